What follows belongs to an exercise in optimizing a design on an open flow for small area; a production flow would make more cautious choices. At most, simulation tests tie the RTL to the original design; equivalence was not proved. Order is by start time. A run may have started before the one above it ended, and the first run may already hold edits. The series may have gaps, and a smaller design here may also do less where the tests do not look. The RTL of runs 2 to 5 was laid out without a check of its function. The clock cells of runs 7 to 12 come from the design's own scripts or RTL, not from TritonCTS. The clock input has no modelled driver; a real chip could not lean on it and would need a root buffer or a full tree. Power figures rest on the tool's default switching activity, not on a simulated workload.

==> design.v <==
module testpc(
	clock,   
	reset,   
	pc,   
	instruction,   
	mem_data,   
	mem_addr,   
	mem_wdata,   
	mwrite_enable,
	mread_enable,
	regwrite_enable,   
	write_addr,   
	reg_write_data   
	);
	input clock, reset;
	input [15:0] instruction, mem_data;
	output [15:0] pc, mem_addr, mem_wdata;
	output [15:0] reg_write_data;
	output mwrite_enable, mread_enable, regwrite_enable;
	output [2:0] write_addr;
	reg [15:0] pc, read_data1, read_data2, ext_imm_data, alu_result;
	reg [15:0] reg_write_data;
	reg [15:0] jump_addr, branch_addr;
	reg [15:0] mwrite_addr, mread_addr;
	reg [6:0] imm_data;
	reg [2:0] read_addr1, read_addr2, write_addr;
	reg [1:0] result_sel;
	reg regwrite_enable, func_sel, imm_sel, mwrite_enable;
	reg mread_enable, memtoreg_sel, jump_enable, branch_enable;
	reg [15:0] reg_table[0:7];
	reg [15:0] c, temp;
	reg c1, c2, s1;
	wire [15:0] b1;
	wire [15:0] and_result, not_result;
	assign mem_addr = alu_result;
	assign mem_wdata = read_data2;
	always@(posedge clock or negedge reset)
	begin
		if(reset == 1'b0)
			pc <= 16'b0000000000000000;
		else if(branch_enable == 1'b1)
		begin
			if(alu_result == 0)
				pc <= pc + branch_addr;
			else
				pc <= pc + 16'b0000000000000001;
		end
		else if(jump_enable == 1'b1)
			pc <= 16'b0000000000000000 + jump_addr;
		else
			pc <= pc + 16'b0000000000000001;
	end
	always@(instruction)
	begin
		begin
			if(instruction[15:13] == 3'b001 && instruction[3:0] <= 4'b0010)   
			begin
				if(instruction[3:0] == 4'b0000)   
				begin
					read_addr1 = instruction[12:10]; 
					read_addr2 = instruction[9:7];  
					write_addr = instruction[6:4];  
					imm_data = 7'b0000000;
					mwrite_addr = 16'b0000000000000000;
					mread_addr = 16'b0000000000000000;
					jump_addr = 16'b0000000000000000;
					branch_addr = 16'b0000000000000000;
					regwrite_enable = 1'b1;
					func_sel = 1'b0;
					result_sel = 2'b00;
					imm_sel = 1'b0;
					mwrite_enable = 1'b0;
					mread_enable = 1'b0;
					memtoreg_sel = 1'b0;
					jump_enable = 1'b0;
					branch_enable = 1'b0;
				end
				else if(instruction[3:0] == 4'b0001)   
				begin
					read_addr1 = instruction[12:10];  
					read_addr2 = instruction[9:7];  
					write_addr = instruction[6:4];  
					imm_data = 7'b0000000;
					mwrite_addr = 16'b0000000000000000;
					mread_addr = 16'b0000000000000000;
					jump_addr = 16'b0000000000000000;
					branch_addr = 16'b0000000000000000;
					regwrite_enable = 1'b1;
					func_sel = 1'b0;
					result_sel = 2'b10;
					imm_sel = 1'b0;
					mwrite_enable = 1'b0;
					mread_enable = 1'b0;
					memtoreg_sel = 1'b0;
					jump_enable = 1'b0;
					branch_enable =	1'b0;		
				end
				else   
				begin
					read_addr1 = instruction[12:10];  
					read_addr2 = instruction[9:7];  
					write_addr = instruction[6:4];  
					imm_data = 7'b0000000;
					mwrite_addr = 16'b0000000000000000;
					mread_addr = 16'b0000000000000000;
					jump_addr = 16'b0000000000000000;
					branch_addr = 16'b0000000000000000;
					regwrite_enable = 1'b1;
					func_sel = 1'b0;
					result_sel = 2'b11;
					imm_sel = 1'b0;
					mwrite_enable = 1'b0;
					mread_enable = 1'b0;
					memtoreg_sel = 1'b0;
					jump_enable = 1'b0;
					branch_enable =	1'b0;		
				end
			end
			else if(instruction[15:13] == 3'b011)   
			begin
				read_addr1 = instruction[12:10];  
				read_addr2 = 3'b000; 
				write_addr = instruction[9:7];  
				imm_data = instruction[6:0];  
				mwrite_addr = 16'b0000000000000000;
				mread_addr = 16'b0000000000000000;
				jump_addr = 16'b0000000000000000;
				branch_addr = 16'b0000000000000000;
				regwrite_enable = 1'b1;
				func_sel = 1'b0;
				result_sel = 2'b00;
				imm_sel = 1'b1;
				mwrite_enable = 1'b0;
				mread_enable = 1'b0;
				memtoreg_sel = 1'b0;
				jump_enable = 1'b0;
				branch_enable =	1'b0;	
			end
			else if(instruction[15:13] == 3'b100)   
			begin
				read_addr1 = instruction[12:10]; 
				read_addr2 = 3'b000;  
				write_addr = instruction[9:7]; 
				imm_data = instruction[6:0];  
				mwrite_addr = 16'b0000000000000000;
				mread_addr = instruction[12:10];
				jump_addr = 16'b0000000000000000;
				branch_addr = 16'b0000000000000000;
				regwrite_enable = 1'b1;
				func_sel = 1'b0;
				result_sel = 2'b00;
				imm_sel = 1'b1;
				mwrite_enable = 1'b0;
				mread_enable = 1'b1;
				memtoreg_sel = 1'b1;
				jump_enable = 1'b0;
				branch_enable =	1'b0;	
			end
			else if(instruction[15:13] == 3'b101)   
			begin
				read_addr1 = instruction[12:10]; 
				read_addr2 = instruction[9:7];
				write_addr = 3'b000;
				imm_data = instruction[6:0]; 
				mwrite_addr = instruction[9:7]; 
				mread_addr = 16'b0000000000000000;
				jump_addr = 16'b0000000000000000;
				branch_addr = 16'b0000000000000000;
				regwrite_enable = 1'b0;
				func_sel = 1'b0;
				result_sel = 2'b00;
				imm_sel = 1'b1;
				mwrite_enable = 1'b1;
				mread_enable = 1'b0;
				memtoreg_sel = 1'b0;
				jump_enable = 1'b0;
				branch_enable =	1'b0;	
			end
			else if(instruction[15:13] == 3'b110)   
			begin
				read_addr1 = instruction[12:10]; 
				read_addr2 = instruction[9:7]; 
				write_addr = 3'b000;
				imm_data = instruction[6:0]; 
				mwrite_addr = 16'b0000000000000000;
				mread_addr = 16'b0000000000000000;
				jump_addr = 16'b0000000000000000;
				branch_addr = instruction[6:0];
				regwrite_enable = 1'b0;
				func_sel = 1'b1;
				result_sel = 2'b00;
				imm_sel = 1'b0;
				mwrite_enable = 1'b0;
				mread_enable = 1'b0;
				memtoreg_sel = 1'b0;
				jump_enable = 1'b0;
				branch_enable =	1'b1;	
			end
			else if(instruction[15:13] == 3'b111)   
			begin
				read_addr1 = 3'b000;
				read_addr2 = 3'b000; 
				write_addr = 3'b000;
				imm_data = 7'b0000000;
				mwrite_addr = 16'b0000000000000000;
				mread_addr = 16'b0000000000000000;
				jump_addr = instruction[12:0];   
				branch_addr = 16'b0000000000000000;
				regwrite_enable = 1'b0;
				func_sel = 1'b0;
				result_sel = 2'b00;
				imm_sel = 1'b0;
				mwrite_enable = 1'b0;
				mread_enable = 1'b0;
				memtoreg_sel = 1'b0;
				jump_enable = 1'b1;
				branch_enable = 1'b0;	
			end
			else   
			begin
				read_addr1 = 3'b000;
				read_addr2 = 3'b000;
				write_addr = 3'b000;
				imm_data = 7'b0000000;
				mwrite_addr = 16'b0000000000000000;
				mread_addr = 16'b0000000000000000;
				jump_addr = 16'b0000000000000000;
				branch_addr = 16'b0000000000000000;
				regwrite_enable = 1'b0;
				func_sel = 1'b0;
				result_sel = 2'b00;
				imm_sel = 1'b0;
				mwrite_enable = 1'b0;
				mread_enable = 1'b0;
				memtoreg_sel = 1'b0;
				jump_enable = 1'b0;
				branch_enable =	1'b0;	
			end
		end
	end
	always@(alu_result, mem_data, memtoreg_sel)
	begin
		if(memtoreg_sel == 1'b1)
			reg_write_data = mem_data;
		else
			reg_write_data = alu_result;
	end
	always@(posedge clock or negedge reset)
	begin
		if(reset == 1'b0)   
		begin
			reg_table[0] <= 16'b0000000000000000;
			reg_table[1] <= 16'b0000000000000000;
			reg_table[2] <= 16'b0000000000000000;
			reg_table[3] <= 16'b0000000000000000;
			reg_table[4] <= 16'b0000000000000000;
			reg_table[5] <= 16'b0000000000000000;
			reg_table[6] <= 16'b0000000000000000;
			reg_table[7] <= 16'b0000000000000000;
		end
		else if(regwrite_enable == 1'b1)
			reg_table[write_addr] <= reg_write_data;
	end
	always@(*)
	begin
		read_data1 = reg_table[read_addr1];
		read_data2 = reg_table[read_addr2];
	end
	reg [15:0] mux_data;
	reg [15:0] adder_result;	
	always@(imm_data)
	begin
		if(imm_data[6] == 1'b1)
			ext_imm_data = 16'b1111111110000000 + imm_data;
		else
			ext_imm_data = 16'b0000000000000000 + imm_data;
	end
	always@(read_data2, ext_imm_data, imm_sel)
	begin
		if(imm_sel == 1'b0)
			mux_data = read_data2;
		else
			mux_data = ext_imm_data;
	end
	always@(mux_data, b1, func_sel)
	case(func_sel)
		1'b0 : temp = mux_data;
		1'b1 : temp = ~mux_data + 1;
	endcase
	assign b1 = temp;
	always@(*)
	begin
	adder_result[0] = read_data1[0] ^ b1[0];
	c[0] = read_data1[0] & b1[0];	
	s1 = b1[1] ^ c[0];
	c1 = b1[1] & c[0];
	adder_result[1] = read_data1[1] ^ s1;
	c2 = read_data1[1] & s1;
	c[1] = c1 | c2;
	s1 = b1[2] ^ c[1];
	c1 = b1[2] & c[1];
	adder_result[2] = read_data1[2] ^ s1;
	c2 = read_data1[2] & s1;
	c[2] = c1 | c2;	
	s1 = b1[3] ^ c[2];
	c1 = b1[3] & c[2];
	adder_result[3] = read_data1[3] ^ s1;
	c2 = read_data1[3] & s1;
	c[3] = c1 | c2;
	s1 = b1[4] ^ c[3];
	c1 = b1[4] & c[3];
	adder_result[4] = read_data1[4] ^ s1;
	c2 = read_data1[4] & s1;
	c[4] = c1 | c2;
	s1 = b1[5] ^ c[4];
	c1 = b1[5] & c[4];
	adder_result[5] = read_data1[5] ^ s1;
	c2 = read_data1[5] & s1;
	c[5] = c1 | c2;
	s1 = b1[6] ^ c[5];
	c1 = b1[6] & c[5];
	adder_result[6] = read_data1[6] ^ s1;
	c2 = read_data1[6] & s1;
	c[6] = c1 | c2;
	s1 = b1[7] ^ c[6];
	c1 = b1[7] & c[6];
	adder_result[7] = read_data1[7] ^ s1;
	c2 = read_data1[7] & s1;
	c[7] = c1 | c2;
	s1 = b1[8] ^ c[7];
	c1 = b1[8] & c[7];
	adder_result[8] = read_data1[8] ^ s1;
	c2 = read_data1[8] & s1;
	c[8] = c1 | c2;
	s1 = b1[9] ^ c[8];
	c1 = b1[9] & c[8];
	adder_result[9] = read_data1[9] ^ s1;
	c2 = read_data1[9] & s1;
	c[9] = c1 | c2;
	s1 = b1[10] ^ c[9];
	c1 = b1[10] & c[9];
	adder_result[10] = read_data1[10] ^ s1;
	c2 = read_data1[10] & s1;
	c[10] = c1 | c2;
	s1 = b1[11] ^ c[10];
	c1 = b1[11] & c[10];
	adder_result[11] = read_data1[11] ^ s1;
	c2 = read_data1[11] & s1;
	c[11] = c1 | c2;
	s1 = b1[12] ^ c[11];
	c1 = b1[12] & c[11];
	adder_result[12] = read_data1[12] ^ s1;
	c2 = read_data1[12] & s1;
	c[12] = c1 | c2;
	s1 = b1[13] ^ c[12];
	c1 = b1[13] & c[12];
	adder_result[13] = read_data1[13] ^ s1;
	c2 = read_data1[13] & s1;
	c[13] = c1 | c2;
	s1 = b1[14] ^ c[13];
	c1 = b1[14] & c[13];
	adder_result[14] = read_data1[14] ^ s1;
	c2 = read_data1[14] & s1;
	c[14] = c1 | c2;
	s1 = b1[15] ^ c[14];
	c1 = b1[15] & c[14];
	adder_result[15] = read_data1[15] ^ s1;
	c2 = read_data1[15] & s1;
	c[15] = c1 | c2;
	end
	assign and_result = read_data1 & mux_data;
	assign not_result = ~read_data1 + mux_data;
	always@(adder_result, and_result, not_result, result_sel)
	case(result_sel)
		2'b00 : alu_result = adder_result;
		2'b01 : 
		begin
			if(adder_result >= 0)
				alu_result = 8'b00000000;
			else
				alu_result = 8'b00000001;
		end
		2'b10 : alu_result = and_result;
		2'b11 : alu_result = not_result;
	endcase
endmodule
==> run.sh <==
#!/bin/bash
# synth_recipe.tcl (not shown) runs the flow's synth.tcl, then flattens the netlist and writes it again
# the make line also repeats each setting of config.mk as NAME=value (left out here)
make -C /OpenROAD-flow-scripts/flow DESIGN_CONFIG=/design/flow/config.mk WORK_HOME=/design/flow/orfs CLKGATE_MAP_FILE= SYNTH_SCRIPT=/design/flow/synth_recipe.tcl finish
==> config.mk <==
export PLATFORM = sky130hd
export DESIGN_NAME = testpc
export DESIGN_NICKNAME = testpc
export VERILOG_FILES = /design/flow/design.v
export SDC_FILE = /design/flow/constraint.sdc
export NUM_CORES = 4
export LEC_CHECK = 0
export CAP_MARGIN = 20
export CORE_MARGIN = 2
export CORE_UTILIZATION = 40
export SLEW_MARGIN = 20
==> constraint.sdc <==
create_clock -name core_clock -period 16.0 [get_ports {clock}]
set_input_delay 3.2000 -clock core_clock [delete_from_list [all_inputs] [get_ports {clock}]]
set_output_delay 3.2000 -clock core_clock [all_outputs]
set_load 0.01 [all_outputs]
==> results.cfg, run 1 <==
[outcome]
status = complete, no violations

[sta]
fin_crit_sh_pct = 98.1
finalSetupViolCount = 0
skew_ps = 17.1
fmax_mhz = 63.7
finalHoldViolCount = 0
rsz0062_at_grt = no
slew_headroom_pct = 36.5
tns_ps = 0
worst_pin_slew_ps = 929
slew_violations = 0
fin_crit_ps = 15690
timing.final.ws_setup_ps = 311

[route]
dr.pass1.iters = 6
routed_via_density = 5.93
ant_nets = 0
wire_per_inst_um = 22.1
drt-total-wl_um = 39100
drc = 0
initialDrtViolationCount = 927
vias = 10486

[global_routing]
track_usage_pct = 27.7
antenna_found_initial = 0
grt_pass1_wl_um = 60800
grt_overflow = 0
grt_max_degree = 79
grt_pass1_vias = 10183

[clock_network]
clock_latency_ps = 430
clk_pin_slew_ps = 60
ctsHoldBuffers = 0
h-tree-depth = 4
cts_tree = built
clkSinkCount = 144
clock_path_buffers = 2
numCtsBuffers = 17
cts_root_buf = clkbuf_16

[floorplanning]
core_area_sq_mm = 0.0270
initial_core_util_pct = 40.6
die_y_um = 169
ioPinCount = 104
die_area_sq_mm = 0.0287
row_count = 60
die_w_um = 169

[power_and_ir_drop]
leakagePower_nw = 5.87
p_per_area_mw_per_mm2 = 197
power_switching_mw = 1.18
clock_power_share_pct = 14.9
p_comb_share_pct = 60.3
vdd_ir_drop_max_v = 0.000116
p_seq_share_pct = 24.9
switching_share_pct = 44.9
intPower_mw = 1.45

[setup_path]
cp_max_fo = 4
path_delay_family = adder cells
cp_num_buf_inv = 5
setup.worst_path.start = instruction[15]
crit_path_max_incr_delay_ps = 580
cpMostUsedCell = fa_1
critPathLaunchType = input port
cp-end-kind = output pin
crit-reg2reg-launch = reg_table[7][0]
cp_slowest_cell = or4b_4
critPathArrivalTime_ps = 12490
required_ps = 12800
worstSetupPathType = in2out

[worst_hold_path]
worstHoldPathType = reg2reg
min_from = reg_table[5][4]

[yosys]
yosys.area.top_type_share_pct = 32.9
ys_ff_latch = 144
synth_ff_type = dfrtp_1
ys_async_sr_fraction_pct = 100
syn_area_sq_mm = 0.0109
syn_nets = 1377
yosys.area.top_type = dfrtp_1
synth_cells = 1287
ys_seq_area_share_pct = 32.9
yosys-top-cells-area = dfrtp_1 33%, mux2_2 6.1%, o21ai_0 4.9%
netlist-cell-type-count = 70
avgSynthCellArea_sq_um = 8.51
synth_warnings = 2
synth-edff-count = 0

[placed_design]
numPortBuffers = 103
globalplace.congestion = 0.961
dp_hpwl_um = 29000
dp_slack_ps = -189

[finish]
nets = 1505
final_common_cell = dfrtp_1
antenna_cells = 0
final_cell_mix = 144 x dfrtp_1, 143 x nand2_1, 119 x nor2_1
post-route-util_pct = 49.7
area_growth_pct = 22.3
drive_gt1_share_pct = 14.7
fillers = 2594

[job]
maxCapViolCount = 0
## sequential cells by signal (all words and copies together) (netlist names)
signal     cells
reg_table    128
pc            16
## logic make-up after synthesis
group	after synthesis	share of synthesized area (%)
mux	100	10.4
compound gates	390	23.5
xor+xnor	36	2.88
flops	144	32.9
buf+inv	149	5.26
fa+ha+maj	56	7.50
simple gates	412	17.5
## cell type report
class / count / area, sq um / share of cell area, %
inverters: 70 / 263 / 1.96
well taps: 341 / 427 / 3.19
repair buffers: 188 / 1670 / 12.5
multi-input cells: 994 / 6860 / 51.2
clock inverters: 12 / 128 / 0.954
flip-flops and latches: 144 / 3600 / 26.9
clock buffers: 20 / 437 / 3.26
## metal layers
metal  part of all wire (%)  GRT usage [%]  vias to the layer above
met1                     44           38.0                     5104
li1                       -              -                     4871
met5                      0              0                        -
met2                     46           44.6                      430
met3                    7.4           4.62                       81
met4                    2.9           8.92                        0
## stage by stage
| step | hold slack (ps) | area (sq um) | std cells | total power, mW |
|---|---|---|---|---|
| final | 514 | 13400 | 1769 | 2.64 |
| after global routing | 548 | 13400 | 1769 | 2.82 |
| after CTS | 513 | 13300 | 1767 | 2.61 |
| after detailed placement | 498 | 12700 | 1733 | 2.20 |
| after global placement | 486 | 12700 | 1733 | 2.19 |
| after floorplan | 461 | 10900 | 1287 | 1.48 |
## worst paths after layout
kind / endpoint / slack [ps] / cells past startpoint
max in group asynchronous: reg_table[0][9] / 12090 / 2
worst max-delay path: mem_addr[15] / 310 / 31
worst max register to register: pc[9] / 6370 / 31
min in group asynchronous: reg_table[7][11] / 2760 / 1
worst min register to register: reg_table[5][4] / 510 / 2
worst min-delay path: reg_table[5][4] / 510 / 2
## repair_timing
| item | in CTS | in global routing |
|---|---|---|
| resized for setup | 3 | 12 |
| buffers inserted | 2 | 2 |
| setup endpoints to repair | 3 | 3 |
| pin swaps | 1 | 4 |
## power by group through the flow
stage	Clock (mW)	Combinational, mW	Sequential [mW]
final	0.392	1.59	0.655
after global routing	0.414	1.73	0.672
after global placement	0	1.53	0.654
after detailed placement	0	1.55	0.657
after floorplan	0	0.877	0.606
after CTS	0.399	1.56	0.651
## cell usage after synthesis, types with 21 or more instances
master,count
inv_1,68
a21oi_1,93
nand2_1,143
clkbuf_1,64
ha_1,40
mux2i_1,35
nor3_1,22
mux2_2,59
nor2_1,119
xnor2_1,21
a22oi_1,34
o21ai_0,108
and2_1,21
dfrtp_1,144
## worst min-delay path, cell delays in order, from the launching register on
cell and delay [ps]:
dfrtp_1 360, nand2_1 50, o21ai_0 60
==> inputs of run 2 (changes only) <==
==> design.v (replaced) <==
module testpc(
	clock,   
	reset,   
	pc,   
	instruction,   
	mem_data,   
	mem_addr,   
	mem_wdata,   
	mwrite_enable,
	mread_enable,
	regwrite_enable,   
	write_addr,   
	reg_write_data   
	);
	input clock, reset;
	input [15:0] instruction, mem_data;
	output [15:0] pc, mem_addr, mem_wdata;
	output [15:0] reg_write_data;
	output mwrite_enable, mread_enable, regwrite_enable;
	output [2:0] write_addr;
	reg [15:0] pc;
	wire [2:0] op = instruction[15:13];
	wire [2:0] rs = instruction[12:10];
	wire [2:0] rt = instruction[9:7];
	wire [2:0] rd = instruction[6:4];
	wire [3:0] fn = instruction[3:0];
	wire [6:0] imm = instruction[6:0];
	wire is_r    = (op == 3'b001);
	wire r_ok    = is_r & ~fn[3] & ~fn[2] & ~(fn[1] & fn[0]);
	wire is_addi = (op == 3'b011);
	wire is_ld   = (op == 3'b100);
	wire is_st   = (op == 3'b101);
	wire is_beq  = (op == 3'b110);
	wire is_jmp  = (op == 3'b111);
	assign regwrite_enable = r_ok | is_addi | is_ld;
	assign mread_enable = is_ld;
	assign mwrite_enable = is_st;
	assign write_addr = (op[2] | op[1]) ? rt : rd;
	reg [15:0] rf [0:7];
	reg [15:0] ra, rb;
	integer k;
	always @(*) begin
		ra = 16'b0;
		rb = 16'b0;
		for (k = 0; k < 8; k = k + 1) begin
			ra = ra | (rf[k] & {16{rs == k && valid[k]}});
			rb = rb | (rf[k] & {16{rt == k && valid[k]}});
		end
	end
	wire imm_sel = op[2] ^ op[1];                
	wire inv = is_beq | (is_r & fn[1]);          
	wire sel_and = ~op[2] & ~op[1] & fn[0];      
	wire s_imm = imm_sel;
	wire s_rb = ~imm_sel & ~sel_and;
	wire [15:0] opb = ({16{s_imm}} & {{9{imm[6]}}, imm}) | ({16{s_rb}} & rb);
	wire [15:0] opa = (ra & (rb | {16{~sel_and}})) ^ {16{inv}};
	wire [15:0] sum;
	wire [16:0] cy;
	assign cy[0] = 1'b0;
	genvar g;
	generate
		for (g = 0; g < 16; g = g + 1) begin : alu_add
			assign sum[g] = opa[g] ^ opb[g] ^ cy[g];
			assign cy[g+1] = (opa[g] & opb[g]) | (cy[g] & (opa[g] ^ opb[g]));
		end
	endgenerate
	wire eq = &sum;
	assign mem_addr = sum;
	assign mem_wdata = rb;
	assign reg_write_data = is_ld ? mem_data : sum;
	reg [7:0] valid;
	always @(posedge clock) begin
		if (regwrite_enable)
			rf[write_addr] <= reg_write_data;
	end
	always @(posedge clock or negedge reset) begin
		if (reset == 1'b0)
			valid <= 8'b0;
		else if (regwrite_enable)
			valid[write_addr] <= 1'b1;
	end
	wire taken = is_beq & eq;
	wire [6:0] pinc = taken ? imm : 7'd1;
	wire [15:0] pc_add;
	wire [16:0] pcy;
	assign pcy[0] = 1'b0;
	generate
		for (g = 0; g < 16; g = g + 1) begin : pc_add_bit
			if (g < 7) begin : fa
				assign pc_add[g] = pc[g] ^ pinc[g] ^ pcy[g];
				assign pcy[g+1] = (pc[g] & pinc[g]) | (pcy[g] & (pc[g] ^ pinc[g]));
			end else begin : ha
				assign pc_add[g] = pc[g] ^ pcy[g];
				assign pcy[g+1] = pc[g] & pcy[g];
			end
		end
	endgenerate
	always @(posedge clock or negedge reset) begin
		if (reset == 1'b0)
			pc <= 16'b0;
		else if (is_jmp)
			pc <= {3'b0, instruction[12:0]};
		else
			pc <= pc_add;
	end
endmodule
--- a/config.mk
+++ b/config.mk
@@ -7,5 +7,5 @@
 export LEC_CHECK = 0
 export CAP_MARGIN = 20
 export CORE_MARGIN = 2
-export CORE_UTILIZATION = 40
+export CORE_UTILIZATION = 70
 export SLEW_MARGIN = 20
==> results.cfg, run 2 <==
[finish]
area_growth_pct = 27.5
post-route-util_pct = 90.8
nets = 810
reg.largest.list = rf (128), pc (16), valid (8)
final_common_cell = edfxtp_1
antenna_cells = 0
largest_reg_flops = 128
fillers = 401
drive_gt1_share_pct = 16.4
instances_no_fill = 894
final_cell_mix = 128 x edfxtp_1, 95 x clkdlybuf4s50_1, 69 x a22oi_1
design_area_sq_mm = 0.00980
regMostFlops = rf

[sta]
skew_ps = 17.4
tns_ps = 0
hold_slack_ps = 506
finalSetupViolCount = 0
slew_violations = 0
fin_crit_ps = 15550
fin_crit_sh_pct = 97.2
worst_pin_slew_ps = 1150
finalHoldViolCount = 0
slew_headroom_pct = 22.8
fmax_mhz = 64.3
timing.final.ws_setup_ps = 449

[route]
routed_via_density = 7.92
vias = 7084
initialDrtViolationCount = 1703
wire_per_inst_um = 32.1
drt-total-wl_um = 28700
dr.pass1.iters = 9
drc = 0
ant_nets = 0

[setup_path]
critPathArrivalTime_ps = 16050
cp-end-kind = flip-flop
critPathLaunchType = input port
required_ps = 16490
worstSetupPathType = in2reg
cp_num_buf_inv = 5
cp_max_fo = 15
cp_slowest_cell = fa_1
path_delay_family = adder cells
cpMostUsedCell = fa_1
crit_path_max_incr_delay_ps = 480

[outcome]
status = complete, no violations

[yosys]
ys_seq_area_share_pct = 57.8
yosys.area.top_type = edfxtp_1
ys_ff_latch = 152
synth_cells = 601
yosys.area.top_type_share_pct = 50.0
synth_warnings = 1
syn_area_sq_mm = 0.00768
yosys-top-cells-area = edfxtp_1 50%, dfrtp_1 7.8%, a22oi_1 6.7%
avgSynthCellArea_sq_um = 12.8
netlist-cell-type-count = 50
synth_common_cells = 128 x edfxtp_1, 69 x a22oi_1, 40 x nand2_1
synth-edff-count = 128
syn_nets = 670
synth_most_common_cell = edfxtp_1
synth_ff_type = edfxtp_1
ys_async_sr_fraction_pct = 15.8

[power_and_ir_drop]
p_per_area_mw_per_mm2 = 150
power_mw = 1.47
vdd_ir_drop_max_v = 0.000120
leakagePower_nw = 3.65

[placed_design]
numPortBuffers = 103
dp_hpwl_um = 16200
dp_slack_ps = -587
placed_cells = 862
place_area_sq_mm = 0.00916
globalplace.congestion = 0.989

[clock_network]
h-tree-depth = 4
clock_latency_ps = 570
clk_pin_slew_ps = 60
clkSinkCount = 152
cts_root_buf = clkbuf_8
clock_path_buffers = 2
numCtsBuffers = 17
cts_tree = built
postCtsSetupRepairBufs = 0

[global_routing]
track_usage_pct = 50.5
grt_pass1_vias = 7244
antenna_found_initial = 0
grt_pass1_wl_um = 42000
grt_max_degree = 32
grt_overflow = 0

[job]
maxCapViolCount = 0

[floorplanning]
ioPinCount = 104
initial_core_util_pct = 71.2
core_area_sq_mm = 0.0108
die_w_um = 109
die_y_um = 109
die_area_sq_mm = 0.0118
row_count = 38

[worst_hold_path]
worstHoldPathType = reg2reg
==> run 2: report_power, final <==
part / switching [mW] / internal (mW) / leakage, nW / total, mW
clock network: 0.175 / 0.226 / 0.275 / 0.401
logic: 0.294 / 0.235 / 1.94 / 0.528
registers: 0.0225 / 0.513 / 1.43 / 0.536
==> run 2: cells by family (layout without fill, tap and decap cells) <==
| family | count (synthesis) | in the layout | share of synthesized area, % |
|---|---|---|---|
| muxes | 11 | 11 | 1.63 |
| and+or+nand+nor | 144 | 144 | 10.5 |
| xor gates and xnor gates | 19 | 19 | 2.36 |
| buffers and inverters | 76 | 229 | 4.18 |
| DFF | 152 | 152 | 57.8 |
| adders and majority gates | 35 | 35 | 7.65 |
| AOI/OAI and AO/OA | 164 | 164 | 15.8 |
==> run 2: worst paths after layout <==
path	start	end	slack, ps	depth (start not counted)
worst max-delay path	instruction[8]	pc[15]	450	44
worst min-delay path	valid[4]	valid[4]	510	1
worst max register to register	valid[4]	pc[15]	2930	42
worst min register to register	valid[4]	valid[4]	510	1
max in group asynchronous	reset	pc[1]	13010	1
min in group asynchronous	reset	pc[15]	2620	1
==> run 2: final cells by class <==
class                      count  area, sq um  area share, %
tap                          140          175           1.79
clock inverter                14          164           1.67
inverter                      32          120           1.23
timing repair buffer         165         1510           15.4
sequential                   152         4440           45.4
clock buffer                  18          418           4.27
multi-input combinational    373         2970           30.3
==> run 2: timing repair <==
| action | CTS | global route |
|---|---|---|
| endpoints found under the setup margin | 7 | 8 |
| hold buffers | 0 | 0 |
| gates resized for setup | 8 | 10 |
| pin swaps | 2 | 4 |
==> run 2: per-layer routing <==
layer	wire length (um)	share of wire [%]	vias up	global-route usage [%]
li1	-	-	2651	-
met1	8590	30	3217	58.4
met2	12400	43	907	74.6
met3	4810	17	309	20.4
met4	2850	10	0	40.1
met5	0	0	-	0
==> run 2: worst reg2reg max path: cells and delay by family, from the launching register on <==
kind / cells / cell delay (ps)
compound gates: 2 / 650
xor+xnor: 4 / 690
fa+ha+maj: 29 / 10200
buf+inv: 3 / 370
flops: 1 / 400
simple gates: 4 / 670
==> inputs of run 3 (changes only) <==
==> flow/run.sh (new file) <==
#!/bin/bash
set -uo pipefail
bash standard.sh \
  BUFFER_PORTS_ARGS="-buffer_cell sky130_fd_sc_hd__buf_1" \
  CTS_ARGS="-sink_clustering_enable -repair_clock_nets -dont_use_dummy_load" \
  finish > standard.log 2>&1
==> standard.sh (new file) <==
#!/bin/bash
# synth_recipe.tcl (not shown) runs the flow's synth.tcl, then flattens the netlist and writes it again
# the make line also repeats each setting of config.mk as NAME=value (left out here)
make -C /OpenROAD-flow-scripts/flow DESIGN_CONFIG=/design/flow/config.mk WORK_HOME=/design/flow/orfs CLKGATE_MAP_FILE= SYNTH_SCRIPT=/design/flow/synth_recipe.tcl "${@:-finish}"
removed: run.sh
==> results.cfg, run 3 <==
[outcome]
status = complete, no violations

[placed_design]
placed_cells = 848
globalplace.congestion = 0.996
numPortBuffers = 103
dp_hpwl_um = 15600

[setup_path]
setup.worst_path.start = instruction[12]
cp-end-kind = flip-flop
reg2regPathDepth = 43
endpoint = pc[15]
cpMostUsedCell = fa_1
required_ps = 16470
worstSetupPathType = in2reg
crit_path_max_incr_delay_ps = 480
cp_slowest_cell = fa_1
critPathArrivalTime_ps = 16020
critPathLaunchType = input port
crit-reg2reg-launch = valid[4]
r2r_end = pc[15]
rrSetupSlack_ps = 2900
cp_max_fo = 8

[route]
drt-total-wl_um = 24500
wire_per_inst_um = 28.3
routed_via_density = 7.58
drc = 0
vias = 6561
ant_nets = 0
initialDrtViolationCount = 1589
dr.pass1.iters = 7

[sta]
finalHoldViolCount = 0
tns_ps = 0
fin_crit_ps = 15550
slew_headroom_pct = 36.4
hold_slack_ps = 501
skew_ps = 21.1
fmax_mhz = 64.3
slew_violations = 0
worst_pin_slew_ps = 950
finalSetupViolCount = 0
fin_crit_sh_pct = 97.2

[power_and_ir_drop]
leakagePower_nw = 3.17
p_per_area_mw_per_mm2 = 141
intPower_mw = 0.827
vdd_ir_drop_max_v = 0.000107
power_switching_mw = 0.420
power_mw = 1.25
clock_power_share_pct = 24.8
p_seq_share_pct = 43.0
switching_share_pct = 33.7
p_comb_share_pct = 32.3

[yosys]
yosys.area.top_type_share_pct = 50.0
synth_cells = 601
synth_common_cells = 128 x edfxtp_1, 69 x a22oi_1, 40 x nand2_1
synth_warnings = 1
synthMuxAreaShare_pct = 1.63
synth-edff-count = 128
syn_area_sq_mm = 0.00768
ys_ff_latch = 152
yosys.area_share.xor_xnor_pct = 2.36
synth_compound_area_share_pct = 15.8
ys_seq_area_share_pct = 57.8
syn_nets = 670
yosys-top-cells-area = edfxtp_1 50%, dfrtp_1 7.8%, a22oi_1 6.7%
netlist-cell-type-count = 50
synth_most_common_cell = edfxtp_1
ys_async_sr_fraction_pct = 15.8
synthAdderAreaFrac_pct = 7.65
synth_top_family_by_area = compound AO/OA/AOI/OAI gates
avgSynthCellArea_sq_um = 12.8
synth-simple-area-share_pct = 10.5
synth_ff_type = edfxtp_1
yosys.area.top_type = edfxtp_1

[job]
maxCapViolCount = 0

[global_routing]
grt_pass1_wl_um = 36000
grt_max_degree = 32
grt_overflow = 0
track_usage_pct = 43.0
grt_pass1_vias = 6625
antenna_found_initial = 0

[finish]
regMostFlops = rf
antenna_cells = 0
drive_gt1_share_pct = 13.1
largest_reg_flops = 128
area_growth_pct = 15.3
final_cell_mix = 128 x edfxtp_1, 102 x buf_1, 69 x a22oi_1
instances_no_fill = 866
nets = 797
final_common_cell = edfxtp_1
reg.largest.list = rf (128), pc (16), valid (8)

[clock_network]
clock_path_buffers = 2
clk_pin_slew_ps = 50
numCtsBuffers = 17
clock_latency_ps = 550
cts_root_buf = clkbuf_8
clkSinkCount = 152
cts_tree = built
h-tree-depth = 4
ctsHoldBuffers = 0

[floorplanning]
die_w_um = 109
initial_core_util_pct = 71.2
die_y_um = 109
ioPinCount = 104
row_count = 38
die_area_sq_mm = 0.0118
core_area_sq_mm = 0.0108

[worst_hold_path]
min_from = valid[5]
worstHoldPathType = reg2reg
[run 3: cell counts after synthesis]
Identical to the previous run, type by type.
[run 3: worst min-delay path by stage]
stage	end	slack [ps]	cells past startpoint
global route	valid[4]	530	1
global placement	valid[2]	480	1
CTS	valid[6]	490	1
detailed placement	valid[6]	480	1
finish	valid[5]	500	1
floorplan	valid[2]	430	1
[run 3: stage by stage]
| stage | cell area, sq um | utilization [%] | setup slack (ps) |
|---|---|---|---|
| finish | 8860 | 82.1 | 448 |
| CTS | 8820 | 81.8 | 144 |
| detailed placement | 8410 | 77.9 | -180 |
| floorplan | 7680 | - | 55.0 |
| global route | 8860 | 82.1 | -31.2 |
| global placement | 8410 | 77.9 | 20.4 |
[run 3: worst max-delay path: cells and delay by family]
family / cells / cell delay [ps]
xor gates and xnor gates: 4 / 770
AOI/OAI and AO/OA: 2 / 470
buffers and inverters: 4 / 430
adders and majority gates: 30 / 10490
and+or+nand+nor: 4 / 670
[run 3: cell type report]
class / count / area (sq um)
Clock buffer: 17 / 414
Sequential cell: 152 / 4440
Tap cell: 140 / 175
Timing Repair Buffer: 152 / 756
Multi-Input combinational cell: 373 / 2950
Inverter: 32 / 120
Fill cell: 602 / 1930
[run 3: power groups by stage]
stage               sequential [mW]  clock (mW)  combinational, mW
floorplan                     0.541           0              0.225
global placement              0.539           0              0.367
detailed placement            0.541           0              0.382
CTS                           0.534       0.309              0.387
global route                  0.538       0.325              0.431
finish                        0.536       0.309              0.402
[run 3: cells by family after synthesis]
family          count (synthesis)
xor+xnor                       19
mux                            11
compound gates                164
simple gates                  144
fa+ha+maj                      35
flops                         152
buf+inv                        76
[run 3: repair_timing]
item	in CTS	in global routing
setup buffers	0	1
gates resized for setup	0	8
setup endpoints to repair	0	6
[run 3: routing by layer]
| metal | vias up | wire (um) | GRT usage, % |
|---|---|---|---|
| met1 | 3024 | 7830 | 52.3 |
| met4 | 0 | 1760 | 29.9 |
| met2 | 742 | 11100 | 64.8 |
| met5 | - | 0 | 0 |
| li1 | 2603 | - | - |
| met3 | 192 | 3810 | 14.9 |
==> inputs of run 4 (changes only) <==
==> design.v (replaced) <==
module tp_ao22 (a, b, c, d, y);
	input a, b, c, d;
	output y;
	assign y = (a & b) | (c & d);
endmodule
module tp_aoi222 (a, b, c, d, e, f, y);
	input a, b, c, d, e, f;
	output y;
	assign y = ~((a & b) | (c & d) | (e & f));
endmodule
module tp_aoi22 (a, b, c, d, y);
	input a, b, c, d;
	output y;
	assign y = ~((a & b) | (c & d));
endmodule
module tp_rport (sel, r0, r1, r2, r3, r4, r5, r6, r7, q);
	input [7:0] sel;
	input [15:0] r0, r1, r2, r3, r4, r5, r6, r7;
	output [15:0] q;
	genvar i;
	generate
		for (i = 0; i < 16; i = i + 1) begin : b
			wire n0, n1, n2;
			tp_aoi222 u0 (.a(sel[0]), .b(r0[i]), .c(sel[1]), .d(r1[i]), .e(sel[2]), .f(r2[i]), .y(n0));
			tp_aoi222 u1 (.a(sel[3]), .b(r3[i]), .c(sel[4]), .d(r4[i]), .e(sel[5]), .f(r5[i]), .y(n1));
			tp_aoi22  u2 (.a(sel[6]), .b(r6[i]), .c(sel[7]), .d(r7[i]), .y(n2));
			assign q[i] = ~(n0 & n1 & n2);
		end
	endgenerate
endmodule
module testpc(
	clock,   
	reset,   
	pc,   
	instruction,   
	mem_data,   
	mem_addr,   
	mem_wdata,   
	mwrite_enable,
	mread_enable,
	regwrite_enable,   
	write_addr,   
	reg_write_data   
	);
	input clock, reset;
	input [15:0] instruction, mem_data;
	output [15:0] pc, mem_addr, mem_wdata;
	output [15:0] reg_write_data;
	output mwrite_enable, mread_enable, regwrite_enable;
	output [2:0] write_addr;
	reg [15:0] pc;
	wire [2:0] op = instruction[15:13];
	wire [2:0] rs = instruction[12:10];
	wire [2:0] rt = instruction[9:7];
	wire [2:0] rd = instruction[6:4];
	wire [3:0] fn = instruction[3:0];
	wire [6:0] imm = instruction[6:0];
	wire is_r    = (op == 3'b001);
	wire r_ok    = is_r & ~fn[3] & ~fn[2] & ~(fn[1] & fn[0]);
	wire is_addi = (op == 3'b011);
	wire is_ld   = (op == 3'b100);
	wire is_st   = (op == 3'b101);
	wire is_beq  = (op == 3'b110);
	wire is_jmp  = (op == 3'b111);
	assign regwrite_enable = r_ok | is_addi | is_ld;
	assign mread_enable = is_ld;
	assign mwrite_enable = is_st;
	assign write_addr = (op[2] | op[1]) ? rt : rd;
	reg [15:0] rf0, rf1, rf2, rf3, rf4, rf5, rf6, rf7;
	reg [7:0] valid;
	wire [7:0] we, hold, sel_a, sel_b;
	wire [15:0] ra, rb;
	genvar r, i;
	generate
		for (r = 0; r < 8; r = r + 1) begin : dec
			assign we[r] = regwrite_enable & (write_addr == r);
			assign hold[r] = ~we[r];
			assign sel_a[r] = valid[r] & (rs == r);
			assign sel_b[r] = valid[r] & (rt == r);
		end
	endgenerate
	tp_rport port_a (.sel(sel_a), .r0(rf0), .r1(rf1), .r2(rf2), .r3(rf3),
		.r4(rf4), .r5(rf5), .r6(rf6), .r7(rf7), .q(ra));
	tp_rport port_b (.sel(sel_b), .r0(rf0), .r1(rf1), .r2(rf2), .r3(rf3),
		.r4(rf4), .r5(rf5), .r6(rf6), .r7(rf7), .q(rb));
	wire imm_sel = op[2] ^ op[1];                
	wire inv = ~op[2] & ~op[1] & fn[1];          
	wire sel_and = ~op[2] & ~op[1] & fn[0];      
	wire s_imm = imm_sel;
	wire s_rb = ~imm_sel & ~sel_and;
	wire [15:0] immx = {{9{imm[6]}}, imm};
	wire [15:0] opa, opb, sum;
	wire [16:0] cy;
	assign cy[0] = 1'b0;
	generate
		for (i = 0; i < 16; i = i + 1) begin : alu
			tp_ao22 u_opb (.a(s_imm), .b(immx[i]), .c(s_rb), .d(rb[i]), .y(opb[i]));
			assign opa[i] = (ra[i] & (rb[i] | ~sel_and)) ^ inv;
			assign sum[i] = opa[i] ^ opb[i] ^ cy[i];
			assign cy[i+1] = (opa[i] & opb[i]) | (cy[i] & (opa[i] ^ opb[i]));
		end
	endgenerate
	wire eq = (ra == rb);
	wire not_ld = ~is_ld;
	assign mem_addr = sum;
	assign mem_wdata = rb;
	generate
		for (i = 0; i < 16; i = i + 1) begin : wb
			tp_ao22 u_wd (.a(is_ld), .b(mem_data[i]), .c(not_ld), .d(sum[i]), .y(reg_write_data[i]));
		end
	endgenerate
	wire [15:0] n0, n1, n2, n3, n4, n5, n6, n7;
	generate
		for (i = 0; i < 16; i = i + 1) begin : wr
			tp_ao22 w0 (.a(we[0]), .b(reg_write_data[i]), .c(hold[0]), .d(rf0[i]), .y(n0[i]));
			tp_ao22 w1 (.a(we[1]), .b(reg_write_data[i]), .c(hold[1]), .d(rf1[i]), .y(n1[i]));
			tp_ao22 w2 (.a(we[2]), .b(reg_write_data[i]), .c(hold[2]), .d(rf2[i]), .y(n2[i]));
			tp_ao22 w3 (.a(we[3]), .b(reg_write_data[i]), .c(hold[3]), .d(rf3[i]), .y(n3[i]));
			tp_ao22 w4 (.a(we[4]), .b(reg_write_data[i]), .c(hold[4]), .d(rf4[i]), .y(n4[i]));
			tp_ao22 w5 (.a(we[5]), .b(reg_write_data[i]), .c(hold[5]), .d(rf5[i]), .y(n5[i]));
			tp_ao22 w6 (.a(we[6]), .b(reg_write_data[i]), .c(hold[6]), .d(rf6[i]), .y(n6[i]));
			tp_ao22 w7 (.a(we[7]), .b(reg_write_data[i]), .c(hold[7]), .d(rf7[i]), .y(n7[i]));
		end
	endgenerate
	always @(posedge clock) begin
		rf0 <= n0; rf1 <= n1; rf2 <= n2; rf3 <= n3;
		rf4 <= n4; rf5 <= n5; rf6 <= n6; rf7 <= n7;
	end
	always @(posedge clock or negedge reset) begin
		if (reset == 1'b0)
			valid <= 8'b0;
		else
			valid <= valid | we;
	end
	wire taken = is_beq & eq;
	wire [6:0] pinc = taken ? imm : 7'd1;
	wire [15:0] pc_add;
	wire [16:0] pcy;
	assign pcy[0] = 1'b0;
	generate
		for (i = 0; i < 16; i = i + 1) begin : pc_add_bit
			if (i < 7) begin : fa
				assign pc_add[i] = pc[i] ^ pinc[i] ^ pcy[i];
				assign pcy[i+1] = (pc[i] & pinc[i]) | (pcy[i] & (pc[i] ^ pinc[i]));
			end else begin : ha
				assign pc_add[i] = pc[i] ^ pcy[i];
				assign pcy[i+1] = pc[i] & pcy[i];
			end
		end
	endgenerate
	always @(posedge clock or negedge reset) begin
		if (reset == 1'b0)
			pc <= 16'b0;
		else if (is_jmp)
			pc <= {3'b0, instruction[12:0]};
		else
			pc <= pc_add;
	end
endmodule
==> flow/run.sh (replaced) <==
#!/bin/bash
set -uo pipefail
bash standard.sh \
  BUFFER_PORTS_ARGS="-buffer_cell sky130_fd_sc_hd__buf_1" \
  CTS_ARGS="-sink_clustering_enable -repair_clock_nets -dont_use_dummy_load -buf_list sky130_fd_sc_hd__clkbuf_4 -root_buf sky130_fd_sc_hd__clkbuf_4" \
  RECOVER_POWER=100 \
  finish > standard.log 2>&1
--- a/config.mk
+++ b/config.mk
@@ -9,3 +9,4 @@
 export CORE_MARGIN = 2
 export CORE_UTILIZATION = 70
 export SLEW_MARGIN = 20
+export SYNTH_HIERARCHICAL = 1
==> results.cfg, run 4 <==
[yosys]
avgSynthCellArea_sq_um = 11.3
synth-edff-count = 0
synth_most_common_cell = a22o_1
synth_common_cells = 160 x a22o_1, 128 x dfxtp_1, 64 x a222oi_1
synth_ff_type = dfxtp_1
synth_cells = 674
syn_nets = 739
ys_async_sr_fraction_pct = 15.8
ys_seq_area_share_pct = 41.7
synth_warnings = 7
ys_ff_latch = 152
yosys-top-cells-area = dfxtp_1 34%, a22o_1 18%, a222oi_1 8.4%
syn_area_sq_mm = 0.00759
yosys.area.top_type = dfxtp_1
yosys.area.top_type_share_pct = 33.8
netlist-cell-type-count = 39

[route]
ant_nets = 0
drt-total-wl_um = 26800
wire_per_inst_um = 28.3
routed_via_density = 7.97
vias = 7555
initialDrtViolationCount = 1390
drc = 0
dr.pass1.iters = 9

[sta]
slew_headroom_pct = 11.5
finalHoldViolCount = 0
fin_crit_ps = 15150
tns_ps = 0
worst_pin_slew_ps = 1330
fin_crit_sh_pct = 94.7
slew_violations = 0
skew_ps = 28.3
fmax_mhz = 66.0
timing.final.ws_setup_ps = 852
rsz0062_at_grt = no
finalSetupViolCount = 0

[power_and_ir_drop]
p_per_area_mw_per_mm2 = 190
power_mw = 1.60
vdd_ir_drop_max_v = 0.000150
leakagePower_nw = 3.43

[clock_network]
clk_pin_slew_ps = 90
cts-resized-gates = 0
clock_path_buffers = 2
h-tree-depth = 4
cts_tree = built
clkSinkCount = 152
postCtsSetupRepairBufs = 0
ctsHoldBuffers = 0
cts_root_buf = clkbuf_4
clock_latency_ps = 560
numCtsBuffers = 17

[global_routing]
grt_overflow = 0
grt_max_degree = 25
track_usage_pct = 45.7
grt_pass1_vias = 7335
grt_pass1_wl_um = 40000
antenna_found_initial = 0

[floorplanning]
ioPinCount = 104
die_y_um = 108
initial_core_util_pct = 70.9
die_w_um = 108
row_count = 38
core_area_sq_mm = 0.0107
die_area_sq_mm = 0.0117

[setup_path]
cp_slowest_cell = fa_1
path_delay_family = adder cells
cp_num_buf_inv = 4
rrSetupSlack_ps = 7220
required_ps = 12800
cp-end-kind = output pin
critPathLaunchType = input port
cpMostUsedCell = fa_1
crit_path_max_incr_delay_ps = 400
worstSetupPathType = in2out
cp_max_fo = 16
critPathArrivalTime_ps = 11950

[worst_hold_path]
worstHoldPathType = reg2reg

[placed_design]
numPortBuffers = 103
place_area_sq_mm = 0.00835
dp_hpwl_um = 17100
globalplace.congestion = 0.940
dp_slack_ps = 1010

[job]
maxCapViolCount = 0

[outcome]
status = complete, no violations

[finish]
area_growth_pct = 11.1
final_cell_mix = 160 x a22o_1, 128 x dfxtp_1, 99 x buf_1
drive_gt1_share_pct = 11.3
final_common_cell = a22o_1
antenna_cells = 0
nets = 875
design_area_sq_mm = 0.00843
## run 4: cell types whose count changed after synthesis, sizes merged, moves of 18 or more
cell	previous run	this run
a22o	3	160
nand3	8	40
nand2	40	14
edfxtp	128	0
dfxtp	0	128
a21oi	33	6
a222oi	30	64
nor2	31	9
a22oi	69	32
xnor2	15	33
clkbuf	32	4
nand4	31	3
## run 4: metal layers
layer,global-route usage [%],up-vias,wire length (um),part of all wire (%)
li1,-,3051,-,-
met1,57.5,3584,9470,35
met2,68.6,702,11400,43
met3,14.6,218,3830,14
met4,28.0,0,2110,7.9
met5,0,-,0,0
## run 4: Yosys stat by module (local to each module, per instance)
module	cell area, sq um	cells inside
tp_ao22	8.76	1
tp_aoi22	12.5	1
tp_aoi222	10.0	1
tp_rport	80.1	16
testpc	4990	386
## run 4: worst reg2reg max path, delay by kind of cell (launching register included)
family / cells / cell delay, ps
buffers and inverters: 2 / 290
AND/OR/NAND/NOR: 2 / 410
adder cells (fa/ha/maj): 15 / 5640
flip-flops: 1 / 400
AO/OA/AOI/OAI: 4 / 1270
XOR/XNOR: 4 / 730
## run 4: per-stage QoR
| stage | std cells | util, % | hold WS [ps] |
|---|---|---|---|
| floorplan | 674 | - | 433 |
| global placement | 931 | 78.0 | 469 |
| detailed placement | 931 | 78.0 | 458 |
| CTS | 948 | 79.2 | 489 |
| global route | 948 | 78.8 | 511 |
| finish | 948 | 78.8 | 486 |
## run 4: final cells by class
cell class                 instances  area (sq um)
multi-input combinational        473          4270
sequential                       152          3160
fill                             725          2270
timing repair buffer             124           537
tap                              140           175
inverter                          42           158
clock buffer                      17           128
## run 4: kinds of logic after synthesis
family / after synthesis / synth area share [%]
xor gates and xnor gates: 35 / 4.04
and+or+nand+nor: 108 / 8.41
adders and majority gates: 31 / 7.09
AOI/OAI and AO/OA: 287 / 34.5
buffers and inverters: 49 / 2.56
muxes: 12 / 1.78
DFF: 152 / 41.7
## run 4: path summary, 6_finish.rpt
path | depth (start not counted) | to | from
worst min register to register | 1 | valid[0] | valid[0]
worst max-delay path | 29 | reg_write_data[15] | instruction[9]
worst min-delay path | 1 | valid[0] | valid[0]
min in group asynchronous | 2 | pc[14] | reset
worst max register to register | 27 | rf3[15] | valid[0]
max in group asynchronous | 2 | valid[1] | reset
## run 4: power by group
part / internal [mW] / switching [mW]
clock network: 0.0486 / 0.117
registers: 0.554 / 0.161
logic: 0.302 / 0.420
total: 0.904 / 0.699
==> inputs of run 5 (changes only) <==
==> config.mk (replaced) <==
export PLATFORM = sky130hd
export DESIGN_NAME = testpc
export DESIGN_NICKNAME = testpc
export VERILOG_FILES = /design/flow/design.v
export SDC_FILE = /design/flow/constraint.sdc
export NUM_CORES = 4
export LEC_CHECK = 0
export CAP_MARGIN = 0
export CORE_MARGIN = 2
export CORE_UTILIZATION = 45
export SLEW_MARGIN = 0
export SYNTH_HIERARCHICAL = 1
==> results.cfg, run 5 <==
[route]
drt-total-wl_um = 28400
routed_via_density = 6.95
ant_nets = 0
wire_per_inst_um = 27.4
dr.pass1.iters = 9
vias = 7198
initialDrtViolationCount = 1177
drc = 0

[clock_network]
clock_path_buffers = 2
postCtsSetupRepairBufs = 0
h-tree-depth = 4
clk_pin_slew_ps = 120
clock_latency_ps = 560
numCtsBuffers = 17
clkSinkCount = 152
cts_tree = built
cts_root_buf = clkbuf_4
ctsHoldBuffers = 0
cts-resized-gates = 0

[placed_design]
placed_cells = 1018
dp_hpwl_um = 18500
globalplace.congestion = 0.956
place_area_sq_mm = 0.00850
numPortBuffers = 103

[floorplanning]
ioPinCount = 104
die_area_sq_mm = 0.0179
core_area_sq_mm = 0.0165
row_count = 47
initial_core_util_pct = 45.9
die_y_um = 134
die_w_um = 134

[sta]
rsz0062_at_grt = no
tns_ps = 0
skew_ps = 31.5
worst_pin_slew_ps = 1430
slew_headroom_pct = 4.89
fin_crit_sh_pct = 95.4
slew_violations = 0
finalSetupViolCount = 0
fmax_mhz = 65.5
fin_crit_ps = 15260
finalHoldViolCount = 0

[global_routing]
track_usage_pct = 31.6
grt_max_degree = 25
grt_pass1_vias = 7098
grt_pass1_wl_um = 42500
grt_overflow = 0
antenna_found_initial = 0

[finish]
post-route-util_pct = 51.7
nets = 882
design_area_sq_mm = 0.00854
area_growth_pct = 12.5
final_common_cell = a22o_1
final_cell_mix = 160 x a22o_1, 128 x dfxtp_1, 100 x buf_1
antenna_cells = 0
drive_gt1_share_pct = 10.8
instances_no_fill = 1035

[power_and_ir_drop]
vdd_ir_drop_max_v = 0.0000926
power_mw = 1.60
leakagePower_nw = 3.46
p_per_area_mw_per_mm2 = 187

[outcome]
status = complete, no violations

[yosys]
ys_ff_latch = 152
yosys.area.top_type = dfxtp_1
netlist-cell-type-count = 39
ys_seq_area_share_pct = 41.7
syn_nets = 739
avgSynthCellArea_sq_um = 11.3
yosys-top-cells-area = dfxtp_1 34%, a22o_1 18%, a222oi_1 8.4%
synth_warnings = 7
ys_async_sr_fraction_pct = 15.8
synth_most_common_cell = a22o_1
synth-edff-count = 0
syn_area_sq_mm = 0.00759
synth_ff_type = dfxtp_1
yosys.area.top_type_share_pct = 33.8
synth_cells = 674
synth_common_cells = 160 x a22o_1, 128 x dfxtp_1, 64 x a222oi_1

[setup_path]
worstSetupPathType = in2out
crit_path_max_incr_delay_ps = 940
crit-reg2reg-launch = valid[6]
required_ps = 12800
critPathArrivalTime_ps = 12060
setup.worst_path.start = instruction[8]
cp_max_fo = 14
cp_slowest_cell = clkbuf_1
critPathLaunchType = input port
cp_num_buf_inv = 3
path_delay_family = adder cells
cp-end-kind = output pin
cpMostUsedCell = fa_1

[job]
maxCapViolCount = 0

[worst_hold_path]
worstHoldPathType = reg2reg
min_from = valid[0]
run 5: modules after synthesis, one instance, submodules excluded:
module | flip-flops and latches | times used | cells inside
testpc | 152 | 1 | 386
tp_aoi22 | 0 | 32 | 1
tp_aoi222 | 0 | 64 | 1
tp_rport | 0 | 2 | 16
tp_ao22 | 0 | 160 | 1
run 5: cells by family after synthesis:
| logic type | count (synthesis) | share of synthesized area [%] |
|---|---|---|
| xor+xnor | 35 | 4.04 |
| fa+ha+maj | 31 | 7.09 |
| mux | 12 | 1.78 |
| buf+inv | 49 | 2.56 |
| compound gates | 287 | 34.5 |
| simple gates | 108 | 8.41 |
| flops | 152 | 41.7 |
run 5: stage by stage:
stage	worst slack, ps	hold slack, ps
after floorplan	824	433
after global placement	1280	473
after detailed placement	1050	473
after CTS	999	504
after global routing	374	521
final	738	508
run 5: metal layers:
layer,share of wire [%],track usage (%)
met5,0,0
met1,41,41.9
met3,9.6,7.22
met4,4.0,14.5
met2,45,49.3
run 5: worst reg2reg max path, stage by stage (launching register included):
cell      delay (ps)
dfrtp_1          390
nand2_1           60
nor2_1           340
clkbuf_1         940
a22oi_1          250
nand3_1          220
o21ai_0          160
xnor2_1          170
fa_1             420
fa_1             400
fa_1             400
fa_1             400
fa_1             400
fa_1             390
fa_1             400
fa_1             390
fa_1             390
fa_1             390
fa_1             390
fa_1             390
fa_1             390
xnor2_1          150
xnor2_1          140
xnor2_1          240
a22o_1           360
a22o_1           220
run 5: final timing paths:
check,end,slack (ps),cells past startpoint
worst max-delay path,reg_write_data[15],740,26
worst min-delay path,valid[0],510,1
worst max register to register,rf3[15],7140,25
worst min register to register,valid[0],510,1
max in group asynchronous,pc[6],12200,2
min in group asynchronous,pc[10],2990,2
run 5: final cells by class:
| cell class | count | area, sq um |
|---|---|---|
| Clock buffer | 17 | 128 |
| Fill cell | 1546 | 7990 |
| Inverter | 42 | 158 |
| Multi-Input combinational cell | 473 | 4230 |
| Sequential cell | 152 | 3160 |
| Tap cell | 220 | 275 |
| Timing Repair Buffer | 131 | 586 |
run 5: power breakdown:
part           switching (mW)  internal [mW]
logic                   0.418          0.302
registers               0.158          0.554
clock network           0.119         0.0485
==> inputs of run 6 (changes only) <==
--- a/design.v
+++ b/design.v
@@ -12,6 +12,28 @@
 	input a, b, c, d;
 	output y;
 	assign y = ~((a & b) | (c & d));
+endmodule
+module tp_and4 (a, b, c, d, y);
+	input a, b, c, d;
+	output y;
+	assign y = a & b & c & d;
+endmodule
+module tp_and3 (a, b, c, y);
+	input a, b, c;
+	output y;
+	assign y = a & b & c;
+endmodule
+module tp_fa (a, b, c, s, co);
+	input a, b, c;
+	output s, co;
+	assign s = a ^ b ^ c;
+	assign co = (a & b) | (c & (a ^ b));
+endmodule
+module tp_ha (a, b, s, co);
+	input a, b;
+	output s, co;
+	assign s = a ^ b;
+	assign co = a & b;
 endmodule
 module tp_rport (sel, r0, r1, r2, r3, r4, r5, r6, r7, q);
 	input [7:0] sel;
@@ -65,18 +87,31 @@
 	assign regwrite_enable = r_ok | is_addi | is_ld;
 	assign mread_enable = is_ld;
 	assign mwrite_enable = is_st;
-	assign write_addr = (op[2] | op[1]) ? rt : rd;
+	wire wsel = op[2] | op[1];
+	wire wsel_n = ~wsel;
+	genvar r, i;
+	generate
+		for (i = 0; i < 3; i = i + 1) begin : wa
+			tp_ao22 u (.a(wsel), .b(rt[i]), .c(wsel_n), .d(rd[i]), .y(write_addr[i]));
+		end
+	endgenerate
 	reg [15:0] rf0, rf1, rf2, rf3, rf4, rf5, rf6, rf7;
 	reg [7:0] valid;
 	wire [7:0] we, hold, sel_a, sel_b;
 	wire [15:0] ra, rb;
-	genvar r, i;
+	wire [2:0] rs_n = ~rs, rt_n = ~rt;
+	wire [2:0] wa_n = ~write_addr;
+	wire wa2_1 = regwrite_enable & write_addr[2];
+	wire wa2_0 = regwrite_enable & wa_n[2];
 	generate
 		for (r = 0; r < 8; r = r + 1) begin : dec
-			assign we[r] = regwrite_enable & (write_addr == r);
+			tp_and3 u_we (.a(r[2] ? wa2_1 : wa2_0), .b(r[1] ? write_addr[1] : wa_n[1]),
+				.c(r[0] ? write_addr[0] : wa_n[0]), .y(we[r]));
 			assign hold[r] = ~we[r];
-			assign sel_a[r] = valid[r] & (rs == r);
-			assign sel_b[r] = valid[r] & (rt == r);
+			tp_and4 u_sa (.a(valid[r]), .b(r[2] ? rs[2] : rs_n[2]),
+				.c(r[1] ? rs[1] : rs_n[1]), .d(r[0] ? rs[0] : rs_n[0]), .y(sel_a[r]));
+			tp_and4 u_sb (.a(valid[r]), .b(r[2] ? rt[2] : rt_n[2]),
+				.c(r[1] ? rt[1] : rt_n[1]), .d(r[0] ? rt[0] : rt_n[0]), .y(sel_b[r]));
 		end
 	endgenerate
 	tp_rport port_a (.sel(sel_a), .r0(rf0), .r1(rf1), .r2(rf2), .r3(rf3),
@@ -90,14 +125,16 @@
 	wire s_rb = ~imm_sel & ~sel_and;
 	wire [15:0] immx = {{9{imm[6]}}, imm};
 	wire [15:0] opa, opb, sum;
-	wire [16:0] cy;
-	assign cy[0] = 1'b0;
+	wire [16:1] cy;
 	generate
 		for (i = 0; i < 16; i = i + 1) begin : alu
 			tp_ao22 u_opb (.a(s_imm), .b(immx[i]), .c(s_rb), .d(rb[i]), .y(opb[i]));
 			assign opa[i] = (ra[i] & (rb[i] | ~sel_and)) ^ inv;
-			assign sum[i] = opa[i] ^ opb[i] ^ cy[i];
-			assign cy[i+1] = (opa[i] & opb[i]) | (cy[i] & (opa[i] ^ opb[i]));
+			if (i == 0) begin : h
+				tp_ha u_add (.a(opa[i]), .b(opb[i]), .s(sum[i]), .co(cy[i+1]));
+			end else begin : f
+				tp_fa u_add (.a(opa[i]), .b(opb[i]), .c(cy[i]), .s(sum[i]), .co(cy[i+1]));
+			end
 		end
 	endgenerate
 	wire eq = (ra == rb);
@@ -135,25 +172,33 @@
 	wire taken = is_beq & eq;
 	wire [6:0] pinc = taken ? imm : 7'd1;
 	wire [15:0] pc_add;
-	wire [16:0] pcy;
-	assign pcy[0] = 1'b0;
+	wire [16:1] pcy;
 	generate
 		for (i = 0; i < 16; i = i + 1) begin : pc_add_bit
-			if (i < 7) begin : fa
-				assign pc_add[i] = pc[i] ^ pinc[i] ^ pcy[i];
-				assign pcy[i+1] = (pc[i] & pinc[i]) | (pcy[i] & (pc[i] ^ pinc[i]));
+			if (i == 0) begin : ha0
+				tp_ha u (.a(pc[i]), .b(pinc[i]), .s(pc_add[i]), .co(pcy[i+1]));
+			end else if (i < 7) begin : fa
+				tp_fa u (.a(pc[i]), .b(pinc[i]), .c(pcy[i]), .s(pc_add[i]), .co(pcy[i+1]));
 			end else begin : ha
-				assign pc_add[i] = pc[i] ^ pcy[i];
-				assign pcy[i+1] = pc[i] & pcy[i];
+				tp_ha u (.a(pc[i]), .b(pcy[i]), .s(pc_add[i]), .co(pcy[i+1]));
+			end
+		end
+	endgenerate
+	wire [15:0] pc_next;
+	wire not_jmp = ~is_jmp;
+	generate
+		for (i = 0; i < 16; i = i + 1) begin : pcm
+			if (i < 13) begin : m
+				tp_ao22 u (.a(is_jmp), .b(instruction[i]), .c(not_jmp), .d(pc_add[i]), .y(pc_next[i]));
+			end else begin : z
+				assign pc_next[i] = not_jmp & pc_add[i];
 			end
 		end
 	endgenerate
 	always @(posedge clock or negedge reset) begin
 		if (reset == 1'b0)
 			pc <= 16'b0;
-		else if (is_jmp)
-			pc <= {3'b0, instruction[12:0]};
 		else
-			pc <= pc_add;
+			pc <= pc_next;
 	end
 endmodule
==> flow/run.sh (replaced) <==
#!/bin/bash
set -uo pipefail
R=orfs/results/sky130hd/testpc/base
bash standard.sh synth > synth.log 2>&1 || exit 1
SYNTH_ODB=$R/1_synth.odb \
TECH_LEF=$FLOW_HOME/platforms/sky130hd/lef/sky130_fd_sc_hd.tlef \
SC_LEF=$FLOW_HOME/platforms/sky130hd/lef/sky130_fd_sc_hd_merged.lef \
  openroad -no_init -exit flow/downsize.tcl > downsize.log 2>&1 || exit 1
touch $R/1_synth.sdc
bash standard.sh \
  BUFFER_PORTS_ARGS="-buffer_cell sky130_fd_sc_hd__buf_1" \
  CTS_ARGS="-sink_clustering_enable -repair_clock_nets -dont_use_dummy_load -buf_list sky130_fd_sc_hd__clkbuf_8 -root_buf sky130_fd_sc_hd__clkbuf_8 -sink_clustering_size 16 -sink_clustering_max_diameter 60" \
  RECOVER_POWER=100 \
  finish > standard.log 2>&1
==> flow/downsize.tcl (new file) <==
# Set every combinational cell of the synthesized netlist to the smallest
# drive strength of its kind; the resizer's repair steps later upsize or
# buffer only where slew, capacitance or timing need it. Registers keep
# their cell type (only combinational cells are touched).
set db [ord::get_db]
set odb_file $::env(SYNTH_ODB)
read_db $odb_file
set block [ord::get_db_block]
set lib [lindex [$db getLibs] end]
set masters [dict create]
foreach l [$db getLibs] {
  foreach m [$l getMasters] { dict set masters [$m getName] $m }
}
set n 0
foreach inst [$block getInsts] {
  set m [$inst getMaster]
  set name [$m getName]
  if {![regexp {^(sky130_fd_sc_hd__)([a-z0-9]+)_([0-9]+)$} $name -> pre base size]} continue
  # leave sequential, clock, tie and physical cells alone
  if {[regexp {^(df|edf|sdf|sedf|dl|clk|conb|tap|fill|decap|diode)} $base]} continue
  set best ""
  foreach s {0 1 2} {
    if {$s >= $size} break
    if {[dict exists $masters ${pre}${base}_$s]} {
      set cand [dict get $masters ${pre}${base}_$s]
      if {$best eq "" || [$cand getWidth] < [$best getWidth]} { set best $cand }
    }
  }
  if {$best ne "" && [$best getWidth] < [$m getWidth]} {
    $inst swapMaster $best
    incr n
  }
}
puts "downsized $n instances"
write_db $odb_file
--- a/config.mk
+++ b/config.mk
@@ -7,6 +7,6 @@
 export LEC_CHECK = 0
 export CAP_MARGIN = 0
 export CORE_MARGIN = 2
-export CORE_UTILIZATION = 45
+export CORE_UTILIZATION = 60
 export SLEW_MARGIN = 0
 export SYNTH_HIERARCHICAL = 1
==> results.cfg, run 6 <==
[outcome]
status = complete, no violations

[sta]
tns_ps = 0
slew_violations = 0
rsz0062_at_grt = no
worst_pin_slew_ps = 1320
skew_ps = 30.1
slew_headroom_pct = 11.7
fin_crit_ps = 15100
fmax_mhz = 66.2
finalHoldViolCount = 0
fin_crit_sh_pct = 94.4
timing.final.ws_setup_ps = 902
finalSetupViolCount = 0

[setup_path]
critPathArrivalTime_ps = 11900
cp_max_fo = 16
required_ps = 12800
cp_slowest_cell = fa_1
worstSetupPathType = in2out
crit_path_max_incr_delay_ps = 520
cpMostUsedCell = fa_1
cp-end-kind = output pin
critPathLaunchType = input port

[finish]
fillers = 904
area_growth_pct = 12.6
final_common_cell = a22o_1
drive_gt1_share_pct = 4.75
post-route-util_pct = 70.1
antenna_cells = 0
nets = 827
multi_input_area_sq_mm = 0.00391
instances_no_fill = 901
design_area_sq_mm = 0.00807
regArea_sq_mm = 0.00316
final_cell_mix = 176 x a22o_1, 128 x dfxtp_1, 101 x buf_1

[clock_network]
clock_path_buffers = 2
numCtsBuffers = 17
clk_pin_slew_ps = 50
ctsHoldBuffers = 0
h-tree-depth = 4
cts-resized-gates = 0
cts_tree = built
postCtsSetupRepairBufs = 0
cts_root_buf = clkbuf_8
clkSinkCount = 152
clock_latency_ps = 460

[worst_hold_path]
worstHoldPathType = reg2reg

[placed_design]
placed_cells = 884
place_area_sq_mm = 0.00787
dp_hpwl_um = 17000
globalplace.congestion = 0.970
numPortBuffers = 103
dp_slack_ps = 1090

[route]
drc = 0
top_layer = met4
initialDrtViolationCount = 1461
vias = 7063
wire_per_inst_um = 29.0
drt-total-wl_um = 26100
dr.pass1.iters = 12
routed_via_density = 7.84
ant_nets = 0
wl_met3_um = 3770
dr_wl_met2_um = 11300
wl_met1_um = 9370

[yosys]
syn_nets = 688
avgSynthCellArea_sq_um = 11.5
synth_warnings = 7
syn_area_sq_mm = 0.00717
synth_cells = 621

[floorplanning]
ioPinCount = 104
die_area_sq_mm = 0.0128
row_count = 39
core_area_sq_mm = 0.0115
die_w_um = 113
die_y_um = 113
initial_core_util_pct = 62.2

[job]
maxCapViolCount = 0

[global_routing]
grt_max_degree = 25
grt_pass1_vias = 7066
track_usage_pct = 40.6
grt_pass1_wl_um = 39600
grt_overflow = 0
antenna_found_initial = 0

[power_and_ir_drop]
vdd_ir_drop_max_v = 0.000134
p_per_area_mw_per_mm2 = 200
leakagePower_nw = 3.38
## run 6: report_power, final
part	switching, mW	internal, mW	leakage, nW
Sequential	0.152	0.553	1.35
Combinational	0.402	0.291	1.91
Clock	0.122	0.0935	0.122
## run 6: worst max-delay path, delay by kind of cell
kind	cells	cell delay, ps
compound gates	3	1010
buf+inv	3	530
fa+ha+maj	16	6320
xor+xnor	1	100
simple gates	2	710
## run 6: worst paths after layout
kind / from / slack [ps] / to / depth (start not counted)
worst max-delay path: instruction[8] / 900 / reg_write_data[15] / 25
worst min-delay path: valid[0] / 490 / valid[0] / 1
worst max register to register: valid[3] / 7140 / rf0[15] / 23
worst min register to register: valid[0] / 490 / valid[0] / 1
max in group asynchronous: reset / 12140 / valid[1] / 2
min in group asynchronous: reset / 3090 / pc[15] / 2
## run 6: routing by layer
layer,global-route usage [%],up-vias
met5,0,-
met4,25.4,0
li1,-,2933
met3,12.6,141
met2,60.5,625
met1,51.5,3364
## run 6: through the flow
stage                     hold slack, ps  power [mW]
final                                486        1.61
after global routing                 510        1.69
after CTS                            486        1.59
after detailed placement             468        1.37
after global placement               472        1.35
after floorplan                      444        1.13
## run 6: area by class of cell
class | instances | area share [%]
multi-input cells | 445 | 48.5
inverters | 22 | 1.02
repair buffers | 122 | 6.19
clock buffers | 17 | 2.90
flip-flops and latches | 152 | 39.2
well taps | 143 | 2.22
==> inputs of run 7 (changes only) <==
==> flow/run.sh (replaced) <==
#!/bin/bash
set -uo pipefail
R=orfs/results/sky130hd/testpc/base
bash standard.sh synth > synth.log 2>&1 || exit 1
SYNTH_ODB=$R/1_synth.odb openroad -no_init -exit flow/downsize.tcl > downsize.log 2>&1 || exit 1
touch $R/1_synth.sdc
CTS_LEAVES=12 CTS_LEAF_BUF=sky130_fd_sc_hd__clkbuf_8 CTS_ROOT_BUF=sky130_fd_sc_hd__clkbuf_8 \
bash standard.sh \
  BUFFER_PORTS_ARGS="-buffer_cell sky130_fd_sc_hd__buf_1" \
  PRE_CTS_TCL=$PWD/flow/manual_cts.tcl \
  RECOVER_POWER=100 \
  finish > standard.log 2>&1
==> flow/manual_cts.tcl (new file) <==
# Manual clock tree: balanced k-means clusters of the clock sinks, one clock
# per cluster at its centroid, all leaf buffers driven by the clock port net
# (or by one root buffer). Then legalize.
proc manual_cts { nclusters leaf_master root_master } {
  set block [ord::get_db_block]
  set db [ord::get_db]
  set net [$block findNet clock]
  set sinks {}
  foreach it [$net getITerms] {
    if {[$it isInputSignal]} { lappend sinks $it }
  }
  # sink coordinates
  set pts {}
  foreach it $sinks {
    set inst [$it getInst]
    set bb [$inst getBBox]
    lappend pts [list [expr {([$bb xMin]+[$bb xMax])/2.0}] [expr {([$bb yMin]+[$bb yMax])/2.0}]]
  }
  set n [llength $pts]
  # init centroids: spread along sorted x then y (deterministic)
  set idx [lsort -integer -increasing [lrange [lsort -indices -real -index 0 $pts] 0 end]]
  set order [lsort -indices -real -index 0 $pts]
  set cents {}
  for {set k 0} {$k < $nclusters} {incr k} {
    set j [lindex $order [expr {int(($k + 0.5) * $n / $nclusters)}]]
    lappend cents [lindex $pts $j]
  }
  set cap [expr {int(ceil(double($n) / $nclusters)) + 2}]
  for {set iter 0} {$iter < 50} {incr iter} {
    # balanced assignment: greedy by distance with capacity
    set pairs {}
    for {set i 0} {$i < $n} {incr i} {
      lassign [lindex $pts $i] x y
      for {set k 0} {$k < $nclusters} {incr k} {
        lassign [lindex $cents $k] cx cy
        lappend pairs [list [expr {abs($x-$cx)+abs($y-$cy)}] $i $k]
      }
    }
    set pairs [lsort -real -index 0 $pairs]
    set assign [lrepeat $n -1]
    set cnt [lrepeat $nclusters 0]
    foreach p $pairs {
      lassign $p d i k
      if {[lindex $assign $i] >= 0} continue
      if {[lindex $cnt $k] >= $cap} continue
      lset assign $i $k
      lset cnt $k [expr {[lindex $cnt $k] + 1}]
    }
    set newc {}
    for {set k 0} {$k < $nclusters} {incr k} {
      set sx 0; set sy 0; set c 0
      for {set i 0} {$i < $n} {incr i} {
        if {[lindex $assign $i] == $k} { lassign [lindex $pts $i] x y; set sx [expr {$sx+$x}]; set sy [expr {$sy+$y}]; incr c }
      }
      if {$c > 0} { lappend newc [list [expr {$sx/$c}] [expr {$sy/$c}]] } else { lappend newc [lindex $cents $k] }
    }
    set cents $newc
  }
  set leafm [$db findMaster $leaf_master]
  set drv_net $net
  if {$root_master ne ""} {
    set rootm [$db findMaster $root_master]
    set sx 0; set sy 0
    foreach c $cents { set sx [expr {$sx+[lindex $c 0]}]; set sy [expr {$sy+[lindex $c 1]}] }
    set rinst [odb::dbInst_create $block $rootm clkbuf_root]
    $rinst setLocation [expr {int($sx/$nclusters)}] [expr {int($sy/$nclusters)}]
    $rinst setPlacementStatus PLACED
    set rnet [odb::dbNet_create $block clknet_root]
    $rnet setSigType CLOCK
    [$rinst findITerm A] connect $net
    [$rinst findITerm X] connect $rnet
    set drv_net $rnet
  }
  for {set k 0} {$k < $nclusters} {incr k} {
    set inst [odb::dbInst_create $block $leafm clkbuf_leaf_$k]
    lassign [lindex $cents $k] cx cy
    $inst setLocation [expr {int($cx)}] [expr {int($cy)}]
    $inst setPlacementStatus PLACED
    set lnet [odb::dbNet_create $block clknet_leaf_$k]
    $lnet setSigType CLOCK
    [$inst findITerm A] connect $drv_net
    [$inst findITerm X] connect $lnet
    for {set i 0} {$i < $n} {incr i} {
      if {[lindex $assign $i] == $k} {
        set it [lindex $sinks $i]
        $it disconnect
        $it connect $lnet
      }
    }
  }
  $net setSigType CLOCK
  puts "manual_cts: $nclusters clusters of [join $cnt ,] sinks, leaf $leaf_master, root '$root_master'"
}

# Used as the PRE_CTS_TCL hook of ORFS's cts.tcl: clock_tree_synthesis is
# replaced by the manual tree above (CTS_LEAVES leaf buffers of CTS_LEAF_BUF,
# one root buffer CTS_ROOT_BUF driven by the clock port).
rename clock_tree_synthesis orfs_clock_tree_synthesis
proc clock_tree_synthesis { args } {
  manual_cts $::env(CTS_LEAVES) $::env(CTS_LEAF_BUF) $::env(CTS_ROOT_BUF)
}
==> results.cfg, run 7 <==
[setup_path]
cp_max_fo = 16
critPathArrivalTime_ps = 11910
critPathLaunchType = input port
reg2regPathDepth = 23
cp.depth = 25
required_ps = 12800
cp-end-kind = output pin
r2r_end = rf0[15]
worstSetupPathType = in2out
rrSetupSlack_ps = 7120
path_delay_family = adder cells
cp_num_buf_inv = 3
crit_path_max_incr_delay_ps = 520
crit-reg2reg-launch = valid[3]
cpMostUsedCell = fa_1
cp_slowest_cell = fa_1

[yosys]
avgSynthCellArea_sq_um = 11.5
synth_warnings = 7
syn_nets = 688
synth_cells = 621
syn_area_sq_mm = 0.00717

[route]
dr.pass1.iters = 12
routed_via_density = 7.81
initialDrtViolationCount = 1213
drc = 0
vias = 7002
drt-total-wl_um = 26100
ant_nets = 0
wire_per_inst_um = 29.1

[finish]
final_cell_mix = 176 x a22o_1, 128 x dfxtp_1, 101 x buf_1
final_common_cell = a22o_1
antenna_cells = 0
area_growth_pct = 11.9
regArea_sq_mm = 0.00316
drive_gt1_share_pct = 4.24
fillers = 919
multi_input_area_sq_mm = 0.00391
nets = 823

[global_routing]
grt_max_degree = 25
grt_use_met2_pct = 59.6
busiest_layer = met2
met3_usage_pct = 9.53
grt_overflow = 0
track_usage_pct = 39.4
antenna_found_initial = 0
use_met1_pct = 52.0
grt_pass1_wl_um = 39600
grt_pass1_vias = 7018

[sta]
slew_headroom_pct = 11.5
finalHoldViolCount = 0
worst_pin_slew_ps = 1330
timing.final.ws_setup_ps = 892
tns_ps = 0
fin_crit_sh_pct = 94.4
rsz0062_at_grt = no
slew_violations = 0
skew_ps = 35.8
finalSetupViolCount = 0
fmax_mhz = 66.2
fin_crit_ps = 15110

[floorplanning]
core_area_sq_mm = 0.0115
ioPinCount = 104
die_w_um = 113
die_y_um = 113
initial_core_util_pct = 62.2
die_area_sq_mm = 0.0128
row_count = 39

[clock_network]
ctsHoldBuffers = 0
cts-resized-gates = 0
clk_pin_slew_ps = 60
postCtsSetupRepairBufs = 0
clock_latency_ps = 470

[job]
maxCapViolCount = 0

[worst_hold_path]
min_from = valid[0]
min_delay_path_depth = 1
worstHoldPathType = reg2reg
min_to = valid[0]

[placed_design]
numPortBuffers = 103
dp_hpwl_um = 17000
globalplace.congestion = 0.970
dp_slack_ps = 1090

[power_and_ir_drop]
power_mw = 1.59
p_per_area_mw_per_mm2 = 199
vdd_ir_drop_max_v = 0.000120
leakagePower_nw = 3.35

[outcome]
status = complete, no violations
[run 7: worst max-delay path by stage]
stage	endpoint	start	slack (ps)
finish	reg_write_data[15]	instruction[8]	890
global route	reg_write_data[15]	instruction[8]	600
CTS	reg_write_data[15]	instruction[8]	1060
detailed placement	reg_write_data[15]	instruction[8]	1090
global placement	reg_write_data[15]	instruction[8]	1280
floorplan	reg_write_data[15]	instruction[8]	1970
[run 7: report_power, final]
group | internal [mW] | leakage [nW] | switching [mW]
clock network | 0.0722 | 0.0935 | 0.122
logic | 0.291 | 1.91 | 0.404
registers | 0.552 | 1.35 | 0.151
[run 7: layout make-up]
type	instances	share of cell area (%)
Multi-Input combinational cell	445	48.8
Inverter	22	1.03
Timing Repair Buffer	122	6.23
Tap cell	143	2.23
Sequential cell	152	39.5
Buffer	13	2.23
[run 7: per-layer routing]
metal | vias up | wire, um | part of all wire (%)
li1 | 2924 | - | -
met1 | 3335 | 9590 | 37
met2 | 625 | 11300 | 44
met3 | 118 | 3640 | 14
met4 | 0 | 1490 | 5.7
met5 | - | 0 | 0
[run 7: through the flow]
stage               utilization (%)  instances  hold WS (ps)  area (sq um)
finish                         69.6        897           497          8020
global route                   69.6        897           517          8020
CTS                            69.9        897           475          8050
detailed placement             68.4        884           468          7870
global placement               68.4        884           472          7870
floorplan                         -        621           444          7170
==> inputs of run 8 (changes only) <==
--- a/flow/manual_cts.tcl
+++ b/flow/manual_cts.tcl
@@ -1,4 +1,4 @@
-# Manual clock tree: balanced k-means clusters of the clock sinks, one clock
+# Manual clock tree: balanced k-means clusters of the clock sinks, one clock buffer
 # per cluster at its centroid, all leaf buffers driven by the clock port net
 # (or by one root buffer). Then legalize.
 proc manual_cts { nclusters leaf_master root_master } {
--- a/config.mk
+++ b/config.mk
@@ -5,8 +5,9 @@
 export SDC_FILE = /design/flow/constraint.sdc
 export NUM_CORES = 4
 export LEC_CHECK = 0
-export CAP_MARGIN = 0
+export CAP_MARGIN = 20
 export CORE_MARGIN = 2
 export CORE_UTILIZATION = 60
-export SLEW_MARGIN = 0
+export GPL_TIMING_DRIVEN = 0
+export SLEW_MARGIN = 20
 export SYNTH_HIERARCHICAL = 1
==> results.cfg, run 8 <==
[clock_network]
postCtsSetupRepairBufs = 0
clock_latency_ps = 460
ctsHoldBuffers = 0
clk_pin_slew_ps = 90
cts-resized-gates = 0

[floorplanning]
ioPinCount = 104
die_y_um = 113
row_count = 39
die_area_sq_mm = 0.0128
initial_core_util_pct = 62.2
core_area_sq_mm = 0.0115
die_w_um = 113

[global_routing]
grt_pass1_wl_um = 39800
grt_use_met2_pct = 62.1
grt_max_degree = 25
antenna_found_initial = 0
use_met1_pct = 52.9
grt_pass1_vias = 7008
busiest_layer = met2
track_usage_pct = 39.8
grt_overflow = 0
met3_usage_pct = 8.46

[placed_design]
dp_slack_ps = 784
numPortBuffers = 103
dp_hpwl_um = 16100
globalplace.congestion = 0.930

[finish]
nets = 808
drive_gt1_share_pct = 3.11
post-route-util_pct = 68.9
final_cell_mix = 176 x a22o_1, 128 x dfxtp_1, 101 x buf_1
antenna_cells = 0
area_growth_pct = 10.6
final_common_cell = a22o_1
fillers = 949

[setup_path]
required_ps = 12800
critPathLaunchType = input port
cp-end-kind = output pin
cp_max_fo = 16
worstSetupPathType = in2out
critPathArrivalTime_ps = 12310

[route]
drt-total-wl_um = 26400
wire_per_inst_um = 29.9
drc = 0
routed_via_density = 8.02
ant_nets = 0
vias = 7076
initialDrtViolationCount = 1584
dr.pass1.iters = 8

[sta]
skew_ps = 27.7
rsz0062_at_grt = no
fmax_mhz = 64.5
timing.final.ws_setup_ps = 488
worst_pin_slew_ps = 1330
fin_crit_ps = 15510
finalSetupViolCount = 0
tns_ps = 0
fin_crit_sh_pct = 96.9
finalHoldViolCount = 0
slew_violations = 0
slew_headroom_pct = 10.9

[worst_hold_path]
worstHoldPathType = reg2reg

[power_and_ir_drop]
p_per_area_mw_per_mm2 = 198
vdd_ir_drop_max_v = 0.000122
leakagePower_nw = 3.29

[outcome]
status = complete, no violations

[yosys]
syn_area_sq_mm = 0.00717
syn_nets = 688
synth_warnings = 7
avgSynthCellArea_sq_um = 11.5
synth_cells = 621

[job]
maxCapViolCount = 0
==> run 8: area by class of cell <==
| type | count | area [sq um] | area share (%) |
|---|---|---|---|
| inverter | 22 | 82.6 | 1.04 |
| sequential | 152 | 3160 | 39.9 |
| buffer | 15 | 186 | 2.35 |
| timing repair buffer | 105 | 402 | 5.06 |
| multi-input combinational | 445 | 3920 | 49.4 |
| tap | 143 | 179 | 2.26 |
==> run 8: layer usage <==
layer / vias up / routed length (um)
met4: 0 / 1330
met3: 128 / 3560
met2: 627 / 11800
li1: 2889 / -
met1: 3432 / 9720
met5: - / 0
==> run 8: path summary, 6_finish.rpt <==
| check | cells after the start | start | end | slack, ps |
|---|---|---|---|---|
| worst min register to register | 1 | valid[2] | valid[2] | 490 |
| worst min-delay path | 1 | valid[2] | valid[2] | 490 |
| worst max register to register | 23 | valid[0] | rf5[15] | 6770 |
| min in group asynchronous | 1 | reset | pc[15] | 2990 |
| max in group asynchronous | 1 | reset | valid[1] | 12250 |
| worst max-delay path | 25 | instruction[7] | reg_write_data[15] | 490 |
==> run 8: critical path: stages <==
cell and delay [ps]:
clkbuf_1 240, inv_1 130, and4_1 550, a222oi_1 480, nand3_1 280, o21ai_0 270, xor2_1 100, ha_1 250
fa_1 390, fa_1 400, fa_1 410, fa_1 410, fa_1 430, fa_1 420, fa_1 400, fa_1 380
fa_1 440, fa_1 420, fa_1 400, fa_1 430, fa_1 400, fa_1 420, fa_1 520, a22o_1 330
buf_1 200
==> run 8: metrics by stage <==
step / power [mW] / std cells / hold WS, ps / instance area [sq um]
5_1_grt: 1.65 / 882 / 506 / 7930
2_1_floorplan: 1.13 / 621 / 444 / 7170
6_report: 1.57 / 882 / 487 / 7930
4_1_cts: 1.50 / 882 / 472 / 7940
3_3_place_gp: 1.32 / 867 / 471 / 7730
3_5_place_dp: 1.35 / 869 / 468 / 7760
==> run 8: power breakdown <==
group | internal [mW] | total (mW) | switching, mW
Combinational | 0.288 | 0.688 | 0.400
Sequential | 0.552 | 0.692 | 0.139
Clock | 0.0722 | 0.193 | 0.121
==> inputs of run 9 (changes only) <==
==> flow/run.sh (replaced) <==
#!/bin/bash
set -uo pipefail
R=orfs/results/sky130hd/testpc/base
bash standard.sh synth > synth.log 2>&1 || exit 1
SYNTH_ODB=$R/1_synth.odb openroad -no_init -exit flow/downsize.tcl > downsize.log 2>&1 || exit 1
touch $R/1_synth.sdc
CTS_LEAVES=10 CTS_LEAF_BUF=sky130_fd_sc_hd__clkbuf_8 CTS_ROOT_BUF=sky130_fd_sc_hd__clkbuf_8 \
bash standard.sh \
  BUFFER_PORTS_ARGS="-buffer_cell sky130_fd_sc_hd__buf_1" \
  PRE_CTS_TCL=$PWD/flow/manual_cts.tcl \
  RECOVER_POWER=100 \
  finish > standard.log 2>&1
--- a/config.mk
+++ b/config.mk
@@ -7,7 +7,7 @@
 export LEC_CHECK = 0
 export CAP_MARGIN = 20
 export CORE_MARGIN = 2
-export CORE_UTILIZATION = 60
+export CORE_UTILIZATION = 70
 export GPL_TIMING_DRIVEN = 0
 export SLEW_MARGIN = 20
 export SYNTH_HIERARCHICAL = 1
==> results.cfg, run 9 <==
[setup_path]
critPathArrivalTime_ps = 12450
cp_max_fo = 16
reg2regPathDepth = 23
critPathLaunchType = input port
worstSetupPathType = in2out
r2r_end = rf5[15]
rrSetupSlack_ps = 6550
cp-end-kind = output pin
crit-reg2reg-launch = valid[6]
required_ps = 12800

[sta]
fin_crit_ps = 15650
slew_headroom_pct = -10.4
fmax_mhz = 63.9
finalSetupViolCount = 0
rsz0062_at_grt = no
worst_pin_slew_ps = 1640
slew_violations = 10
timing.final.ws_setup_ps = 353
fin_crit_sh_pct = 97.8
finalHoldViolCount = 0
skew_ps = 25.6
tns_ps = 0

[worst_hold_path]
min_delay_path_depth = 1
worstHoldPathType = reg2reg
min_to = valid[7]
min_from = valid[7]

[global_routing]
grt_overflow = 0
track_usage_pct = 46.1
grt_max_degree = 25
grt_pass1_vias = 7176
grt_pass1_wl_um = 39800
antenna_found_initial = 0

[placed_design]
numPortBuffers = 103
dp_hpwl_um = 15900
placed_cells = 858
dp_slack_ps = 754
globalplace.congestion = 0.921

[route]
initialDrtViolationCount = 1535
vias = 7344
dr.pass1.iters = 10
wire_per_inst_um = 30.4
drt-total-wl_um = 26400
ant_nets = 0
routed_via_density = 8.45
drc = 0

[floorplanning]
row_count = 36
die_y_um = 105
initial_core_util_pct = 72.7
core_area_sq_mm = 0.00986
die_w_um = 105
ioPinCount = 104
die_area_sq_mm = 0.0111

[finish]
area_growth_pct = 9.93
fillers = 645
final_common_cell = a22o_1
drive_gt1_share_pct = 2.72
post-route-util_pct = 79.9
antenna_cells = 0
final_cell_mix = 176 x a22o_1, 128 x dfxtp_1, 101 x buf_1
multi_input_area_sq_mm = 0.00392
instances_no_fill = 869
regArea_sq_mm = 0.00316
nets = 805

[power_and_ir_drop]
vdd_ir_drop_max_v = 0.000120
p_per_area_mw_per_mm2 = 199
leakagePower_nw = 3.27
power_mw = 1.56

[outcome]
failed_checks = max-capacitance violations, max-slew violations
status = complete, but fails checks

[job]
maxCapViolCount = 1

[yosys]
synth_warnings = 7
avgSynthCellArea_sq_um = 11.5
syn_area_sq_mm = 0.00717
synth_cells = 621
syn_nets = 688

[clock_network]
postCtsSetupRepairBufs = 0
clk_pin_slew_ps = 90
cts-resized-gates = 0
clock_latency_ps = 450
ctsHoldBuffers = 0
## run 9: worst max path at each step
stage	start	endpoint	slack, ps	cells past startpoint
after global placement	instruction[8]	reg_write_data[15]	860	25
after global routing	instruction[8]	reg_write_data[15]	250	25
final	instruction[7]	reg_write_data[15]	350	25
after detailed placement	instruction[8]	reg_write_data[15]	750	25
after floorplan	instruction[8]	reg_write_data[15]	1970	23
after CTS	instruction[8]	reg_write_data[15]	700	25
## run 9: area by class of cell
class                           instances  area share, %
Sequential cell                       152           40.1
Timing Repair Buffer                  104           4.95
Multi-Input combinational cell        445           49.7
Tap cell                              133           2.11
Inverter                               22           1.05
Buffer                                 13           2.02
## run 9: power by group
part           total [mW]  leakage (nW)  internal (mW)  switching, mW
Combinational       0.690          1.84          0.288          0.403
Sequential          0.698          1.35          0.552          0.146
Clock               0.176        0.0791         0.0616          0.115
## run 9: per-layer routing
| layer | part of all wire (%) | vias up | wire [um] | track usage (%) |
|---|---|---|---|---|
| met1 | 33 | 3459 | 8790 | 57.0 |
| met5 | 0 | - | 0 | 0 |
| met2 | 43 | 768 | 11400 | 69.7 |
| met3 | 16 | 233 | 4270 | 16.0 |
| li1 | - | 2884 | - | - |
| met4 | 7.6 | 0 | 2020 | 27.0 |
## run 9: critical path: stages
cell and delay (ps):
clkbuf_1 150, inv_1 140, and4_1 990, a22oi_1 240, nand3_1 260, o21ai_0 160
xor2_1 170, ha_1 280, fa_1 400, fa_1 390, fa_1 420, fa_1 420
fa_1 400, fa_1 430, fa_1 420, fa_1 400, fa_1 450, fa_1 440
fa_1 400, fa_1 410, fa_1 400, fa_1 410, fa_1 510, a22o_1 340
buf_1 190
## run 9: stage by stage
stage / hold WS, ps / area [sq um]
floorplan: 444 / 7170
global placement: 472 / 7720
detailed placement: 474 / 7740
CTS: 477 / 7890
global route: 518 / 7880
finish: 505 / 7880
==> inputs of run 10 (changes only) <==
==> flow/run.sh (replaced) <==
#!/bin/bash
set -uo pipefail
R=orfs/results/sky130hd/testpc/base
bash standard.sh synth > synth.log 2>&1 || exit 1
SYNTH_ODB=$R/1_synth.odb openroad -no_init -exit flow/downsize.tcl > downsize.log 2>&1 || exit 1
touch $R/1_synth.sdc
CTS_LEAVES=12 CTS_LEAF_BUF=sky130_fd_sc_hd__clkbuf_8 CTS_ROOT_BUF=sky130_fd_sc_hd__clkbuf_4 \
bash standard.sh \
  BUFFER_PORTS_ARGS="-buffer_cell sky130_fd_sc_hd__buf_1" \
  PRE_CTS_TCL=$PWD/flow/manual_cts.tcl \
  RECOVER_POWER=100 \
  finish > standard.log 2>&1
--- a/config.mk
+++ b/config.mk
@@ -7,7 +7,7 @@
 export LEC_CHECK = 0
 export CAP_MARGIN = 20
 export CORE_MARGIN = 2
-export CORE_UTILIZATION = 70
+export CORE_UTILIZATION = 60
 export GPL_TIMING_DRIVEN = 0
 export SLEW_MARGIN = 20
 export SYNTH_HIERARCHICAL = 1
==> results.cfg, run 10 <==
[floorplanning]
die_area_sq_mm = 0.0128
ioPinCount = 104
row_count = 39
die_w_um = 113
core_area_sq_mm = 0.0115
die_y_um = 113
initial_core_util_pct = 62.2

[placed_design]
globalplace.congestion = 0.930
placed_cells = 869
numPortBuffers = 103
dp_hpwl_um = 16100

[finish]
final_common_cell = a22o_1
final_cell_mix = 176 x a22o_1, 128 x dfxtp_1, 101 x buf_1
area_growth_pct = 10.6
nets = 808
drive_gt1_share_pct = 3.11
instances_no_fill = 882
antenna_cells = 0

[setup_path]
endpoint = reg_write_data[15]
required_ps = 12800
setup.worst_path.start = instruction[8]
rrSetupSlack_ps = 6740
cp_num_buf_inv = 3
cpMostUsedCell = fa_1
path_delay_family = adder cells
crit-reg2reg-launch = valid[0]
critPathArrivalTime_ps = 12320
cp_max_fo = 16
reg2regPathDepth = 23
cp-end-kind = output pin
critPathLaunchType = input port
r2r_end = rf5[15]
cp_slowest_cell = and4_1
cp.depth = 25
crit_path_max_incr_delay_ps = 550
worstSetupPathType = in2out

[route]
drc = 0
routed_via_density = 7.99
dr.pass1.iters = 9
vias = 7043
initialDrtViolationCount = 1414
ant_nets = 0
drt-total-wl_um = 26500
wire_per_inst_um = 30.0

[global_routing]
met3_usage_pct = 8.41
grt_max_degree = 25
use_met1_pct = 52.9
grt_pass1_vias = 7014
grt_pass1_wl_um = 39700
grt_overflow = 0
busiest_layer = met2
antenna_found_initial = 0
grt_use_met2_pct = 62.1
track_usage_pct = 39.8

[job]
maxCapViolCount = 0

[sta]
fin_crit_sh_pct = 97.0
finalSetupViolCount = 0
fmax_mhz = 64.5
skew_ps = 25.7
rsz0062_at_grt = no
worst_pin_slew_ps = 1390
tns_ps = 0
fin_crit_ps = 15520
slew_headroom_pct = 6.88
hold_slack_ps = 494
finalHoldViolCount = 0
slew_violations = 0

[power_and_ir_drop]
power_mw = 1.57
vdd_ir_drop_max_v = 0.000122
p_per_area_mw_per_mm2 = 198
leakagePower_nw = 3.29

[clock_network]
cts-resized-gates = 0
postCtsSetupRepairBufs = 0
clk_pin_slew_ps = 90
clock_latency_ps = 610
ctsHoldBuffers = 0

[outcome]
status = complete, no violations

[yosys]
synth_warnings = 7
syn_area_sq_mm = 0.00717
syn_nets = 688
avgSynthCellArea_sq_um = 11.5
synth_cells = 621

[worst_hold_path]
worstHoldPathType = reg2reg
## run 10: per-layer routing
| metal | wire length, um | up-vias |
|---|---|---|
| met2 | 11800 | 655 |
| met3 | 3530 | 123 |
| met1 | 9800 | 3377 |
| met5 | 0 | - |
| li1 | - | 2888 |
| met4 | 1370 | 0 |
## run 10: final cells by class
class	instances	area (sq um)
buffer	15	180
fill	952	3590
inverter	22	82.6
multi-input combinational	445	3920
sequential	152	3160
tap	143	179
timing repair buffer	105	402
## run 10: worst min-delay path by stage
stage / start / end / slack (ps) / depth (start not counted)
CTS: valid[2] / valid[2] / 470 / 1
floorplan: valid[0] / valid[0] / 440 / 1
global route: valid[5] / valid[5] / 510 / 1
finish: valid[2] / valid[2] / 490 / 1
detailed placement: valid[7] / valid[7] / 470 / 1
global placement: valid[7] / valid[7] / 470 / 1
## run 10: power breakdown
| part | leakage [nW] | switching (mW) | internal [mW] | total (mW) |
|---|---|---|---|---|
| Sequential | 1.35 | 0.139 | 0.552 | 0.691 |
| Clock | 0.0909 | 0.122 | 0.0688 | 0.190 |
| Combinational | 1.85 | 0.400 | 0.288 | 0.689 |
| Total | 3.29 | 0.661 | 0.909 | 1.57 |
## run 10: through the flow
stage	worst slack (ps)	util [%]	cell area, sq um
finish	485	68.8	7920
global route	314	68.8	7920
CTS	739	68.9	7930
detailed placement	784	67.4	7760
global placement	834	67.1	7730
floorplan	1970	-	7170
==> inputs of run 11 (changes only) <==
--- a/design.v
+++ b/design.v
@@ -125,15 +125,17 @@
 	wire s_rb = ~imm_sel & ~sel_and;
 	wire [15:0] immx = {{9{imm[6]}}, imm};
 	wire [15:0] opa, opb, sum;
-	wire [16:1] cy;
+	wire [15:1] cy;
 	generate
 		for (i = 0; i < 16; i = i + 1) begin : alu
 			tp_ao22 u_opb (.a(s_imm), .b(immx[i]), .c(s_rb), .d(rb[i]), .y(opb[i]));
 			assign opa[i] = (ra[i] & (rb[i] | ~sel_and)) ^ inv;
 			if (i == 0) begin : h
 				tp_ha u_add (.a(opa[i]), .b(opb[i]), .s(sum[i]), .co(cy[i+1]));
-			end else begin : f
+			end else if (i < 15) begin : f
 				tp_fa u_add (.a(opa[i]), .b(opb[i]), .c(cy[i]), .s(sum[i]), .co(cy[i+1]));
+			end else begin : t
+				assign sum[i] = opa[i] ^ opb[i] ^ cy[i];
 			end
 		end
 	endgenerate
@@ -172,15 +174,17 @@
 	wire taken = is_beq & eq;
 	wire [6:0] pinc = taken ? imm : 7'd1;
 	wire [15:0] pc_add;
-	wire [16:1] pcy;
+	wire [15:1] pcy;
 	generate
 		for (i = 0; i < 16; i = i + 1) begin : pc_add_bit
 			if (i == 0) begin : ha0
 				tp_ha u (.a(pc[i]), .b(pinc[i]), .s(pc_add[i]), .co(pcy[i+1]));
 			end else if (i < 7) begin : fa
 				tp_fa u (.a(pc[i]), .b(pinc[i]), .c(pcy[i]), .s(pc_add[i]), .co(pcy[i+1]));
-			end else begin : ha
+			end else if (i < 15) begin : ha
 				tp_ha u (.a(pc[i]), .b(pcy[i]), .s(pc_add[i]), .co(pcy[i+1]));
+			end else begin : t
+				assign pc_add[i] = pc[i] ^ pcy[i];
 			end
 		end
 	endgenerate
--- a/flow/run.sh
+++ b/flow/run.sh
@@ -2,7 +2,7 @@
 set -uo pipefail
 R=orfs/results/sky130hd/testpc/base
 bash standard.sh synth > synth.log 2>&1 || exit 1
-SYNTH_ODB=$R/1_synth.odb openroad -no_init -exit flow/downsize.tcl > downsize.log 2>&1 || exit 1
+SYNTH_ODB=$R/1_synth.odb LIB_FILE=$FLOW_HOME/platforms/sky130hd/lib/sky130_fd_sc_hd__tt_025C_1v80.lib openroad -no_init -exit flow/downsize.tcl > downsize.log 2>&1 || exit 1
 touch $R/1_synth.sdc
 CTS_LEAVES=12 CTS_LEAF_BUF=sky130_fd_sc_hd__clkbuf_8 CTS_ROOT_BUF=sky130_fd_sc_hd__clkbuf_4 \
 bash standard.sh \
--- a/flow/downsize.tcl
+++ b/flow/downsize.tcl
@@ -1,10 +1,13 @@
-# Set every combinational cell of the synthesized netlist to the smallest
-# drive strength of its kind; the resizer's repair steps later upsize or
-# buffer only where slew, capacitance or timing need it. Registers keep
-# their cell type (only combinational cells are touched).
+# Remove the buffers synthesis inserted and set every combinational cell of
+# the synthesized netlist to the smallest drive strength of its kind; the
+# resizer's repair steps later upsize or buffer only where slew, capacitance
+# or timing need it. Registers keep their cell type (only combinational cells
+# are touched).
 set db [ord::get_db]
 set odb_file $::env(SYNTH_ODB)
 read_db $odb_file
+read_liberty $::env(LIB_FILE)
+remove_buffers
 set block [ord::get_db_block]
 set lib [lindex [$db getLibs] end]
 set masters [dict create]
==> results.cfg, run 11 <==
[outcome]
status = complete, no violations

[power_and_ir_drop]
clock_power_share_pct = 12.2
p_per_area_mw_per_mm2 = 199
p_seq_share_pct = 44.1
switching_share_pct = 42.2
power_mw = 1.57
leakagePower_nw = 3.27
vdd_ir_drop_max_v = 0.000132
power_switching_mw = 0.664
p_comb_share_pct = 43.7
intPower_mw = 0.908

[floorplanning]
core_area_sq_mm = 0.0115
ioPinCount = 104
die_y_um = 113
initial_core_util_pct = 62.1
die_area_sq_mm = 0.0128
die_w_um = 113
row_count = 39

[sta]
tns_ps = 0
timing.final.ws_setup_ps = 237
slew_headroom_pct = 11.1
fmax_mhz = 63.4
rsz0062_at_grt = no
fin_crit_sh_pct = 98.5
fin_crit_ps = 15760
hold_slack_ps = 493
finalSetupViolCount = 0
slew_violations = 0
worst_pin_slew_ps = 1320
finalHoldViolCount = 0
skew_ps = 19.7

[placed_design]
dp_hpwl_um = 15900
numPortBuffers = 103
globalplace.congestion = 0.903
dp_slack_ps = 449
place_area_sq_mm = 0.00774
placed_cells = 867

[global_routing]
grt_pass1_vias = 6896
antenna_found_initial = 0
use_met1_pct = 51.4
grt_use_met2_pct = 61.2
busiest_layer = met2
met3_usage_pct = 10.8
track_usage_pct = 39.9
grt_overflow = 0
grt_pass1_wl_um = 39500
grt_max_degree = 25

[job]
maxCapViolCount = 0

[clock_network]
clock_latency_ps = 600
ctsHoldBuffers = 0
postCtsSetupRepairBufs = 0
clk_pin_slew_ps = 80
cts-resized-gates = 0

[setup_path]
worstSetupPathType = in2out
cp-end-kind = output pin
required_ps = 12800
critPathLaunchType = input port
critPathArrivalTime_ps = 12560
cp_max_fo = 16

[finish]
instances_no_fill = 880
final_common_cell = a22o_1
post-route-util_pct = 68.6
drive_gt1_share_pct = 2.99
final_cell_mix = 176 x a22o_1, 128 x dfxtp_1, 98 x buf_1
area_growth_pct = 10.4
fillers = 934
antenna_cells = 0
nets = 804
design_area_sq_mm = 0.00790

[yosys]
syn_area_sq_mm = 0.00715
synth_warnings = 7
avgSynthCellArea_sq_um = 11.5
synth_cells = 620
syn_nets = 685

[worst_hold_path]
worstHoldPathType = reg2reg

[route]
dr.pass1.iters = 24
drc = 0
ant_nets = 0
vias = 7036
wire_per_inst_um = 30.3
routed_via_density = 8.00
initialDrtViolationCount = 1417
drt-total-wl_um = 26700
==> run 11: path summary, 6_finish.rpt <==
check	slack, ps	depth (start not counted)	startpoint	to
worst max-delay path	240	26	instruction[9]	reg_write_data[15]
worst min-delay path	490	1	valid[4]	valid[4]
worst max register to register	6510	25	valid[3]	rf2[15]
worst min register to register	490	1	valid[4]	valid[4]
min in group asynchronous	2840	1	reset	pc[10]
max in group asynchronous	12410	1	reset	valid[2]
==> run 11: final cells by class <==
type	count	area [sq um]	share of cell area, %
Buffer	13	173	2.19
Inverter	22	82.6	1.05
Multi-Input combinational cell	446	3910	49.5
Sequential cell	152	3160	40.1
Tap cell	143	179	2.27
Timing Repair Buffer	104	390	4.94
==> run 11: power by group through the flow <==
stage	Sequential (mW)	Combinational, mW	Clock, mW
detailed placement	0.688	0.670	0
finish	0.694	0.687	0.191
global placement	0.675	0.652	0
CTS	0.693	0.672	0.139
global route	0.708	0.737	0.202
floorplan	0.660	0.473	0
==> run 11: per-layer routing <==
metal	share of wire (%)	vias up
met5	0	-
met1	36	3375
met3	15	123
met2	45	651
met4	4.5	0
li1	-	2887
==> run 11: critical path, stage by stage <==
cell      delay, ps
clkbuf_1        270
and4_1          980
a22oi_1         240
nand3_1         250
o21ai_0         150
xor2_1          180
ha_1            290
fa_1            420
fa_1            400
fa_1            390
fa_1            420
fa_1            440
fa_1            420
fa_1            430
fa_1            410
fa_1            450
fa_1            410
fa_1            390
fa_1            410
fa_1            400
fa_1            400
xor2_1          170
xnor2_1         140
xnor2_1         320
a22o_1          380
buf_1           190
==> inputs of run 12 (changes only) <==
--- a/design.v
+++ b/design.v
@@ -80,7 +80,9 @@
 	wire is_r    = (op == 3'b001);
 	wire r_ok    = is_r & ~fn[3] & ~fn[2] & ~(fn[1] & fn[0]);
 	wire is_addi = (op == 3'b011);
-	wire is_ld   = (op == 3'b100);
+	wire is_ld;
+	wire op1_n = ~op[1], op0_n = ~op[0];
+	tp_and3 u_ld (.a(op[2]), .b(op1_n), .c(op0_n), .y(is_ld));
 	wire is_st   = (op == 3'b101);
 	wire is_beq  = (op == 3'b110);
 	wire is_jmp  = (op == 3'b111);
==> results.cfg, run 12 <==
[setup_path]
critPathLaunchType = input port
cp-end-kind = output pin
cp_max_fo = 16
r2r_end = rf5[15]
crit-reg2reg-launch = valid[0]
required_ps = 12800
critPathArrivalTime_ps = 12490
worstSetupPathType = in2out
rrSetupSlack_ps = 6590
reg2regPathDepth = 25

[global_routing]
track_usage_pct = 39.1
grt_pass1_wl_um = 38800
grt_max_degree = 25
grt_overflow = 0
grt_pass1_vias = 6780
antenna_found_initial = 0

[power_and_ir_drop]
p_per_area_mw_per_mm2 = 198
leakagePower_nw = 3.29
vdd_ir_drop_max_v = 0.000120
power_mw = 1.57

[finish]
final_cell_mix = 176 x a22o_1, 128 x dfxtp_1, 100 x buf_1
multi_input_area_sq_mm = 0.00391
regArea_sq_mm = 0.00316
drive_gt1_share_pct = 2.99
area_growth_pct = 10.4
antenna_cells = 0
nets = 802
final_common_cell = a22o_1
post-route-util_pct = 68.5
fillers = 915

[sta]
skew_ps = 24.8
fin_crit_ps = 15690
finalHoldViolCount = 0
rsz0062_at_grt = no
tns_ps = 0
timing.final.ws_setup_ps = 313
slew_headroom_pct = 16.1
fmax_mhz = 63.7
worst_pin_slew_ps = 1260
fin_crit_sh_pct = 98.0
finalSetupViolCount = 0
slew_violations = 0

[route]
routed_via_density = 8.03
drc = 0
drt-total-wl_um = 26000
wire_per_inst_um = 29.6
ant_nets = 0
dr.pass1.iters = 24
initialDrtViolationCount = 1312
vias = 7048

[floorplanning]
initial_core_util_pct = 62.1
die_area_sq_mm = 0.0128
die_y_um = 113
row_count = 39
core_area_sq_mm = 0.0115
ioPinCount = 104
die_w_um = 113

[worst_hold_path]
min_delay_path_depth = 1
min_to = valid[0]
min_from = valid[0]
worstHoldPathType = reg2reg

[clock_network]
clk_pin_slew_ps = 70
postCtsSetupRepairBufs = 0
clock_latency_ps = 590
ctsHoldBuffers = 0
cts-resized-gates = 0

[placed_design]
dp_slack_ps = 515
dp_hpwl_um = 15700
globalplace.congestion = 0.917
numPortBuffers = 103

[job]
maxCapViolCount = 0

[yosys]
synth_warnings = 7
avgSynthCellArea_sq_um = 11.5
syn_area_sq_mm = 0.00715
syn_nets = 684
synth_cells = 619

[outcome]
status = complete, no violations
==> run 12: final cells by class <==
type	instances	share of cell area (%)
sequential	152	40.1
multi-input combinational	445	49.5
tap	143	2.27
inverter	22	1.05
timing repair buffer	103	4.90
buffer	13	2.19
==> run 12: stage by stage <==
stage	std cells	hold slack (ps)	cell area (sq um)
after detailed placement	865	479	7720
after global placement	865	471	7710
final	878	502	7890
after floorplan	619	444	7150
after global routing	878	515	7890
after CTS	878	482	7890
==> run 12: worst max-delay path, cell delays in order <==
cell      delay (ps)
clkbuf_1         230
inv_1            120
and4_1           550
a222oi_1         500
nand3_1          290
o21ai_1          240
xor2_1           100
ha_1             290
fa_1             400
fa_1             390
fa_1             400
fa_1             400
fa_1             410
fa_1             440
fa_1             430
fa_1             460
fa_1             420
fa_1             400
fa_1             400
fa_1             430
fa_1             440
fa_1             400
xor2_1           170
xnor2_1          140
xnor2_1          270
a22o_1           380
buf_1            200
==> run 12: report_power, final <==
| part | internal (mW) | total (mW) | leakage (nW) | switching, mW |
|---|---|---|---|---|
| combinational | 0.287 | 0.687 | 1.85 | 0.400 |
| sequential | 0.552 | 0.692 | 1.35 | 0.140 |
| clock | 0.0688 | 0.187 | 0.0909 | 0.118 |
==> run 12: metal layers <==
metal | GRT usage, % | wire (um) | up-vias
met4 | 22.8 | 1470 | 0
met3 | 8.57 | 3540 | 137
met2 | 60.1 | 11500 | 619
met5 | 0 | 0 | -
met1 | 50.8 | 9530 | 3402
li1 | - | - | 2890
==> run 12: how the worst max path moves through the flow <==
stage                         from                  to  slack, ps  depth (start not counted)
floorplan           instruction[8]  reg_write_data[15]       1870                         25
global placement    instruction[8]  reg_write_data[15]        710                         27
detailed placement  instruction[8]  reg_write_data[15]        520                         27
CTS                 instruction[8]  reg_write_data[15]        470                         27
global route        instruction[8]  reg_write_data[15]         70                         27
finish              instruction[8]  reg_write_data[15]        310                         27

static timing again, ports no longer ideal:
Ports are ideal in the flow. The routed layouts listed here were re-timed in OpenROAD.
Step 1 assumes that a clkbuf_16 drives the clock port and a buf_2 every other input.
Step 2, shift: input delay + t, output delay - t, t = (earliest + latest rising clock arrival at the registers) / 2. This alone moves slack from input paths to output paths.
Slacks: no drivers / after step 1 / after step 2; pairs: no drivers / after step 1.
run | t, ns | slack for setup (ns) | worst hold slack (ns) | worst slew at a driven data input, ns
run 1 | 0.473 | 0.311 / 0.287 / 0.287 | 0.514 / 0.514 / 0.514 | 0.05
run 2 | 0.598 | 0.449 / 0.432 / -0.134 | 0.506 / 0.506 / 0.506 | 0.06
run 3 | 0.573 | 0.448 / 0.447 / -0.126 | 0.501 / 0.501 / 0.501 | 0.04
run 4 | 0.579 | 0.852 / 0.829 / 0.829 | 0.486 / 0.486 / 0.486 | 0.03
run 5 | 0.585 | 0.738 / 0.712 / 0.712 | 0.508 / 0.508 / 0.508 | 0.04
run 6 | 0.477 | 0.902 / 0.877 / 0.877 | 0.486 / 0.486 / 0.486 | 0.04
run 7 | 0.494 | 0.892 / 0.867 / 0.867 | 0.497 / 0.497 / 0.497 | 0.04
run 8 | 0.482 | 0.488 / 0.463 / 0.463 | 0.487 / 0.487 / 0.487 | 0.03
run 9 | 0.474 | 0.353 / 0.329 / 0.329 | 0.505 / 0.505 / 0.505 | 0.04
run 10 | 0.631 | 0.485 / 0.459 / 0.459 | 0.494 / 0.494 / 0.494 | 0.03
run 11 | 0.630 | 0.237 / 0.209 / 0.209 | 0.493 / 0.493 / 0.493 | 0.04
run 12 | 0.621 | 0.313 / 0.289 / 0.289 | 0.502 / 0.502 / 0.502 | 0.04
Met with ideal ports but missed after step 2: setup timing in run 2 and run 3. For run 2, which loses most, drivers alone change the setup slack by -0.017 ns; drivers and shift together by -0.583 ns.
